Background: an optimization exercise with open tools, aiming at small area. Do not read the settings as production practice.
At most, simulation tests tie the RTL to the original design; equivalence was not proved.
The runs stand in the order in which they began. Some may have run side by side, so a run need not build on the results above it, and the first need not be the original design.
The series may have gaps, and a smaller design here may also do less where the tests do not look.
The RTL of run 1 was laid out without a check of its function.
No activity file was given, so power comes from the tool's default toggle rates.

===== flow/config.mk =====
export PLATFORM = sky130hd
export DESIGN_NAME = eeg_filter_chain
export DESIGN_NICKNAME = eeg_filter_chain
export VERILOG_FILES = /design/flow/design.v
export SDC_FILE = /design/flow/constraint.sdc
export NUM_CORES = 4
export LEC_CHECK = 0
export CAP_MARGIN = 20
export CORE_MARGIN = 2
export CORE_UTILIZATION = 40
export PLACE_DENSITY = 0.55
export SLEW_MARGIN = 20

===== flow/constraint.sdc =====
create_clock -name core_clock -period 18.0 [get_ports {clk}]
set_input_delay 3.6000 -clock core_clock [delete_from_list [all_inputs] [get_ports {clk}]]
set_output_delay 3.6000 -clock core_clock [all_outputs]
set_load 0.01 [all_outputs]

===== flow/design.v =====
`timescale 1ns / 1ps
module biquad_notch_filter(
    input   logic               clk,               
    input   logic               rst,
    input   logic               enable,            
    input   logic signed [31:0] filter_in,
    output  logic               valid,
    output  logic signed [31:0] filter_out
    );
    localparam logic signed [15:0] coeff_a1 = -16'sd10778;  
    localparam logic signed [15:0] coeff_a2 = 16'sd15599;
    localparam logic signed [15:0] coeff_b1 = -16'sd11043;
    logic signed [31:0] x_reg [2:0];
    logic signed [31:0] y_reg [1:0];
    logic signed [49:0] accumulator;
    logic signed [47:0] shift_b0, mult_b1, shift_b2, mult_a1, mult_a2;
    logic [2:0] counter_for_valid;
    always_ff @(posedge clk) begin
        if (rst | ~enable) begin  
        x_reg[0]            <= 0;        
        x_reg[1]            <= 0;        
        x_reg[2]            <= 0;        
        y_reg[0]            <= 0;        
        y_reg[1]            <= 0;
        counter_for_valid   <= 0;
        valid               <= 0;        
        end else begin          
        counter_for_valid   <= counter_for_valid + 1;   
        x_reg[0] <= filter_in;     
        x_reg[1] <= x_reg[0]; 
        x_reg[2] <= x_reg[1]; 
        y_reg[0] <= filter_out;    
        y_reg[1] <= y_reg[0]; 
        if (counter_for_valid == 7) begin
            valid <= 1;
            counter_for_valid   <= 7;
        end
        end                         
    end
    always_ff @(posedge clk) begin
        if (rst | ~enable) begin
            shift_b0 <= 0;
            mult_b1 <= 0;
            shift_b2 <= 0;
            mult_a1 <= 0;
            mult_a2 <= 0;
            accumulator <= 0;
        end else begin     
            shift_b0 <= x_reg[0] <<< 14;
            mult_b1 <= x_reg[1] * coeff_b1;   
            shift_b2 <= x_reg[2] <<< 14;
            mult_a1 <= y_reg[0] * coeff_a1;   
            mult_a2 <= y_reg[1] * coeff_a2;   
            accumulator <= shift_b0 + mult_b1 + shift_b2 - mult_a1 - mult_a2;
        end
    end     
    assign filter_out = {accumulator[49], (accumulator[45:15] + accumulator[14] + accumulator[15])};
endmodule
`timescale 1ns / 1ps
module moving_difference #(
    parameter WINDOW_LENGTH = 128
)(
    input                         clk,
    input                         rst,
    input                         en,
    input                         validIn,
    input         signed [31:0]   filter_in,
    output  logic                 valid,
    output  logic signed [31:0]   filter_out
);
logic [31:0] window [0:WINDOW_LENGTH - 1];
logic [31:0] window_out;
logic [39:0] sum;
logic [39:0] average; 
logic [7:0] counter_for_valid;
integer i,j;
always_ff @(posedge clk) begin
    if (rst | ~en) begin
        for (i = 0; i < WINDOW_LENGTH; i = i + 1) begin
            window[i] <= 0;
        end
        window_out <= 0;
        valid <= 0;
        counter_for_valid <= 0;
    end
    else if (validIn) begin
        counter_for_valid <= counter_for_valid + 1;
        window[0] <= filter_in;
        window_out <= window[WINDOW_LENGTH - 1];
        for (j = 1; j < WINDOW_LENGTH; j = j + 1) begin
            window[j] <= window[j - 1];
        end
        if (counter_for_valid == 127) begin
            valid <= 1;
            counter_for_valid <= 127;
        end
    end
end
always_ff @(posedge clk) begin
    if (rst | ~en) begin
        filter_out  <= 0;
        average     <= 0;
        sum         <= 0;
    end
    else if (validIn) begin
        sum     <= $signed(sum) + $signed(filter_in) - $signed(window_out);
        average <= $signed(sum) / WINDOW_LENGTH;
        filter_out <= $signed(window[WINDOW_LENGTH - 1]) - $signed(average);
    end
end
endmodule
`timescale 1ns / 1ps
module fir_lowpass(
    input                   clk, rst, en, validIn,
    input  signed [31:0]    in_signal,
    output logic            valid,
    output signed [31:0]    out_signal
    );
    wire  signed [15:0] coeff [0:15];            
    assign coeff[0] = -16'sd48;
    assign coeff[1] = -16'sd47;
    assign coeff[2] = 16'sd354;
    assign coeff[3] = -16'sd923;
    assign coeff[4] = 16'sd1301;
    assign coeff[5] = -16'sd472;
    assign coeff[6] = -16'sd3268;
    assign coeff[7] = 16'sd19486;
    assign coeff[8] = 16'sd19486;
    assign coeff[9] = -16'sd3268;
    assign coeff[10] = -16'sd472;
    assign coeff[11] = 16'sd1301;
    assign coeff[12] = -16'sd923;
    assign coeff[13] = 16'sd354;
    assign coeff[14] = -16'sd47;
    assign coeff[15] = -16'sd48;
    logic signed [31:0] input_reg [0:15];        
    logic signed [47:0] product [0:15];          
    logic signed [51:0] accumulator_s0 [7:0];
    logic signed [51:0] accumulator_s1 [3:0];
    logic signed [51:0] accumulator_s2 [1:0];
    logic signed [51:0] accumulator_s3;
    logic [4:0] counter_for_valid;
    integer i, j, k, l, m;
    always_ff @(posedge clk) begin
        if (rst | ~en) begin
            for (i = 0; i <= 15; i = i + 1) begin
                input_reg[i] <= 0;
            end
            valid <= 0;
            counter_for_valid <= 0;
        end else if (validIn) begin
            counter_for_valid <= counter_for_valid + 1;
            input_reg[0] <= in_signal;
            for (i = 1; i <= 15; i = i + 1) begin
                input_reg[i] <= input_reg[i - 1];
            end  
            if (counter_for_valid == 21) begin
                valid <= 1;
                counter_for_valid <= 21;
            end 
        end
    end
    always_ff @(posedge clk) begin
        if (rst | ~en) begin
            for (j = 0; j <= 15; j = j + 1) begin
                product[j] <= 0;
            end
        end else if (validIn) begin
            for (j = 0; j <= 15; j = j + 1) begin
                product[j] <= input_reg[j] * coeff[j];
            end           
        end
    end
    always_ff @(posedge clk) begin
        if (rst | ~en) begin
            for (k = 0; k <= 7; k = k + 1) begin
                accumulator_s0[k] <= 0;
            end
        end else if (validIn) begin
            for (k = 0; k <= 7; k = k + 1) begin
                accumulator_s0[k] <= product[2*k] + product[2*k+1];          
            end
        end
    end
    always_ff @(posedge clk) begin
        if (rst | ~en) begin
            for (l = 0; l <= 3; l = l + 1) begin
                accumulator_s1[l] <= 0;
            end
        end else if (validIn) begin
            for (l = 0; l <= 3; l = l + 1) begin
                accumulator_s1[l] <= accumulator_s0[2*l] + accumulator_s0[2*l+1];          
            end
        end
    end
    always_ff @(posedge clk) begin
        if (rst | ~en) begin
            for (m = 0; m <= 1; m = m + 1) begin
                accumulator_s2[m] <= 0;
            end
        end else if (validIn) begin
            for (m = 0; m <= 1; m = m + 1) begin
                accumulator_s2[m] <= accumulator_s1[2*m] + accumulator_s1[2*m+1];          
            end
        end
    end    
    always_ff @(posedge clk) begin
        if (rst | ~en) begin
            accumulator_s3 <= 0;
        end else if (validIn) begin
            accumulator_s3 <= accumulator_s2[0] + accumulator_s2[1];          
        end
    end
    assign out_signal = {accumulator_s3[51], accumulator_s3[44:14]};
endmodule
`timescale 1ns / 1ps
module eeg_filter_chain(
    input                   clk,
    input                   rst,
    input                   en,
    input   signed [31:0]   in_signal,
    output  signed [31:0]   out_signal,
    output                  valid
    );
localparam WINDOW_LENGTH    = 128;
logic signed [31:0] notch_out;
logic signed [31:0] movdiff_out;
logic signed [31:0] lpf_out;
logic               notch_valid;
logic               movdiff_valid;
biquad_notch_filter first_stage_notch (
    .clk        (clk),
    .rst        (rst),
    .enable     (en),
    .filter_in  (in_signal),
    .filter_out (notch_out),
    .valid      (notch_valid)
);
moving_difference # (
    .WINDOW_LENGTH  (WINDOW_LENGTH)
) second_stage_difference(
    .clk        (clk),
    .rst        (rst),
    .en         (en),
    .validIn    (notch_valid),
    .filter_in  (notch_out),
    .filter_out (movdiff_out),
    .valid      (movdiff_valid)
);
fir_lowpass third_stage_lowpass(
    .clk        (clk),
    .rst        (rst),
    .en         (en),
    .validIn    (movdiff_valid),
    .in_signal  (movdiff_out),
    .out_signal (lpf_out),
    .valid      (valid)
);
assign out_signal = valid ? lpf_out : 32'd0;
endmodule

===== flow/run.sh =====
#!/bin/bash
# synth_recipe.tcl (not shown) runs the flow's synth.tcl, then flattens the netlist and writes it again
# the make line also repeats each setting of config.mk as NAME=value (left out here)
make -C /OpenROAD-flow-scripts/flow DESIGN_CONFIG=/design/flow/config.mk WORK_HOME=/design/flow/orfs CLKGATE_MAP_FILE= SYNTH_SCRIPT=/design/flow/synth_recipe.tcl finish

==> flow_results.xml, run 1 <==
<?xml version="1.0" encoding="UTF-8"?>
<metrics>
  <group name="timing">
    <metric name="fin_crit" unit="ns">7.96</metric>
    <metric name="tightestPinTransition" unit="ns">1.13</metric>
    <metric name="fin_worst_skew" unit="ns">0.140</metric>
    <metric name="final_hold_viol_count" unit="">0</metric>
    <metric name="final_min_period_over_clock_period" unit="%">44.2</metric>
    <metric name="fin_worst_hold_slack" unit="ns">0.416</metric>
    <metric name="worst_slew_margin_rel" unit="%">23.5</metric>
    <metric name="maxSlewViolCount" unit="">0</metric>
    <metric name="grt_setup_unrepaired" unit="">false</metric>
    <metric name="finalSetupTns" unit="ns">0</metric>
    <metric name="maxClockFrequency" unit="MHz">126</metric>
    <metric name="setup_viol_count_final" unit="">0</metric>
  </group>
  <group name="power_and_ir_drop">
    <metric name="clock_power_share" unit="%">44.7</metric>
    <metric name="peakVddDrop" unit="mV">0.129</metric>
    <metric name="share_comb_of_total_power" unit="%">13.0</metric>
    <metric name="total_power" unit="mW">34.3</metric>
    <metric name="switching_power" unit="mW">8.94</metric>
    <metric name="cell_internal_pwr" unit="mW">25.3</metric>
    <metric name="power-per-cell-area" unit="mW/mm²">82.9</metric>
    <metric name="power_frac_seq" unit="%">42.3</metric>
    <metric name="switching_share" unit="%">26.1</metric>
    <metric name="static-leakage-power" unit="nW">171</metric>
  </group>
  <group name="critical_path">
    <metric name="cp_cell_sequence" unit="">clkdlybuf4s50_1 -&gt; nand2b_4 -&gt; buf_12 -&gt; buf_4 -&gt; buf_4 -&gt; buf_12 -&gt; buf_4 -&gt; nor2_1</metric>
    <metric name="cp.arrival" unit="ns">8.85</metric>
    <metric name="reg2reg_setup_slack" unit="ns">10.60</metric>
    <metric name="timing.critical_path.fanout_max" unit="">204</metric>
    <metric name="critical-path-slowest-cell" unit="">sky130_fd_sc_hd__buf_4</metric>
    <metric name="cp.depth" unit="">8</metric>
    <metric name="crit_path_end_kind" unit="">flop</metric>
    <metric name="timing.reg2reg.worst_path_depth" unit="">21</metric>
    <metric name="critical_path.startpoint" unit="">rst</metric>
    <metric name="worst-endpoint-required" unit="ns">18.90</metric>
    <metric name="timing.critical_path.mode_cell" unit="">sky130_fd_sc_hd__buf_4</metric>
    <metric name="crit-reg2reg-capture" unit="">first_stage_notch.mult_b1[39]</metric>
    <metric name="r2r-start" unit="">first_stage_notch.shift_b0[28]</metric>
    <metric name="critical_path.startpoint_type" unit="">input port</metric>
    <metric name="critical_path.top_delay_family" unit="">buffers and inverters</metric>
    <metric name="max_stage_delay" unit="ns">0.93</metric>
    <metric name="critical_path.endpoint" unit="">second_stage_difference.window[59][7]</metric>
    <metric name="critPathBufInv" unit="">6</metric>
    <metric name="critPathKind" unit="">input port to flop</metric>
  </group>
  <group name="synth">
    <metric name="synthMostInstantiatedCell" unit="">sky130_fd_sc_hd__nor2_1</metric>
    <metric name="synth.cell_area" unit="mm²">0.376</metric>
    <metric name="postSynthCellCount" unit="">39500</metric>
    <metric name="synth_enable_flop_cells" unit="">0</metric>
    <metric name="synth_warnings" unit="">11</metric>
    <metric name="postSynth.topFlopCell" unit="">sky130_fd_sc_hd__dfxtp_1</metric>
    <metric name="synth_commonest_cells" unit="">6520 x sky130_fd_sc_hd__nor2_1, 6471 x sky130_fd_sc_hd__dfxtp_1, 5264 x sky130_fd_sc_hd__mux2i_1, 4269 x sky130_fd_sc_hd__inv_1, 3527 x sky130_fd_sc_hd__ha_1</metric>
    <metric name="yosysTopAreaCellShare" unit="%">34.4</metric>
    <metric name="synth_top_area_cell" unit="">sky130_fd_sc_hd__dfxtp_1</metric>
    <metric name="cell_types_with_the_largest_area_share_after_synthesis" unit="">sky130_fd_sc_hd__dfxtp_1 34%, sky130_fd_sc_hd__mux2i_1 14%, sky130_fd_sc_hd__ha_1 12%</metric>
    <metric name="synthDistinctLibCells" unit="">108</metric>
    <metric name="synth_fp_nets" unit="">45100</metric>
    <metric name="postSynth.asyncResetShare" unit="%">0</metric>
    <metric name="yosysSeqAreaShare" unit="%">34.4</metric>
    <metric name="synth_seq_cells" unit="">6471</metric>
    <metric name="syn-mean-instance-area" unit="µm²">9.53</metric>
  </group>
  <group name="route">
    <metric name="drc_errors_left" unit="">0</metric>
    <metric name="drt_first_iter_violations" unit="">13800</metric>
    <metric name="wl" unit="mm">886</metric>
    <metric name="drtPass1Iterations" unit="">6</metric>
    <metric name="post_drt_wl_per_cell" unit="µm">17.0</metric>
    <metric name="antenna_left" unit="">0</metric>
    <metric name="route.detailed.vias_per_inst" unit="">5.01</metric>
    <metric name="vias" unit="">260000</metric>
  </group>
  <group name="layout">
    <metric name="syn2layout_area_growth" unit="%">9.83</metric>
    <metric name="fillerInstances" unit="">90500</metric>
    <metric name="layout-drive-gt1-share" unit="%">3.96</metric>
    <metric name="largest_reg_flops" unit="">4096</metric>
    <metric name="finish.net_count" unit="">44500</metric>
  </group>
  <group name="clock_network">
    <metric name="numCtsBuffers" unit="">751</metric>
    <metric name="hold_buffers" unit="">0</metric>
    <metric name="tritoncts_clock_tree" unit="">yes</metric>
    <metric name="cts_resized" unit="">0</metric>
    <metric name="cts_setup_buffers" unit="">0</metric>
    <metric name="clock_insertion_delay_worst_skew" unit="ns">1.17</metric>
    <metric name="clock-root-buffer" unit="">sky130_fd_sc_hd__clkbuf_16</metric>
    <metric name="clk_pin_slew_worst_paths" unit="ns">0.06</metric>
    <metric name="cts_max_level" unit="">6</metric>
    <metric name="cts-root-to-sink-buffers" unit="">5</metric>
    <metric name="tritoncts_num_sinks" unit="">6471</metric>
  </group>
  <group name="placed_design">
    <metric name="hpwlAfterDp" unit="mm">658</metric>
    <metric name="port-buffer-count" unit="">67</metric>
    <metric name="routability_congestion_estimate_from_global_placement" unit="">0.886</metric>
  </group>
  <group name="die">
    <metric name="design.die.area" unit="mm²">0.948</metric>
    <metric name="die_h" unit="µm">974</metric>
    <metric name="fp.coreArea" unit="mm²">0.939</metric>
    <metric name="floorplan.initialDensity" unit="%">40.1</metric>
    <metric name="die_width" unit="µm">974</metric>
    <metric name="design.portCount" unit="">68</metric>
    <metric name="rows" unit="">356</metric>
  </group>
  <group name="global_routing">
    <metric name="maximum_number_of_pins_on_one_net_before_global_route_repair" unit="">232</metric>
    <metric name="wire_length_of_the_first_global_routing_pass" unit="mm">1420</metric>
    <metric name="grt_usage" unit="%">18.2</metric>
    <metric name="globalRouteOverflowTotal" unit="">0</metric>
    <metric name="antenna_violations_before_repair" unit="">12</metric>
    <metric name="first_global_vias" unit="">259000</metric>
  </group>
  <group name="worst_hold_path">
    <metric name="worst_min_path_class" unit="">flop to flop</metric>
  </group>
  <group name="run_status">
    <metric name="status" unit="">timing/DRC/antenna clean</metric>
  </group>
  <group name="flow_run">
    <metric name="timing.max_cap.violations" unit="">0</metric>
  </group>
</metrics>
==> tightest hold or removal path: stages, from the launching register on <==
cell,delay (ns)
sky130_fd_sc_hd__dfxtp_1,0.32
sky130_fd_sc_hd__mux2i_1,0.07
sky130_fd_sc_hd__nor2_1,0.07
==> through the flow <==
step	util (%)	instance area [µm²]	cells	worst slack (ns)
after global placement	41.4	388000	50600	9.03
after floorplan	-	376000	39500	11.61
after global routing	44.0	413000	52000	9.74
final	44.0	413000	52000	10.04
after CTS	44.0	413000	52000	10.16
after detailed placement	41.4	388000	50600	8.96
==> final cells by class <==
type	count	area [µm²]	area share (%)
Antenna cell	5	12.5	0.00303
Clock buffer	1058	21500	5.21
Clock inverter	251	3210	0.778
Sequential cell	6471	130000	31.4
Multi-Input combinational cell	27100	224000	54.3
Tap cell	12500	15700	3.79
Inverter	4269	16000	3.88
Timing Repair Buffer	294	2720	0.658
==> worst min-delay path by stage <==
stage                                           from                               endpoint  slack, ns  depth (start not counted)
2_1_floorplan          first_stage_notch.x_reg[0][0]         first_stage_notch.shift_b0[14]       0.41                          1
3_3_place_gp           first_stage_notch.x_reg[0][2]         first_stage_notch.shift_b0[16]       0.41                          1
3_5_place_dp          first_stage_notch.x_reg[2][31]         first_stage_notch.shift_b2[45]       0.41                          1
4_1_cts        second_stage_difference.window[98][1]  second_stage_difference.window[99][1]       0.41                          2
5_1_grt               first_stage_notch.x_reg[2][23]         first_stage_notch.shift_b2[37]       0.44                          1
6_report       second_stage_difference.window[98][1]  second_stage_difference.window[99][1]       0.42                          2
==> cells by family after synthesis <==
group,Yosys count,synth area share [%]
AND/OR/NAND/NOR,9656,10.8
flip-flops,6471,34.4
buffers and inverters,5921,5.91
adder cells (fa/ha/maj),5591,22.7
multiplexers,5284,14.1
AO/OA/AOI/OAI,5168,8.83
XOR/XNOR,1381,3.22
==> layer usage <==
metal  global-route usage (%)  up-vias  part of all wire, %
met2                     31.1     3293                   47
met5                        0        -               0.0014
met3                     2.00     1277                  2.9
li1                         -   131000                    -
met4                     5.88        2                  3.3
met1                     24.2   125000                   46
==> power groups by stage <==
stage | registers, mW | logic [mW] | clock network [mW]
floorplan | 14.8 | 3.29 | 0
global placement | 14.8 | 4.46 | 0
detailed placement | 14.8 | 4.52 | 0
CTS | 14.5 | 4.55 | 15.9
global route | 14.5 | 5.04 | 16.4
finish | 14.5 | 4.46 | 15.3
==> cell usage in the layout, fill, tap and decap left out, types with 380 or more instances in the layout <==
master / synthesis / routed
sky130_fd_sc_hd__fa_1: 2063 / 2063
sky130_fd_sc_hd__a21o_1: 922 / 922
sky130_fd_sc_hd__xnor2_1: 836 / 836
sky130_fd_sc_hd__dfxtp_1: 6471 / 6468
sky130_fd_sc_hd__mux2i_1: 5264 / 5264
sky130_fd_sc_hd__a21oi_1: 1494 / 1494
sky130_fd_sc_hd__clkbuf_16: 0 / 758
sky130_fd_sc_hd__inv_1: 4269 / 4268
sky130_fd_sc_hd__nand2_1: 1178 / 1177
sky130_fd_sc_hd__xor2_1: 544 / 544
sky130_fd_sc_hd__o21ai_0: 1005 / 1005
sky130_fd_sc_hd__nor2_1: 6520 / 6518
sky130_fd_sc_hd__ha_1: 3527 / 3527
sky130_fd_sc_hd__nand3_1: 380 / 380
==> inputs of run 2 (changes only) <==
==> flow/design.v (replaced) <==
`timescale 1ns / 1ps
module eeg_filter_chain(
    input                   clk,
    input                   rst,
    input                   en,
    input   signed [31:0]   in_signal,
    output  signed [31:0]   out_signal,
    output                  valid
    );
localparam logic signed [15:0] coeff_a1 = -16'sd10778;
localparam logic signed [15:0] coeff_a2 = 16'sd15599;
localparam logic signed [15:0] coeff_b1 = -16'sd11043;
wire clr = rst | ~en;
logic [7:0] cnt;             
logic       vld;
wire        add_en  = (cnt >= 8'd6);
wire        sub_en  = (cnt >= 8'd135);
wire        vld_nxt = (cnt >= 8'd157);
always_ff @(posedge clk) begin
    if (clr) begin
        cnt <= 0;
        vld <= 0;
    end else begin
        if (cnt != 8'd157) cnt <= cnt + 1'b1;
        vld <= vld_nxt;
    end
end
logic signed [31:0] u1, u2;
logic signed [31:0] f0, f1, f2, f3;      
wire signed [47:0] sb0 = in_signal <<< 14;
wire signed [47:0] mb1 = u1 * coeff_b1;
wire signed [47:0] sb2 = u2 <<< 14;
wire signed [47:0] ma1 = f2 * coeff_a1;
wire signed [47:0] ma2 = f3 * coeff_a2;
wire signed [49:0] acc = sb0 + mb1 + sb2 - ma1 - ma2;
wire signed [31:0] fo  = {acc[49], (acc[45:15] + acc[14] + acc[15])};
always_ff @(posedge clk) begin
    if (clr) begin
        u1 <= 0; u2 <= 0;
        f0 <= 0; f1 <= 0; f2 <= 0; f3 <= 0;
    end else begin
        u1 <= in_signal;
        u2 <= u1;
        f0 <= fo;
        f1 <= f0;
        f2 <= f1;
        f3 <= f2;
    end
end
logic [126*32-1:0] win;
always_ff @(posedge clk) win <= {win[125*32-1:0], f3};
wire [31:0] l127 = win[(127-4)*32 +: 32];
wire [31:0] l129 = win[(129-4)*32 +: 32];
logic [39:0] rsum;
wire  [31:0] addv = add_en ? f0   : 32'd0;
wire  [31:0] subv = sub_en ? l129 : 32'd0;
always_ff @(posedge clk) begin
    if (clr) rsum <= 0;
    else     rsum <= rsum + {{8{addv[31]}}, addv} - {{8{subv[31]}}, subv};
end
wire        rnd  = rsum[39] & (|rsum[6:0]);
wire [31:0] ynew = l127 + ~rsum[38:7] + {31'd0, ~rnd};
logic [24*32-1:0] fline;
always_ff @(posedge clk) fline <= {fline[23*32-1:0], ynew};
wire signed [15:0] coeff [0:15];
assign coeff[0] = -16'sd48;
assign coeff[1] = -16'sd47;
assign coeff[2] = 16'sd354;
assign coeff[3] = -16'sd923;
assign coeff[4] = 16'sd1301;
assign coeff[5] = -16'sd472;
assign coeff[6] = -16'sd3268;
assign coeff[7] = 16'sd19486;
assign coeff[8] = 16'sd19486;
assign coeff[9] = -16'sd3268;
assign coeff[10] = -16'sd472;
assign coeff[11] = 16'sd1301;
assign coeff[12] = -16'sd923;
assign coeff[13] = 16'sd354;
assign coeff[14] = -16'sd47;
assign coeff[15] = -16'sd48;
logic signed [51:0] fsum;
integer j;
always_comb begin
    fsum = 0;
    for (j = 0; j < 16; j = j + 1)
        fsum = fsum + $signed(fline[(8+j)*32 +: 32]) * coeff[j];
end
logic [31:0] outr;
always_ff @(posedge clk) begin
    if (clr | ~vld_nxt) outr <= 0;
    else                outr <= {fsum[51], fsum[44:14]};
end
assign out_signal = outr;
assign valid      = vld;
endmodule
==> run 2 against run 1 <==
Sequential cell count down 1398. Routed wire length down 42%. First-iteration DRC count fell by 62%. Sequential share of layout area up 6.9 points. Final area fell by 36%. Non-clock buffer count shrank 198. Global-route usage decreased by 0.73 points. Cell count is 46% lower. Count of clock-buffer cells in the layout fell by 352. Via count is 52% lower. Still clean on timing, DRC and antenna.
==> flow_results.xml, run 2 <==
<?xml version="1.0" encoding="UTF-8"?>
<metrics>
  <group name="run_status">
    <metric name="status" unit="">timing/DRC/antenna clean</metric>
  </group>
  <group name="route">
    <metric name="drtPass1Iterations" unit="">6</metric>
    <metric name="antenna_left" unit="">0</metric>
    <metric name="route.detailed.vias_per_inst" unit="">4.44</metric>
    <metric name="drc_errors_left" unit="">0</metric>
    <metric name="wl" unit="mm">515</metric>
    <metric name="post_drt_wl_per_cell" unit="µm">18.4</metric>
    <metric name="drt_first_iter_violations" unit="">5207</metric>
    <metric name="vias" unit="">124000</metric>
  </group>
  <group name="global_routing">
    <metric name="wire_length_of_the_first_global_routing_pass" unit="mm">804</metric>
    <metric name="globalRouteOverflowTotal" unit="">0</metric>
    <metric name="gr-max-usage-layer" unit="">met2</metric>
    <metric name="gr-usage-met3" unit="%">2.25</metric>
    <metric name="first_global_vias" unit="">138000</metric>
    <metric name="grt_met2_usage" unit="%">29.8</metric>
    <metric name="grt_usage" unit="%">17.5</metric>
    <metric name="grt_use_met1" unit="%">23.6</metric>
    <metric name="maximum_number_of_pins_on_one_net_before_global_route_repair" unit="">90</metric>
    <metric name="antenna_violations_before_repair" unit="">30</metric>
  </group>
  <group name="timing">
    <metric name="maxSlewViolCount" unit="">0</metric>
    <metric name="fin_crit" unit="ns">14.81</metric>
    <metric name="worst_slew_margin_rel" unit="%">26.1</metric>
    <metric name="fin_worst_skew" unit="ns">0.0832</metric>
    <metric name="grt_setup_unrepaired" unit="">false</metric>
    <metric name="finalSetupTns" unit="ns">0</metric>
    <metric name="tightestPinTransition" unit="ns">1.09</metric>
    <metric name="maxClockFrequency" unit="MHz">67.5</metric>
    <metric name="setup_viol_count_final" unit="">0</metric>
    <metric name="final_hold_viol_count" unit="">0</metric>
    <metric name="final_min_period_over_clock_period" unit="%">82.3</metric>
  </group>
  <group name="die">
    <metric name="design.portCount" unit="">68</metric>
    <metric name="floorplan.initialDensity" unit="%">40.2</metric>
    <metric name="rows" unit="">282</metric>
    <metric name="die_h" unit="µm">774</metric>
    <metric name="design.die.area" unit="mm²">0.599</metric>
    <metric name="fp.coreArea" unit="mm²">0.590</metric>
    <metric name="die_width" unit="µm">774</metric>
  </group>
  <group name="critical_path">
    <metric name="crit-reg2reg-capture" unit="">outr[30]</metric>
    <metric name="critical-path-slowest-cell" unit="">sky130_fd_sc_hd__o41ai_1</metric>
    <metric name="cp.arrival" unit="ns">15.74</metric>
    <metric name="reg2reg_setup_slack" unit="ns">3.19</metric>
    <metric name="max_stage_delay" unit="ns">0.79</metric>
    <metric name="timing.critical_path.fanout_max" unit="">6</metric>
    <metric name="r2r-start" unit="">fline[494]</metric>
    <metric name="critPathKind" unit="">flop to flop</metric>
    <metric name="timing.critical_path.mode_cell" unit="">sky130_fd_sc_hd__fa_1</metric>
    <metric name="critical_path.startpoint_type" unit="">flop</metric>
    <metric name="timing.reg2reg.worst_path_depth" unit="">46</metric>
    <metric name="worst-endpoint-required" unit="ns">18.93</metric>
    <metric name="crit_path_end_kind" unit="">flop</metric>
  </group>
  <group name="flow_run">
    <metric name="timing.max_cap.violations" unit="">0</metric>
  </group>
  <group name="layout">
    <metric name="fillerInstances" unit="">54200</metric>
    <metric name="multi_input_gate_area_in_the_final_layout" unit="mm²">0.117</metric>
    <metric name="layout.cells.most_common_list" unit="">5071 x sky130_fd_sc_hd__dfxtp_1, 4856 x sky130_fd_sc_hd__inv_1, 3046 x sky130_fd_sc_hd__fa_1, 2825 x sky130_fd_sc_hd__ha_1, 525 x sky130_fd_sc_hd__clkbuf_16</metric>
    <metric name="layoutNonFillerInstCount" unit="">28000</metric>
    <metric name="finish.net_count" unit="">25700</metric>
    <metric name="final_core_utilization" unit="%">45.0</metric>
    <metric name="max_flop_register" unit="">win</metric>
    <metric name="mostFrequentLayoutCell" unit="">sky130_fd_sc_hd__dfxtp_1</metric>
    <metric name="area.sequential" unit="mm²">0.102</metric>
    <metric name="largest_reg_flops" unit="">4032</metric>
    <metric name="layout-drive-gt1-share" unit="%">4.72</metric>
    <metric name="fin_area" unit="mm²">0.266</metric>
    <metric name="syn2layout_area_growth" unit="%">12.0</metric>
  </group>
  <group name="worst_hold_path">
    <metric name="worst_min_path_class" unit="">flop to flop</metric>
    <metric name="timing.hold.worst.start" unit="">win[786]</metric>
    <metric name="whs_path_depth" unit="">0</metric>
    <metric name="hold_end" unit="">win[818]</metric>
  </group>
  <group name="synth">
    <metric name="synth.cell_area" unit="mm²">0.237</metric>
    <metric name="yosysSeqAreaShare" unit="%">42.8</metric>
    <metric name="synth_seq_cells" unit="">5073</metric>
    <metric name="synth_top_area_cell" unit="">sky130_fd_sc_hd__dfxtp_1</metric>
    <metric name="yosysTopAreaCellShare" unit="%">42.8</metric>
    <metric name="syn-mean-instance-area" unit="µm²">12.4</metric>
    <metric name="synth_enable_flop_cells" unit="">0</metric>
    <metric name="synthMostInstantiatedCell" unit="">sky130_fd_sc_hd__dfxtp_1</metric>
    <metric name="postSynth.topFlopCell" unit="">sky130_fd_sc_hd__dfxtp_1</metric>
    <metric name="postSynthCellCount" unit="">19200</metric>
    <metric name="synthDistinctLibCells" unit="">95</metric>
    <metric name="synth_fp_nets" unit="">25100</metric>
    <metric name="cell_types_with_the_largest_area_share_after_synthesis" unit="">sky130_fd_sc_hd__dfxtp_1 43%, sky130_fd_sc_hd__fa_1 26%, sky130_fd_sc_hd__ha_1 15%</metric>
    <metric name="synth_commonest_cells" unit="">5073 x sky130_fd_sc_hd__dfxtp_1, 4856 x sky130_fd_sc_hd__inv_1, 3046 x sky130_fd_sc_hd__fa_1, 2825 x sky130_fd_sc_hd__ha_1, 440 x sky130_fd_sc_hd__a21oi_1</metric>
    <metric name="postSynth.asyncResetShare" unit="%">0</metric>
    <metric name="synth_warnings" unit="">1</metric>
  </group>
  <group name="clock_network">
    <metric name="numCtsBuffers" unit="">519</metric>
    <metric name="tritoncts_clock_tree" unit="">yes</metric>
    <metric name="clk_pin_slew_worst_paths" unit="ns">0.06</metric>
    <metric name="cts_resized" unit="">0</metric>
    <metric name="tritoncts_num_sinks" unit="">5073</metric>
    <metric name="hold_buffers" unit="">0</metric>
    <metric name="clock-root-buffer" unit="">sky130_fd_sc_hd__clkbuf_16</metric>
    <metric name="clock_insertion_delay_worst_skew" unit="ns">1.08</metric>
    <metric name="cts_max_level" unit="">6</metric>
    <metric name="cts-root-to-sink-buffers" unit="">4</metric>
    <metric name="cts_setup_buffers" unit="">0</metric>
  </group>
  <group name="placed_design">
    <metric name="port-buffer-count" unit="">67</metric>
    <metric name="numPlacedInstances" unit="">27000</metric>
    <metric name="routability_congestion_estimate_from_global_placement" unit="">0.887</metric>
    <metric name="hpwlAfterDp" unit="mm">425</metric>
    <metric name="placement.cell_area" unit="mm²">0.248</metric>
  </group>
</metrics>
[run 2: logic make-up after synthesis]
logic type	Yosys count	share of synthesized area [%]
adder cells (fa/ha/maj)	5871	40.6
flip-flops	5073	42.8
buffers and inverters	4912	7.79
AND/OR/NAND/NOR	1373	2.89
AO/OA/AOI/OAI	1343	3.64
XOR/XNOR	590	2.18
multiplexers	23	0.103
other	1	0.00158
[run 2: how the worst max path moves through the flow]
| stage | cells past startpoint | startpoint | end |
|---|---|---|---|
| final | 46 | fline[494] | outr[30] |
| after global routing | 48 | fline[522] | outr[30] |
| after CTS | 48 | fline[524] | outr[30] |
| after detailed placement | 48 | fline[524] | outr[30] |
| after global placement | 46 | fline[490] | outr[30] |
| after floorplan | 42 | fline[511] | outr[30] |
[run 2: metrics by stage]
| step | setup slack, ns | hold WS [ns] |
|---|---|---|
| after global placement | 2.96 | 0.310 |
| after global routing | 2.58 | 0.266 |
| after floorplan | 5.17 | 0.310 |
| after CTS | 3.20 | 0.263 |
| final | 3.19 | 0.266 |
| after detailed placement | 3.31 | 0.312 |
[run 2: critical path: cells and delay by family (launching register included)]
family	cells	cell delay, ns
and+or+nand+nor	5	0.71
AOI/OAI and AO/OA	12	4.08
buffers and inverters	9	0.62
xor gates and xnor gates	2	0.37
DFF	1	0.59
adders and majority gates	18	8.29
[run 2: layer usage]
layer,vias to the layer above,wire length [µm]
met3,762,18400
met2,1711,247000
li1,59400,-
met1,62300,235000
met4,4,14500
met5,-,27
[run 2: final cells by class]
| class | instances | area share (%) |
|---|---|---|
| tap | 7810 | 3.68 |
| timing repair buffer | 96 | 0.334 |
| sequential | 5073 | 38.2 |
| clock buffer | 706 | 5.56 |
| inverter | 4856 | 6.86 |
| multi-input combinational | 9201 | 44.1 |
| antenna | 7 | 0.00659 |
| clock inverter | 212 | 1.21 |
Power of run 2 is not shown: default switching activity piles up to over one toggle a cycle in this logic, so the estimate is an artifact.
--- run 3: outline of the changes from run 2 ---
flow/design.v: 96 -> 5190 lines; modules unchanged: 0
  eeg_filter_chain: edited, 95 -> 5179 lines, shown in part
  eeg_fa: new, 10 lines
==> module eeg_filter_chain, changes in run 3, first 48 of 5204 lines <==
@@ -8,5 +8,2 @@
     );
-localparam logic signed [15:0] coeff_a1 = -16'sd10778;
-localparam logic signed [15:0] coeff_a2 = 16'sd15599;
-localparam logic signed [15:0] coeff_b1 = -16'sd11043;
 wire clr = rst | ~en;
@@ -26,11 +23,5130 @@
 end
-logic signed [31:0] u1, u2;
-logic signed [31:0] f0, f1, f2, f3;      
-wire signed [47:0] sb0 = in_signal <<< 14;
-wire signed [47:0] mb1 = u1 * coeff_b1;
-wire signed [47:0] sb2 = u2 <<< 14;
-wire signed [47:0] ma1 = f2 * coeff_a1;
-wire signed [47:0] ma2 = f3 * coeff_a2;
-wire signed [49:0] acc = sb0 + mb1 + sb2 - ma1 - ma2;
-wire signed [31:0] fo  = {acc[49], (acc[45:15] + acc[14] + acc[15])};
+logic [31:0] u1, u2;
+logic [31:0] f0, f1, f2, f3;         
+logic [126*32-1:0] win;              
+logic [39:0] rsum;
+logic [23*32-1:0] fline;             
+logic [48-1:0] fcs;                 
+logic fcin;
+logic [31:0] outr;
+wire [31:0] l127 = win[(127-4)*32 +: 32];
+wire [31:0] l129 = win[(129-4)*32 +: 32];
+wire [31:0] addv = add_en ? f0   : 32'd0;
+wire [31:0] subv = sub_en ? l129 : 32'd0;
+wire [31:0] m0 = fline[0*32 +: 32];
+wire [31:0] m1 = fline[1*32 +: 32];
+wire [31:0] m2 = fline[2*32 +: 32];
+wire [31:0] m3 = fline[3*32 +: 32];
+wire [31:0] m4 = fline[4*32 +: 32];
+wire [31:0] m5 = fline[5*32 +: 32];
+wire [31:0] m6 = fline[6*32 +: 32];
+wire [31:0] m7 = fline[7*32 +: 32];
+wire [31:0] m8 = fline[8*32 +: 32];
+wire [31:0] m9 = fline[9*32 +: 32];
+wire [31:0] m10 = fline[10*32 +: 32];
+wire [31:0] m11 = fline[11*32 +: 32];
+wire [31:0] m12 = fline[12*32 +: 32];
+wire [31:0] m13 = fline[13*32 +: 32];
+wire [31:0] m14 = fline[14*32 +: 32];
+wire [31:0] m15 = fline[15*32 +: 32];
+wire [31:0] m16 = fline[16*32 +: 32];
+wire [31:0] m17 = fline[17*32 +: 32];
+wire [31:0] m18 = fline[18*32 +: 32];
==> module eeg_fa as of run 3 <==
module eeg_fa(
    input  a,
    input  b,
    input  c,
    output s,
    output co
    );
assign s  = a ^ b ^ c;
assign co = (a & b) | (a & c) | (b & c);
endmodule
--- a/flow/config.mk
+++ b/flow/config.mk
@@ -12 +12,3 @@
 export SLEW_MARGIN = 20
+export SYNTH_HIERARCHICAL = 1
+export SYNTH_MINIMUM_KEEP_SIZE = 0
==> run 3 against run 2 <==
Still clean. Via count shrank 55%. Die area shrank 38%. Sequential share of layout area grew 22 points. Count of clock-buffer cells in the layout shrank 25. Worst hold slack lost 0.043 ns. Setup slack gained 0.29 ns. Global-route usage shrank 2.9 points. Clock skew grew 0.023 ns. Core utilization grew 1.2 points. Critical endpoint is now f0[31]. Largest cell class is now flip-flops and latches.
==> flow_results.xml, run 3 <==
<?xml version="1.0" encoding="UTF-8"?>
<metrics>
  <group name="timing">
    <metric name="fin_worst_skew" unit="ns">0.106</metric>
    <metric name="post-route-worst-setup-slack" unit="ns">3.48</metric>
    <metric name="fin_worst_hold_slack" unit="ns">0.223</metric>
    <metric name="setup_viol_count_final" unit="">0</metric>
    <metric name="tightestPinTransition" unit="ns">0.954</metric>
    <metric name="maxSlewViolCount" unit="">0</metric>
    <metric name="final_hold_viol_count" unit="">0</metric>
    <metric name="grt_setup_unrepaired" unit="">false</metric>
    <metric name="fin_crit" unit="ns">14.52</metric>
    <metric name="maxClockFrequency" unit="MHz">68.9</metric>
    <metric name="worst_slew_margin_rel" unit="%">36.4</metric>
    <metric name="final_min_period_over_clock_period" unit="%">80.7</metric>
    <metric name="finalSetupTns" unit="ns">0</metric>
  </group>
  <group name="die">
    <metric name="design.die.area" unit="mm²">0.374</metric>
    <metric name="die_width" unit="µm">611</metric>
    <metric name="rows" unit="">223</metric>
    <metric name="floorplan.initialDensity" unit="%">40.1</metric>
    <metric name="die_h" unit="µm">611</metric>
    <metric name="design.portCount" unit="">68</metric>
    <metric name="fp.coreArea" unit="mm²">0.368</metric>
  </group>
  <group name="worst_hold_path">
    <metric name="whs_path_depth" unit="">0</metric>
    <metric name="timing.hold.worst.start" unit="">win[2989]</metric>
    <metric name="worst_min_path_class" unit="">flop to flop</metric>
    <metric name="hold_end" unit="">win[3021]</metric>
  </group>
  <group name="synth">
    <metric name="synth_enable_flop_cells" unit="">0</metric>
    <metric name="synthXorXnorAreaFrac" unit="%">0.0415</metric>
    <metric name="yosysSeqAreaShare" unit="%">69.0</metric>
    <metric name="synthDistinctLibCells" unit="">39</metric>
    <metric name="synth_compound_gate_area_share" unit="%">0.246</metric>
    <metric name="postSynth.topFlopCell" unit="">sky130_fd_sc_hd__dfxtp_1</metric>
    <metric name="synth_top_family_by_area" unit="">adder cells</metric>
    <metric name="postSynthCellCount" unit="">8132</metric>
    <metric name="synthAdderAreaFrac" unit="%">27.9</metric>
    <metric name="synthMostInstantiatedCell" unit="">sky130_fd_sc_hd__dfxtp_1</metric>
    <metric name="synth_top_area_cell" unit="">sky130_fd_sc_hd__dfxtp_1</metric>
    <metric name="synth.cell_area" unit="mm²">0.148</metric>
    <metric name="syn-mean-instance-area" unit="µm²">18.1</metric>
    <metric name="postSynth.asyncResetShare" unit="%">0</metric>
    <metric name="synth_commonest_cells" unit="">5090 x sky130_fd_sc_hd__dfxtp_1, 1962 x sky130_fd_sc_hd__fa_1, 484 x sky130_fd_sc_hd__inv_1, 228 x sky130_fd_sc_hd__and2_1, 154 x sky130_fd_sc_hd__ha_1</metric>
    <metric name="synth_fp_nets" unit="">10300</metric>
    <metric name="cell_types_with_the_largest_area_share_after_synthesis" unit="">sky130_fd_sc_hd__dfxtp_1 69%, sky130_fd_sc_hd__fa_1 27%, sky130_fd_sc_hd__ha_1 1.3%</metric>
    <metric name="synth_warnings" unit="">7</metric>
    <metric name="synthMuxAreaShare" unit="%">0</metric>
    <metric name="yosysTopAreaCellShare" unit="%">69.0</metric>
    <metric name="synth_seq_cells" unit="">5090</metric>
    <metric name="simple_gate_share_of_the_synthesized_area" unit="%">1.41</metric>
  </group>
  <group name="layout">
    <metric name="layout-drive-gt1-share" unit="%">8.68</metric>
    <metric name="mostFrequentLayoutCell" unit="">sky130_fd_sc_hd__dfxtp_1</metric>
    <metric name="layout.cells.most_common_list" unit="">5090 x sky130_fd_sc_hd__dfxtp_1, 1962 x sky130_fd_sc_hd__fa_1, 484 x sky130_fd_sc_hd__inv_1, 466 x sky130_fd_sc_hd__clkbuf_16, 228 x sky130_fd_sc_hd__and2_1</metric>
    <metric name="syn2layout_area_growth" unit="%">15.3</metric>
    <metric name="max_flop_register" unit="">win</metric>
    <metric name="finish.net_count" unit="">10800</metric>
    <metric name="largest_reg_flops" unit="">4032</metric>
  </group>
  <group name="route">
    <metric name="met2WireLength" unit="mm">125</metric>
    <metric name="post_drt_wl_per_cell" unit="µm">18.9</metric>
    <metric name="antenna_left" unit="">0</metric>
    <metric name="maxUsedRoutingLayer" unit="">met4</metric>
    <metric name="wl_met1" unit="mm">120</metric>
    <metric name="drc_errors_left" unit="">0</metric>
    <metric name="drtPass1Iterations" unit="">5</metric>
    <metric name="route.detailed.vias_per_inst" unit="">4.07</metric>
    <metric name="met3RoutedLength" unit="mm">10.1</metric>
    <metric name="drt_first_iter_violations" unit="">2261</metric>
    <metric name="wl" unit="mm">262</metric>
    <metric name="vias" unit="">56500</metric>
  </group>
  <group name="clock_network">
    <metric name="cts_max_level" unit="">5</metric>
    <metric name="clk_pin_slew_worst_paths" unit="ns">0.06</metric>
    <metric name="cts_resized" unit="">0</metric>
    <metric name="tritoncts_num_sinks" unit="">5090</metric>
    <metric name="cts_setup_buffers" unit="">0</metric>
    <metric name="tritoncts_clock_tree" unit="">yes</metric>
    <metric name="clock_insertion_delay_worst_skew" unit="ns">0.97</metric>
    <metric name="hold_buffers" unit="">0</metric>
    <metric name="cts-root-to-sink-buffers" unit="">4</metric>
    <metric name="clock-root-buffer" unit="">sky130_fd_sc_hd__clkbuf_16</metric>
    <metric name="numCtsBuffers" unit="">465</metric>
  </group>
  <group name="placed_design">
    <metric name="port-buffer-count" unit="">67</metric>
    <metric name="minimum_setup_slack_after_placement" unit="ns">3.19</metric>
    <metric name="routability_congestion_estimate_from_global_placement" unit="">0.868</metric>
    <metric name="hpwlAfterDp" unit="mm">192</metric>
  </group>
  <group name="critical_path">
    <metric name="critical-path-slowest-cell" unit="">sky130_fd_sc_hd__dfxtp_1</metric>
    <metric name="worst-endpoint-required" unit="ns">18.81</metric>
    <metric name="timing.critical_path.mode_cell" unit="">sky130_fd_sc_hd__ha_1</metric>
    <metric name="timing.critical_path.fanout_max" unit="">8</metric>
    <metric name="max_stage_delay" unit="ns">0.88</metric>
    <metric name="critical_path.startpoint_type" unit="">flop</metric>
    <metric name="timing.reg2reg.worst_path_depth" unit="">48</metric>
    <metric name="crit-reg2reg-capture" unit="">f0[31]</metric>
    <metric name="r2r-start" unit="">u1[2]</metric>
    <metric name="cp.arrival" unit="ns">15.34</metric>
    <metric name="crit_path_end_kind" unit="">flop</metric>
    <metric name="critPathKind" unit="">flop to flop</metric>
    <metric name="reg2reg_setup_slack" unit="ns">3.48</metric>
  </group>
  <group name="global_routing">
    <metric name="antenna_violations_before_repair" unit="">7</metric>
    <metric name="wire_length_of_the_first_global_routing_pass" unit="mm">408</metric>
    <metric name="first_global_vias" unit="">66500</metric>
    <metric name="maximum_number_of_pins_on_one_net_before_global_route_repair" unit="">151</metric>
    <metric name="grt_usage" unit="%">14.7</metric>
    <metric name="globalRouteOverflowTotal" unit="">0</metric>
  </group>
  <group name="run_status">
    <metric name="status" unit="">timing/DRC/antenna clean</metric>
  </group>
  <group name="flow_run">
    <metric name="timing.max_cap.violations" unit="">0</metric>
  </group>
</metrics>
-- run 3: worst max-delay path by stage --
stage	startpoint	endpoint	slack, ns	cells after the start
after floorplan	in_signal[0]	f0[31]	4.59	42
after global placement	in_signal[0]	f0[31]	2.98	43
after detailed placement	in_signal[0]	f0[31]	3.19	43
after CTS	u1[2]	f0[31]	3.31	48
final	u1[2]	f0[31]	3.48	48
after global routing	u1[2]	f0[31]	2.72	48
-- run 3: cell type report --
type	instances	area (µm²)
antenna	9	22.5
clock buffer	681	13500
clock inverter	169	2230
fill	31200	198000
inverter	484	1820
multi-input combinational	2516	43700
sequential	5090	102000
tap	4837	6050
timing repair buffer	105	968
-- run 3: through the flow --
| stage | utilization, % | cells | cell area, µm² |
|---|---|---|---|
| finish | 46.2 | 13900 | 170000 |
| global route | 46.2 | 13900 | 170000 |
| CTS | 46.2 | 13900 | 170000 |
| detailed placement | 42.0 | 13000 | 154000 |
| global placement | 42.0 | 13000 | 154000 |
| floorplan | - | 8132 | 148000 |
-- run 3: metal layers --
metal	vias up	track usage, %
met1	29400	19.9
met3	439	2.57
met4	0	4.02
met2	842	24.2
met5	-	0
li1	25800	-
-- run 3: kinds of logic after synthesis --
group | count (synthesis)
compound gates | 51
simple gates | 342
fa+ha+maj | 2116
flops | 5090
xor+xnor | 7
buf+inv | 526
-- run 3: Yosys stat by module, one instance, submodules excluded --
module            flops+latches  cell area (µm²)
eeg_filter_chain           5090           108000
eeg_fa                        0             20.0
-- run 3: critical path, delay by kind of cell (launching register included) --
kind	cells	cell delay [ns]
adders and majority gates	42	12.39
DFF	1	0.88
and+or+nand+nor	3	0.70
buffers and inverters	2	0.10
AOI/OAI and AO/OA	1	0.32
Power of run 3 is left out for the same reason.
==> inputs of run 4 (changes only) <==
==> flow/flow/run.sh (new file) <==
#!/bin/bash
# Own flow: the standard layout (standard.sh, unchanged synthesis and
# steps), with clock-tree synthesis run without dummy loads and with
# mid-size clock buffers in clusters of at most 18 flip-flops.
set -euo pipefail
export CTS_ARGS="-sink_clustering_enable -repair_clock_nets -dont_use_dummy_load -buf_list sky130_fd_sc_hd__clkbuf_8 -sink_clustering_size 18 -sink_clustering_max_diameter 60"
bash standard.sh > standard_make.log 2>&1
==> flow/standard.sh (new file) <==
#!/bin/bash
# synth_recipe.tcl (not shown) runs the flow's synth.tcl, then flattens the netlist and writes it again
# the make line also repeats each setting of config.mk as NAME=value (left out here)
make -C /OpenROAD-flow-scripts/flow DESIGN_CONFIG=/design/flow/config.mk WORK_HOME=/design/flow/orfs CLKGATE_MAP_FILE= SYNTH_SCRIPT=/design/flow/synth_recipe.tcl "${@:-finish}"
removed: flow/run.sh
==> run 4 against run 3 <==
Via count decreased by 2.6%. Synthesized cell count unchanged. Core utilization shrank 2.9 points. Global-route usage down 0.24 points. Non-clock buffer count stayed put. Worst hold slack improved by 0.023 ns.
==> flow_results.xml, run 4 <==
<?xml version="1.0" encoding="UTF-8"?>
<metrics>
  <group name="synth">
    <metric name="yosysSeqAreaShare" unit="%">69.0</metric>
    <metric name="syn-mean-instance-area" unit="µm²">18.1</metric>
    <metric name="synth_commonest_cells" unit="">5090 x sky130_fd_sc_hd__dfxtp_1, 1962 x sky130_fd_sc_hd__fa_1, 484 x sky130_fd_sc_hd__inv_1, 228 x sky130_fd_sc_hd__and2_1, 154 x sky130_fd_sc_hd__ha_1</metric>
    <metric name="postSynth.topFlopCell" unit="">sky130_fd_sc_hd__dfxtp_1</metric>
    <metric name="synth.cell_area" unit="mm²">0.148</metric>
    <metric name="synth_warnings" unit="">7</metric>
    <metric name="synthDistinctLibCells" unit="">39</metric>
    <metric name="synth_top_area_cell" unit="">sky130_fd_sc_hd__dfxtp_1</metric>
    <metric name="synth_enable_flop_cells" unit="">0</metric>
    <metric name="synth_fp_nets" unit="">10300</metric>
    <metric name="cell_types_with_the_largest_area_share_after_synthesis" unit="">sky130_fd_sc_hd__dfxtp_1 69%, sky130_fd_sc_hd__fa_1 27%, sky130_fd_sc_hd__ha_1 1.3%</metric>
    <metric name="yosysTopAreaCellShare" unit="%">69.0</metric>
    <metric name="synthMostInstantiatedCell" unit="">sky130_fd_sc_hd__dfxtp_1</metric>
    <metric name="postSynth.asyncResetShare" unit="%">0</metric>
    <metric name="synth_seq_cells" unit="">5090</metric>
    <metric name="postSynthCellCount" unit="">8132</metric>
  </group>
  <group name="placed_design">
    <metric name="hpwlAfterDp" unit="mm">192</metric>
    <metric name="routability_congestion_estimate_from_global_placement" unit="">0.868</metric>
    <metric name="minimum_setup_slack_after_placement" unit="ns">3.19</metric>
    <metric name="port-buffer-count" unit="">67</metric>
    <metric name="placement.cell_area" unit="mm²">0.154</metric>
  </group>
  <group name="timing">
    <metric name="fin_worst_skew" unit="ns">0.110</metric>
    <metric name="fin_crit" unit="ns">14.46</metric>
    <metric name="final_min_period_over_clock_period" unit="%">80.3</metric>
    <metric name="grt_setup_unrepaired" unit="">false</metric>
    <metric name="final_hold_viol_count" unit="">0</metric>
    <metric name="worst_slew_margin_rel" unit="%">26.4</metric>
    <metric name="finalSetupTns" unit="ns">0</metric>
    <metric name="post-route-worst-setup-slack" unit="ns">3.54</metric>
    <metric name="tightestPinTransition" unit="ns">1.09</metric>
    <metric name="maxSlewViolCount" unit="">0</metric>
    <metric name="setup_viol_count_final" unit="">0</metric>
    <metric name="maxClockFrequency" unit="MHz">69.1</metric>
    <metric name="fin_worst_hold_slack" unit="ns">0.246</metric>
  </group>
  <group name="flow_run">
    <metric name="timing.max_cap.violations" unit="">0</metric>
  </group>
  <group name="die">
    <metric name="rows" unit="">223</metric>
    <metric name="die_h" unit="µm">611</metric>
    <metric name="design.portCount" unit="">68</metric>
    <metric name="die_width" unit="µm">611</metric>
    <metric name="floorplan.initialDensity" unit="%">40.1</metric>
    <metric name="design.die.area" unit="mm²">0.374</metric>
    <metric name="fp.coreArea" unit="mm²">0.368</metric>
  </group>
  <group name="global_routing">
    <metric name="wire_length_of_the_first_global_routing_pass" unit="mm">401</metric>
    <metric name="first_global_vias" unit="">64900</metric>
    <metric name="grt_usage" unit="%">14.4</metric>
    <metric name="antenna_violations_before_repair" unit="">9</metric>
    <metric name="maximum_number_of_pins_on_one_net_before_global_route_repair" unit="">151</metric>
    <metric name="globalRouteOverflowTotal" unit="">0</metric>
  </group>
  <group name="layout">
    <metric name="syn2layout_area_growth" unit="%">8.01</metric>
    <metric name="mostFrequentLayoutCell" unit="">sky130_fd_sc_hd__dfxtp_1</metric>
    <metric name="multi_input_gate_area_in_the_final_layout" unit="mm²">0.0437</metric>
    <metric name="layout.cells.most_common_list" unit="">5090 x sky130_fd_sc_hd__dfxtp_1, 1962 x sky130_fd_sc_hd__fa_1, 484 x sky130_fd_sc_hd__inv_1, 358 x sky130_fd_sc_hd__clkbuf_8, 228 x sky130_fd_sc_hd__and2_1</metric>
    <metric name="fillerInstances" unit="">32100</metric>
    <metric name="finish.net_count" unit="">10700</metric>
    <metric name="max_flop_register" unit="">win</metric>
    <metric name="largest_reg_flops" unit="">4032</metric>
    <metric name="fin_area" unit="mm²">0.159</metric>
    <metric name="area.sequential" unit="mm²">0.102</metric>
    <metric name="layout-drive-gt1-share" unit="%">4.74</metric>
  </group>
  <group name="clock_network">
    <metric name="cts_setup_buffers" unit="">0</metric>
    <metric name="numCtsBuffers" unit="">358</metric>
    <metric name="cts_max_level" unit="">5</metric>
    <metric name="hold_buffers" unit="">0</metric>
    <metric name="clk_pin_slew_worst_paths" unit="ns">0.10</metric>
    <metric name="tritoncts_num_sinks" unit="">5090</metric>
    <metric name="tritoncts_clock_tree" unit="">yes</metric>
    <metric name="cts-root-to-sink-buffers" unit="">4</metric>
    <metric name="clock-root-buffer" unit="">sky130_fd_sc_hd__clkbuf_8</metric>
    <metric name="clock_insertion_delay_worst_skew" unit="ns">0.99</metric>
    <metric name="cts_resized" unit="">0</metric>
  </group>
  <group name="route">
    <metric name="route.detailed.vias_per_inst" unit="">4.11</metric>
    <metric name="drt_first_iter_violations" unit="">2209</metric>
    <metric name="drc_errors_left" unit="">0</metric>
    <metric name="vias" unit="">55000</metric>
    <metric name="antenna_left" unit="">0</metric>
    <metric name="wl" unit="mm">258</metric>
    <metric name="drtPass1Iterations" unit="">4</metric>
    <metric name="post_drt_wl_per_cell" unit="µm">19.2</metric>
  </group>
  <group name="worst_hold_path">
    <metric name="worst_min_path_class" unit="">flop to flop</metric>
  </group>
  <group name="critical_path">
    <metric name="critical_path.startpoint_type" unit="">flop</metric>
    <metric name="cp.arrival" unit="ns">15.38</metric>
    <metric name="critical-path-slowest-cell" unit="">sky130_fd_sc_hd__dfxtp_1</metric>
    <metric name="timing.critical_path.fanout_max" unit="">8</metric>
    <metric name="critPathKind" unit="">flop to flop</metric>
    <metric name="max_stage_delay" unit="ns">0.88</metric>
    <metric name="timing.critical_path.mode_cell" unit="">sky130_fd_sc_hd__ha_1</metric>
    <metric name="worst-endpoint-required" unit="ns">18.92</metric>
    <metric name="crit_path_end_kind" unit="">flop</metric>
  </group>
  <group name="run_status">
    <metric name="status" unit="">timing/DRC/antenna clean</metric>
  </group>
</metrics>
run 4: cell types whose count changed in the layout (fill, tap and decap cells not counted), sizes merged:
cell      before  now
clkbuf       681  358
bufinv        35    0
clkinv       100    0
diode          9   10
clkinvlp       9    0
inv          509  484
run 4: cell type report:
| class | instances | area share (%) |
|---|---|---|
| Clock buffer | 358 | 3.09 |
| Multi-Input combinational cell | 2516 | 27.4 |
| Antenna cell | 10 | 0.0157 |
| Sequential cell | 5090 | 63.9 |
| Inverter | 484 | 1.14 |
| Tap cell | 4837 | 3.80 |
| Timing Repair Buffer | 105 | 0.607 |
run 4: worst paths after layout:
check	endpoint	cells past startpoint	slack, ns	start
worst max-delay path	f0[31]	48	3.54	u1[2]
worst min-delay path	win[3637]	0	0.25	win[3605]
worst max register to register	f0[31]	48	3.54	u1[2]
worst min register to register	win[3637]	0	0.25	win[3605]
run 4: per-module statistics from Yosys (local to each module, per instance):
module            flip-flops and latches  cells inside  times used  area (µm²)
eeg_fa                                 0             1        1961        20.0
eeg_filter_chain                    5090          6171           1      108000
run 4: per-layer routing:
layer	up-vias	track usage [%]	routed length (µm)
li1	25100	-	-
met1	28800	19.7	118000
met2	748	23.8	123000
met3	416	2.37	9840
met4	6	3.92	7100
met5	-	0	34
run 4: stage by stage:
stage	instances	utilization [%]
6_report	13400	43.3
5_1_grt	13400	43.3
4_1_cts	13400	43.3
3_5_place_dp	13000	42.0
3_3_place_gp	13000	42.0
2_1_floorplan	8132	-
run 4: logic make-up after synthesis:
kind of cell,synth area share (%)
flip-flops,69.0
adder cells (fa/ha/maj),27.9
buffers and inverters,1.35
AND/OR/NAND/NOR,1.41
AO/OA/AOI/OAI,0.246
XOR/XNOR,0.0415
run 4: worst max-delay path: cells and delay by family, from the launching register on:
family / cells / cell delay, ns
flip-flops: 1 / 0.88
AO/OA/AOI/OAI: 1 / 0.33
buffers and inverters: 2 / 0.11
adder cells (fa/ha/maj): 42 / 12.39
AND/OR/NAND/NOR: 3 / 0.69
Power of run 4 is left out for the same reason.
--- run 5: outline of the changes from run 4 ---
flow/design.v: 5190 -> 5021 lines; modules unchanged: 1
  eeg_filter_chain: edited, 5179 -> 5010 lines, shown in part
==> module eeg_filter_chain, changes in run 5, first 42 of 8458 lines <==
@@ -26,3 +26,3 @@
 logic [126*32-1:0] win;              
-logic [39:0] rsum;
+logic [39:0] rsum_n;
 logic [23*32-1:0] fline;             
@@ -68,5085 +68,4916 @@
 eeg_fa fa6 (.a(u1[4]), .b(f2[3]), .c(f3[4]), .s(s6), .co(c6));
-wire n7 = ~f3[0];
+wire s7, c7;
+eeg_fa fa7 (.a(u1[5]), .b(f2[4]), .c(f2[0]), .s(s7), .co(c7));
 wire s8, c8;
-eeg_fa fa8 (.a(u1[2]), .b(f2[1]), .c(n7), .s(s8), .co(c8));
-wire s9, c9;
-eeg_fa fa9 (.a(u1[5]), .b(f2[4]), .c(f2[0]), .s(s9), .co(c9));
-wire s10, c10;
-eeg_fa fa10 (.a(u1[3]), .b(u1[0]), .c(f2[2]), .s(s10), .co(c10));
-wire s11 = ~(f3[5] ^ f3[1]);
-wire c12 = f3[5] | f3[1];
+eeg_fa fa8 (.a(u1[3]), .b(u1[0]), .c(f2[2]), .s(s8), .co(c8));
+wire s9 = ~(f3[5] ^ f3[1]);
+wire c10 = f3[5] | f3[1];
+wire s11, c11;
+eeg_fa fa11 (.a(u1[6]), .b(f2[5]), .c(f2[1]), .s(s11), .co(c11));
+wire s12, c12;
+eeg_fa fa12 (.a(u1[4]), .b(u1[1]), .c(f2[3]), .s(s12), .co(c12));
 wire s13, c13;
-eeg_fa fa13 (.a(u1[6]), .b(f2[5]), .c(f2[1]), .s(s13), .co(c13));
+eeg_fa fa13 (.a(u1[7]), .b(f2[6]), .c(f2[2]), .s(s13), .co(c13));
 wire s14, c14;
-eeg_fa fa14 (.a(u1[4]), .b(u1[1]), .c(f2[3]), .s(s14), .co(c14));
+eeg_fa fa14 (.a(u1[5]), .b(u1[2]), .c(f2[4]), .s(s14), .co(c14));
 wire s15, c15;
-eeg_fa fa15 (.a(u1[7]), .b(f2[6]), .c(f2[2]), .s(s15), .co(c15));
+eeg_fa fa15 (.a(u1[8]), .b(u1[0]), .c(f2[7]), .s(s15), .co(c15));
 wire s16, c16;
-eeg_fa fa16 (.a(u1[5]), .b(u1[2]), .c(f2[4]), .s(s16), .co(c16));
+eeg_fa fa16 (.a(f2[3]), .b(f3[8]), .c(f3[4]), .s(s16), .co(c16));
 wire s17, c17;
-eeg_fa fa17 (.a(u1[8]), .b(u1[0]), .c(f2[7]), .s(s17), .co(c17));
+eeg_fa fa17 (.a(u1[6]), .b(u1[3]), .c(f2[5]), .s(s17), .co(c17));
 wire s18, c18;
-eeg_fa fa18 (.a(f2[3]), .b(f3[8]), .c(f3[4]), .s(s18), .co(c18));
==> flow/flow/run.sh (replaced) <==
#!/bin/bash
# Own flow: the standard layout (standard.sh: unchanged synthesis and
# steps) with two settings passed through the environment:
#  - clock-tree synthesis without dummy loads, with clkbuf_8 buffers in
#    clusters of at most 18 flip-flops;
#  - port buffers of the smallest buffer cell.
set -euo pipefail
export CTS_ARGS="-sink_clustering_enable -repair_clock_nets -dont_use_dummy_load -buf_list sky130_fd_sc_hd__clkbuf_8 -sink_clustering_size 18 -sink_clustering_max_diameter 60"
export BUFFER_PORTS_ARGS="-buffer_cell sky130_fd_sc_hd__buf_1"
bash standard.sh > standard_make.log 2>&1
==> run 5 against run 4 <==
Sequential cell count did not move. First-iteration DRC count rose by 5.6%. Non-clock buffer count rose by 37. Synthesized cell count fell by 2.2%. Critical path depth rose by 5. Critical endpoint unchanged. Sequential share of layout area rose by 0.35 points. Critical path type unchanged. Clock skew rose by 0.020 ns. Global-route usage rose by 0.079 points. Area after synthesis fell by 0.52%. Register-to-register slack got worse by 1.2 ns.
==> flow_results.xml, run 5 <==
<?xml version="1.0" encoding="UTF-8"?>
<metrics>
  <group name="critical_path">
    <metric name="max_stage_delay" unit="ns">0.65</metric>
    <metric name="critical-path-slowest-cell" unit="">sky130_fd_sc_hd__dfxtp_1</metric>
    <metric name="critical_path.startpoint_type" unit="">flop</metric>
    <metric name="timing.critical_path.mode_cell" unit="">sky130_fd_sc_hd__ha_1</metric>
    <metric name="crit-reg2reg-capture" unit="">f0[31]</metric>
    <metric name="timing.reg2reg.worst_path_depth" unit="">53</metric>
    <metric name="critPathKind" unit="">flop to flop</metric>
    <metric name="crit_path_end_kind" unit="">flop</metric>
    <metric name="r2r-start" unit="">u1[0]</metric>
    <metric name="timing.critical_path.fanout_max" unit="">7</metric>
    <metric name="cp.arrival" unit="ns">16.63</metric>
    <metric name="reg2reg_setup_slack" unit="ns">2.33</metric>
    <metric name="worst-endpoint-required" unit="ns">18.96</metric>
  </group>
  <group name="placed_design">
    <metric name="placement.cell_area" unit="mm²">0.154</metric>
    <metric name="routability_congestion_estimate_from_global_placement" unit="">0.867</metric>
    <metric name="port-buffer-count" unit="">67</metric>
    <metric name="hpwlAfterDp" unit="mm">191</metric>
    <metric name="numPlacedInstances" unit="">12900</metric>
  </group>
  <group name="clock_network">
    <metric name="clock_insertion_delay_worst_skew" unit="ns">1.07</metric>
    <metric name="cts_max_level" unit="">5</metric>
    <metric name="clock-root-buffer" unit="">sky130_fd_sc_hd__clkbuf_8</metric>
    <metric name="hold_buffers" unit="">0</metric>
    <metric name="cts-root-to-sink-buffers" unit="">4</metric>
    <metric name="tritoncts_clock_tree" unit="">yes</metric>
    <metric name="tritoncts_num_sinks" unit="">5090</metric>
    <metric name="cts_setup_buffers" unit="">0</metric>
    <metric name="clk_pin_slew_worst_paths" unit="ns">0.10</metric>
    <metric name="numCtsBuffers" unit="">363</metric>
    <metric name="cts_resized" unit="">0</metric>
  </group>
  <group name="die">
    <metric name="rows" unit="">222</metric>
    <metric name="floorplan.initialDensity" unit="%">40.2</metric>
    <metric name="die_width" unit="µm">610</metric>
    <metric name="design.portCount" unit="">68</metric>
    <metric name="die_h" unit="µm">610</metric>
    <metric name="design.die.area" unit="mm²">0.372</metric>
    <metric name="fp.coreArea" unit="mm²">0.366</metric>
  </group>
  <group name="timing">
    <metric name="final_hold_viol_count" unit="">0</metric>
    <metric name="fin_crit" unit="ns">15.67</metric>
    <metric name="setup_viol_count_final" unit="">0</metric>
    <metric name="fin_worst_skew" unit="ns">0.131</metric>
    <metric name="final_min_period_over_clock_period" unit="%">87.1</metric>
    <metric name="tightestPinTransition" unit="ns">1.03</metric>
    <metric name="worst_slew_margin_rel" unit="%">30.5</metric>
    <metric name="fin_worst_hold_slack" unit="ns">0.264</metric>
    <metric name="maxSlewViolCount" unit="">0</metric>
    <metric name="grt_setup_unrepaired" unit="">false</metric>
    <metric name="finalSetupTns" unit="ns">0</metric>
    <metric name="maxClockFrequency" unit="MHz">63.8</metric>
  </group>
  <group name="global_routing">
    <metric name="grt_usage" unit="%">14.5</metric>
    <metric name="grt_use_met1" unit="%">21.0</metric>
    <metric name="maximum_number_of_pins_on_one_net_before_global_route_repair" unit="">76</metric>
    <metric name="globalRouteOverflowTotal" unit="">0</metric>
    <metric name="gr-usage-met3" unit="%">2.87</metric>
    <metric name="grt_met2_usage" unit="%">22.2</metric>
    <metric name="gr-max-usage-layer" unit="">met2</metric>
    <metric name="first_global_vias" unit="">63200</metric>
    <metric name="antenna_violations_before_repair" unit="">16</metric>
    <metric name="wire_length_of_the_first_global_routing_pass" unit="mm">401</metric>
  </group>
  <group name="synth">
    <metric name="synthDistinctLibCells" unit="">36</metric>
    <metric name="postSynth.topFlopCell" unit="">sky130_fd_sc_hd__dfxtp_1</metric>
    <metric name="synth_fp_nets" unit="">10100</metric>
    <metric name="cell_types_with_the_largest_area_share_after_synthesis" unit="">sky130_fd_sc_hd__dfxtp_1 69%, sky130_fd_sc_hd__fa_1 27%, sky130_fd_sc_hd__ha_1 1.3%</metric>
    <metric name="synth_commonest_cells" unit="">5090 x sky130_fd_sc_hd__dfxtp_1, 1962 x sky130_fd_sc_hd__fa_1, 312 x sky130_fd_sc_hd__inv_1, 223 x sky130_fd_sc_hd__and2_1, 154 x sky130_fd_sc_hd__ha_1</metric>
    <metric name="postSynth.asyncResetShare" unit="%">0</metric>
    <metric name="synth_warnings" unit="">7</metric>
    <metric name="postSynthCellCount" unit="">7954</metric>
    <metric name="synth_top_area_cell" unit="">sky130_fd_sc_hd__dfxtp_1</metric>
    <metric name="synth.cell_area" unit="mm²">0.147</metric>
    <metric name="synth_seq_cells" unit="">5090</metric>
    <metric name="synth_enable_flop_cells" unit="">0</metric>
    <metric name="synthMostInstantiatedCell" unit="">sky130_fd_sc_hd__dfxtp_1</metric>
    <metric name="syn-mean-instance-area" unit="µm²">18.5</metric>
    <metric name="yosysSeqAreaShare" unit="%">69.4</metric>
    <metric name="yosysTopAreaCellShare" unit="%">69.4</metric>
  </group>
  <group name="run_status">
    <metric name="status" unit="">timing/DRC/antenna clean</metric>
  </group>
  <group name="layout">
    <metric name="fin_area" unit="mm²">0.159</metric>
    <metric name="largest_reg_flops" unit="">4032</metric>
    <metric name="mostFrequentLayoutCell" unit="">sky130_fd_sc_hd__dfxtp_1</metric>
    <metric name="finish.net_count" unit="">10600</metric>
    <metric name="layoutNonFillerInstCount" unit="">13200</metric>
    <metric name="max_flop_register" unit="">win</metric>
    <metric name="layout.cells.most_common_list" unit="">5090 x sky130_fd_sc_hd__dfxtp_1, 1962 x sky130_fd_sc_hd__fa_1, 363 x sky130_fd_sc_hd__clkbuf_8, 312 x sky130_fd_sc_hd__inv_1, 223 x sky130_fd_sc_hd__and2_1</metric>
    <metric name="syn2layout_area_growth" unit="%">7.97</metric>
    <metric name="layout-drive-gt1-share" unit="%">5.30</metric>
  </group>
  <group name="route">
    <metric name="antenna_left" unit="">0</metric>
    <metric name="vias" unit="">54500</metric>
    <metric name="route.detailed.vias_per_inst" unit="">4.12</metric>
    <metric name="post_drt_wl_per_cell" unit="µm">19.6</metric>
    <metric name="drt_first_iter_violations" unit="">2333</metric>
    <metric name="wl" unit="mm">260</metric>
    <metric name="drc_errors_left" unit="">0</metric>
    <metric name="drtPass1Iterations" unit="">5</metric>
  </group>
  <group name="flow_run">
    <metric name="timing.max_cap.violations" unit="">0</metric>
  </group>
  <group name="worst_hold_path">
    <metric name="whs_path_depth" unit="">0</metric>
    <metric name="timing.hold.worst.start" unit="">win[72]</metric>
    <metric name="worst_min_path_class" unit="">flop to flop</metric>
    <metric name="hold_end" unit="">win[104]</metric>
  </group>
</metrics>
[run 5: cell count changes after synthesis, sizes merged, moves of 2 or more]
cell	previous run	this run
xor2	3	5
inv	484	312
a21boi	32	1
nand2	37	55
nand3	7	9
nand2b	3	20
nor2	8	6
nand4	1	3
buf	11	7
and2	228	223
xnor2	4	2
nor3b	31	29
[run 5: layer usage]
metal / wire, µm / vias up
met3: 12100 / 454
met2: 114000 / 864
met5: 13 / -
met1: 126000 / 28400
li1: - / 24800
met4: 7400 / 2
[run 5: cells by family after synthesis]
family	synth area share, %
AO/OA/AOI/OAI	0.0750
XOR/XNOR	0.0418
adder cells (fa/ha/maj)	28.1
buffers and inverters	0.912
flip-flops	69.4
AND/OR/NAND/NOR	1.51
[run 5: per-stage QoR]
step                worst slack [ns]  utilization (%)
detailed placement              2.13             42.0
floorplan                       3.33                -
global placement                1.81             42.0
global route                    1.62             43.4
finish                          2.33             43.4
CTS                             2.21             43.4
[run 5: area by class of cell]
class	instances	area, µm²
Antenna cell	5	12.5
Sequential cell	5090	102000
Multi-Input combinational cell	2513	43600
Clock buffer	363	5000
Tap cell	4816	6030
Fill cell	32000	207000
Timing Repair Buffer	142	815
Inverter	312	1170
[run 5: how the worst max path moves through the flow]
stage	from	end	slack, ns	cells past startpoint
floorplan	u1[2]	f0[31]	3.33	53
CTS	u1[0]	f0[31]	2.21	53
global route	u1[0]	f0[31]	1.62	53
detailed placement	u1[0]	f0[31]	2.13	53
finish	u1[0]	f0[31]	2.33	53
global placement	u1[0]	f0[31]	1.81	53
[run 5: Yosys stat by module, one instance, submodules excluded]
module	area [µm²]	flops+latches	cells inside
eeg_filter_chain	108000	5090	5993
eeg_fa	20.0	0	1
[run 5: critical path: cells and delay by family (launching register included)]
family                   cells  cell delay [ns]
AO/OA/AOI/OAI                1             0.33
buffers and inverters        4             0.24
AND/OR/NAND/NOR              3             0.73
adder cells (fa/ha/maj)     45            13.73
flip-flops                   1             0.65
Power of run 5 is left out for the same reason.
==> inputs of run 6 (changes only) <==
--- a/flow/config.mk
+++ b/flow/config.mk
@@ -9,4 +9,4 @@
 export CORE_MARGIN = 2
-export CORE_UTILIZATION = 40
-export PLACE_DENSITY = 0.55
+export CORE_UTILIZATION = 60
+export PLACE_DENSITY = 0.7
 export SLEW_MARGIN = 20
==> run 6 against run 5 <==
Still clean on timing, DRC and antenna. Fmax decreased by 1.9%. Final area decreased by 1.4%. Global-route usage increased by 6.2 points. Die area decreased by 33%. Critical path type unchanged. Critical endpoint unchanged.
==> flow_results.xml, run 6 <==
<?xml version="1.0" encoding="UTF-8"?>
<metrics>
  <group name="layout">
    <metric name="fillerInstances" unit="">16700</metric>
    <metric name="multi_input_gate_area_in_the_final_layout" unit="mm²">0.0436</metric>
    <metric name="area.sequential" unit="mm²">0.102</metric>
    <metric name="finish.net_count" unit="">10500</metric>
    <metric name="layout.cells.most_common_list" unit="">5090 x sky130_fd_sc_hd__dfxtp_1, 1962 x sky130_fd_sc_hd__fa_1, 353 x sky130_fd_sc_hd__clkbuf_8, 312 x sky130_fd_sc_hd__inv_1, 223 x sky130_fd_sc_hd__and2_1</metric>
    <metric name="layout-drive-gt1-share" unit="%">4.97</metric>
    <metric name="mostFrequentLayoutCell" unit="">sky130_fd_sc_hd__dfxtp_1</metric>
    <metric name="syn2layout_area_growth" unit="%">6.41</metric>
    <metric name="max_flop_register" unit="">win</metric>
    <metric name="largest_reg_flops" unit="">4032</metric>
  </group>
  <group name="synth">
    <metric name="synthMostInstantiatedCell" unit="">sky130_fd_sc_hd__dfxtp_1</metric>
    <metric name="postSynth.asyncResetShare" unit="%">0</metric>
    <metric name="syn-mean-instance-area" unit="µm²">18.5</metric>
    <metric name="synth_enable_flop_cells" unit="">0</metric>
    <metric name="cell_types_with_the_largest_area_share_after_synthesis" unit="">sky130_fd_sc_hd__dfxtp_1 69%, sky130_fd_sc_hd__fa_1 27%, sky130_fd_sc_hd__ha_1 1.3%</metric>
    <metric name="postSynth.topFlopCell" unit="">sky130_fd_sc_hd__dfxtp_1</metric>
    <metric name="postSynthCellCount" unit="">7954</metric>
    <metric name="synth_top_area_cell" unit="">sky130_fd_sc_hd__dfxtp_1</metric>
    <metric name="synth_seq_cells" unit="">5090</metric>
    <metric name="synthDistinctLibCells" unit="">36</metric>
    <metric name="synth_fp_nets" unit="">10100</metric>
    <metric name="yosysTopAreaCellShare" unit="%">69.4</metric>
    <metric name="synth.cell_area" unit="mm²">0.147</metric>
    <metric name="synth_commonest_cells" unit="">5090 x sky130_fd_sc_hd__dfxtp_1, 1962 x sky130_fd_sc_hd__fa_1, 312 x sky130_fd_sc_hd__inv_1, 223 x sky130_fd_sc_hd__and2_1, 154 x sky130_fd_sc_hd__ha_1</metric>
    <metric name="synth_warnings" unit="">7</metric>
    <metric name="yosysSeqAreaShare" unit="%">69.4</metric>
  </group>
  <group name="worst_hold_path">
    <metric name="whs_path_depth" unit="">0</metric>
    <metric name="worst_min_path_class" unit="">flop to flop</metric>
    <metric name="hold_end" unit="">win[3517]</metric>
    <metric name="timing.hold.worst.start" unit="">win[3485]</metric>
  </group>
  <group name="run_status">
    <metric name="status" unit="">timing/DRC/antenna clean</metric>
  </group>
  <group name="critical_path">
    <metric name="cp.arrival" unit="ns">16.83</metric>
    <metric name="critical-path-slowest-cell" unit="">sky130_fd_sc_hd__dfxtp_1</metric>
    <metric name="worst-endpoint-required" unit="ns">18.87</metric>
    <metric name="critPathBufInv" unit="">4</metric>
    <metric name="timing.critical_path.fanout_max" unit="">7</metric>
    <metric name="timing.critical_path.mode_cell" unit="">sky130_fd_sc_hd__ha_1</metric>
    <metric name="critPathKind" unit="">flop to flop</metric>
    <metric name="r2r-start" unit="">f2[7]</metric>
    <metric name="crit-reg2reg-capture" unit="">f0[31]</metric>
    <metric name="max_stage_delay" unit="ns">0.78</metric>
    <metric name="timing.reg2reg.worst_path_depth" unit="">53</metric>
    <metric name="reg2reg_setup_slack" unit="ns">2.03</metric>
    <metric name="crit_path_end_kind" unit="">flop</metric>
    <metric name="critical_path.startpoint_type" unit="">flop</metric>
    <metric name="critical_path.startpoint" unit="">f2[7]</metric>
    <metric name="critical_path.top_delay_family" unit="">adder cells</metric>
  </group>
  <group name="die">
    <metric name="design.portCount" unit="">68</metric>
    <metric name="die_width" unit="µm">499</metric>
    <metric name="die_h" unit="µm">499</metric>
    <metric name="design.die.area" unit="mm²">0.249</metric>
    <metric name="rows" unit="">181</metric>
    <metric name="floorplan.initialDensity" unit="%">60.4</metric>
    <metric name="fp.coreArea" unit="mm²">0.243</metric>
  </group>
  <group name="global_routing">
    <metric name="antenna_violations_before_repair" unit="">4</metric>
    <metric name="wire_length_of_the_first_global_routing_pass" unit="mm">382</metric>
    <metric name="globalRouteOverflowTotal" unit="">0</metric>
    <metric name="maximum_number_of_pins_on_one_net_before_global_route_repair" unit="">228</metric>
    <metric name="first_global_vias" unit="">62400</metric>
    <metric name="grt_usage" unit="%">20.7</metric>
  </group>
  <group name="flow_run">
    <metric name="timing.max_cap.violations" unit="">0</metric>
  </group>
  <group name="timing">
    <metric name="setup_viol_count_final" unit="">0</metric>
    <metric name="fin_worst_skew" unit="ns">0.134</metric>
    <metric name="maxSlewViolCount" unit="">0</metric>
    <metric name="grt_setup_unrepaired" unit="">false</metric>
    <metric name="fin_crit" unit="ns">15.97</metric>
    <metric name="final_min_period_over_clock_period" unit="%">88.7</metric>
    <metric name="final_hold_viol_count" unit="">0</metric>
    <metric name="finalSetupTns" unit="ns">0</metric>
    <metric name="worst_slew_margin_rel" unit="%">25.0</metric>
    <metric name="tightestPinTransition" unit="ns">1.12</metric>
    <metric name="fin_worst_hold_slack" unit="ns">0.221</metric>
    <metric name="maxClockFrequency" unit="MHz">62.6</metric>
  </group>
  <group name="clock_network">
    <metric name="clock-root-buffer" unit="">sky130_fd_sc_hd__clkbuf_8</metric>
    <metric name="hold_buffers" unit="">0</metric>
    <metric name="cts_max_level" unit="">5</metric>
    <metric name="cts_setup_buffers" unit="">0</metric>
    <metric name="tritoncts_num_sinks" unit="">5090</metric>
    <metric name="clock_insertion_delay_worst_skew" unit="ns">1.03</metric>
    <metric name="tritoncts_clock_tree" unit="">yes</metric>
    <metric name="cts-root-to-sink-buffers" unit="">4</metric>
    <metric name="cts_resized" unit="">0</metric>
    <metric name="clk_pin_slew_worst_paths" unit="ns">0.09</metric>
    <metric name="numCtsBuffers" unit="">353</metric>
  </group>
  <group name="route">
    <metric name="antenna_left" unit="">0</metric>
    <metric name="drc_errors_left" unit="">0</metric>
    <metric name="drt_first_iter_violations" unit="">2717</metric>
    <metric name="post_drt_wl_per_cell" unit="µm">21.1</metric>
    <metric name="wl" unit="mm">245</metric>
    <metric name="vias" unit="">54200</metric>
    <metric name="drtPass1Iterations" unit="">5</metric>
    <metric name="route.detailed.vias_per_inst" unit="">4.67</metric>
  </group>
  <group name="placed_design">
    <metric name="hpwlAfterDp" unit="mm">181</metric>
    <metric name="port-buffer-count" unit="">67</metric>
    <metric name="routability_congestion_estimate_from_global_placement" unit="">0.915</metric>
  </group>
</metrics>
[run 6: cell count changes in the layout (fill, tap and decap cells not counted), sizes merged]
cell	previous run	this run
buf	142	124
clkbuf	363	353
[run 6: area by class of cell]
class,count,share of cell area [%]
sequential,5090,65.2
multi-input combinational,2513,27.9
clock buffer,353,3.11
tap,3202,2.56
inverter,312,0.750
timing repair buffer,124,0.443
antenna,5,0.00801
[run 6: metrics by stage]
| stage | utilization, % | instances | cell area [µm²] | setup slack, ns |
|---|---|---|---|---|
| final | 64.2 | 11600 | 156000 | 2.03 |
| after floorplan | - | 7954 | 147000 | 3.33 |
| after global routing | 64.2 | 11600 | 156000 | 1.32 |
| after global placement | 62.2 | 11200 | 151000 | 1.81 |
| after detailed placement | 62.2 | 11200 | 151000 | 2.03 |
| after CTS | 64.2 | 11600 | 156000 | 1.92 |
[run 6: cells by family after synthesis]
family | Yosys count | synth area share (%)
buffers and inverters | 351 | 0.912
adders and majority gates | 2116 | 28.1
DFF | 5090 | 69.4
xor gates and xnor gates | 7 | 0.0418
AOI/OAI and AO/OA | 18 | 0.0750
and+or+nand+nor | 372 | 1.51
[run 6: worst max path at each step]
stage	to	depth (start not counted)
2_1_floorplan	f0[31]	53
3_3_place_gp	f0[31]	53
3_5_place_dp	f0[31]	53
4_1_cts	f0[31]	53
5_1_grt	f0[31]	53
6_report	f0[31]	53
[run 6: per-layer routing]
| layer | global-route usage, % | part of all wire [%] |
|---|---|---|
| met5 | 0 | 0 |
| met1 | 31.8 | 50 |
| met3 | 3.29 | 3.8 |
| met4 | 5.33 | 2.4 |
| met2 | 31.2 | 44 |
[run 6: Yosys stat by module, one instance, submodules excluded]
module	area, µm²	times used	cells inside	flops+latches
eeg_fa	20.0	1961	1	0
eeg_filter_chain	108000	1	5993	5090
[run 6: worst reg2reg max path, delay by kind of cell (launching register included)]
| family | cells | cell delay [ns] |
|---|---|---|
| AOI/OAI and AO/OA | 1 | 0.29 |
| adders and majority gates | 45 | 13.82 |
| buffers and inverters | 4 | 0.21 |
| DFF | 1 | 0.78 |
| and+or+nand+nor | 3 | 0.73 |
Power of run 6 is left out for the same reason.
==> run 7: too many edits to list; what changed since run 6 <==
flow/design.v: 5021 -> 5034 lines; modules unchanged: 1
  eeg_filter_chain: edited, 5010 -> 5023 lines, shown in part
==> module eeg_filter_chain, changes in run 7, first 44 of 7445 lines <==
@@ -35,2 +35,11 @@
 wire [31:0] subv = sub_en ? l129 : 32'd0;
+logic [3:0] gate;       
+always_ff @(posedge clk) begin
+    if (clr) gate <= 4'd0;
+    else     gate <= {gate[2:0], 1'b1};
+end
+wire [31:0] u1g = u1 & {32{gate[0]}};
+wire [31:0] u2g = u2 & {32{gate[1]}};
+wire [31:0] f2g = f2 & {32{gate[2]}};
+wire [31:0] f3g = f3 & {32{gate[3]}};
 wire [31:0] m0 = fline[0*32 +: 32];
@@ -59,369 +68,369 @@
 wire s1, c1;
-eeg_fa fa1 (.a(u1[1]), .b(f2[0]), .c(f3[1]), .s(s1), .co(c1));
+eeg_fa fa1 (.a(u1g[1]), .b(f2g[0]), .c(f3g[1]), .s(s1), .co(c1));
 wire s2, c2;
-eeg_fa fa2 (.a(u1[2]), .b(f2[1]), .c(f3[2]), .s(s2), .co(c2));
+eeg_fa fa2 (.a(u1g[2]), .b(f2g[1]), .c(f3g[2]), .s(s2), .co(c2));
 wire s3, c3;
-eeg_fa fa3 (.a(u1[3]), .b(f2[2]), .c(f3[3]), .s(s3), .co(c3));
-wire s4 = u1[1] ^ f2[0];
-wire c5 = u1[1] & f2[0];
+eeg_fa fa3 (.a(u1g[3]), .b(f2g[2]), .c(f3g[3]), .s(s3), .co(c3));
+wire s4 = u1g[1] ^ f2g[0];
+wire c5 = u1g[1] & f2g[0];
 wire s6, c6;
-eeg_fa fa6 (.a(u1[4]), .b(f2[3]), .c(f3[4]), .s(s6), .co(c6));
+eeg_fa fa6 (.a(u1g[4]), .b(f2g[3]), .c(f3g[4]), .s(s6), .co(c6));
 wire s7, c7;
-eeg_fa fa7 (.a(u1[5]), .b(f2[4]), .c(f2[0]), .s(s7), .co(c7));
+eeg_fa fa7 (.a(u1g[5]), .b(f2g[4]), .c(f2g[0]), .s(s7), .co(c7));
 wire s8, c8;
-eeg_fa fa8 (.a(u1[3]), .b(u1[0]), .c(f2[2]), .s(s8), .co(c8));
-wire s9 = ~(f3[5] ^ f3[1]);
-wire c10 = f3[5] | f3[1];
+eeg_fa fa8 (.a(u1g[3]), .b(u1g[0]), .c(f2g[2]), .s(s8), .co(c8));
+wire s9 = ~(f3g[5] ^ f3g[1]);
+wire c10 = f3g[5] | f3g[1];
 wire s11, c11;
-eeg_fa fa11 (.a(u1[6]), .b(f2[5]), .c(f2[1]), .s(s11), .co(c11));
+eeg_fa fa11 (.a(u1g[6]), .b(f2g[5]), .c(f2g[1]), .s(s11), .co(c11));
 wire s12, c12;
-eeg_fa fa12 (.a(u1[4]), .b(u1[1]), .c(f2[3]), .s(s12), .co(c12));
==> run 7 against run 6 <==
Fmax shrank 2.2%. Setup slack lost 0.35 ns. Die area shrank 0.19%. Core utilization is essentially flat. Final area shrank 0.13%.
==> flow_results.xml, run 7 <==
<?xml version="1.0" encoding="UTF-8"?>
<metrics>
  <group name="run_status">
    <metric name="status" unit="">timing/DRC/antenna clean</metric>
  </group>
  <group name="synth">
    <metric name="yosysTopAreaCellShare" unit="%">69.6</metric>
    <metric name="synthDistinctLibCells" unit="">36</metric>
    <metric name="postSynthCellCount" unit="">7896</metric>
    <metric name="synth_commonest_cells" unit="">5094 x sky130_fd_sc_hd__dfxtp_1, 1962 x sky130_fd_sc_hd__fa_1, 318 x sky130_fd_sc_hd__inv_1, 157 x sky130_fd_sc_hd__and2_1, 154 x sky130_fd_sc_hd__ha_1</metric>
    <metric name="postSynth.topFlopCell" unit="">sky130_fd_sc_hd__dfxtp_1</metric>
    <metric name="synth.cell_area" unit="mm²">0.147</metric>
    <metric name="syn-mean-instance-area" unit="µm²">18.6</metric>
    <metric name="postSynth.asyncResetShare" unit="%">0</metric>
    <metric name="yosysSeqAreaShare" unit="%">69.6</metric>
    <metric name="cell_types_with_the_largest_area_share_after_synthesis" unit="">sky130_fd_sc_hd__dfxtp_1 70%, sky130_fd_sc_hd__fa_1 27%, sky130_fd_sc_hd__ha_1 1.3%</metric>
    <metric name="synth_seq_cells" unit="">5094</metric>
    <metric name="synth_enable_flop_cells" unit="">0</metric>
    <metric name="synth_fp_nets" unit="">10000</metric>
    <metric name="synthMostInstantiatedCell" unit="">sky130_fd_sc_hd__dfxtp_1</metric>
    <metric name="synth_top_area_cell" unit="">sky130_fd_sc_hd__dfxtp_1</metric>
    <metric name="synth_warnings" unit="">7</metric>
  </group>
  <group name="critical_path">
    <metric name="timing.critical_path.fanout_max" unit="">9</metric>
    <metric name="reg2reg_setup_slack" unit="ns">1.68</metric>
    <metric name="critical-path-slowest-cell" unit="">sky130_fd_sc_hd__dfxtp_1</metric>
    <metric name="timing.critical_path.mode_cell" unit="">sky130_fd_sc_hd__ha_1</metric>
    <metric name="max_stage_delay" unit="ns">0.69</metric>
    <metric name="cp.arrival" unit="ns">17.23</metric>
    <metric name="critical_path.startpoint_type" unit="">flop</metric>
    <metric name="crit_path_end_kind" unit="">flop</metric>
    <metric name="critPathKind" unit="">flop to flop</metric>
    <metric name="worst-endpoint-required" unit="ns">18.91</metric>
  </group>
  <group name="die">
    <metric name="floorplan.initialDensity" unit="%">60.3</metric>
    <metric name="die_width" unit="µm">498</metric>
    <metric name="fp.coreArea" unit="mm²">0.243</metric>
    <metric name="design.die.area" unit="mm²">0.248</metric>
    <metric name="design.portCount" unit="">68</metric>
    <metric name="die_h" unit="µm">498</metric>
    <metric name="rows" unit="">181</metric>
  </group>
  <group name="clock_network">
    <metric name="cts_max_level" unit="">5</metric>
    <metric name="tritoncts_clock_tree" unit="">yes</metric>
    <metric name="cts_resized" unit="">0</metric>
    <metric name="tritoncts_num_sinks" unit="">5094</metric>
    <metric name="clock_insertion_delay_worst_skew" unit="ns">1.05</metric>
    <metric name="clk_pin_slew_worst_paths" unit="ns">0.10</metric>
    <metric name="numCtsBuffers" unit="">352</metric>
    <metric name="hold_buffers" unit="">0</metric>
    <metric name="cts_setup_buffers" unit="">0</metric>
    <metric name="cts-root-to-sink-buffers" unit="">4</metric>
    <metric name="clock-root-buffer" unit="">sky130_fd_sc_hd__clkbuf_8</metric>
  </group>
  <group name="route">
    <metric name="antenna_left" unit="">0</metric>
    <metric name="drt_first_iter_violations" unit="">2740</metric>
    <metric name="met2WireLength" unit="mm">115</metric>
    <metric name="post_drt_wl_per_cell" unit="µm">21.5</metric>
    <metric name="wl" unit="mm">248</metric>
    <metric name="met3RoutedLength" unit="mm">9.45</metric>
    <metric name="drtPass1Iterations" unit="">5</metric>
    <metric name="vias" unit="">54000</metric>
    <metric name="drc_errors_left" unit="">0</metric>
    <metric name="route.detailed.vias_per_inst" unit="">4.67</metric>
    <metric name="wl_met1" unit="mm">118</metric>
    <metric name="maxUsedRoutingLayer" unit="">met5</metric>
  </group>
  <group name="placed_design">
    <metric name="minimum_setup_slack_after_placement" unit="ns">1.44</metric>
    <metric name="hpwlAfterDp" unit="mm">186</metric>
    <metric name="port-buffer-count" unit="">67</metric>
    <metric name="placement.cell_area" unit="mm²">0.151</metric>
    <metric name="routability_congestion_estimate_from_global_placement" unit="">0.918</metric>
  </group>
  <group name="worst_hold_path">
    <metric name="worst_min_path_class" unit="">flop to flop</metric>
  </group>
  <group name="layout">
    <metric name="mostFrequentLayoutCell" unit="">sky130_fd_sc_hd__dfxtp_1</metric>
    <metric name="syn2layout_area_growth" unit="%">6.48</metric>
    <metric name="finish.net_count" unit="">10500</metric>
    <metric name="max_flop_register" unit="">win</metric>
    <metric name="largest_reg_flops" unit="">4032</metric>
    <metric name="layout-drive-gt1-share" unit="%">5.14</metric>
    <metric name="fin_area" unit="mm²">0.156</metric>
    <metric name="layout.cells.most_common_list" unit="">5094 x sky130_fd_sc_hd__dfxtp_1, 1962 x sky130_fd_sc_hd__fa_1, 352 x sky130_fd_sc_hd__clkbuf_8, 318 x sky130_fd_sc_hd__inv_1, 157 x sky130_fd_sc_hd__and2_1</metric>
  </group>
  <group name="timing">
    <metric name="grt_setup_unrepaired" unit="">false</metric>
    <metric name="final_hold_viol_count" unit="">0</metric>
    <metric name="setup_viol_count_final" unit="">0</metric>
    <metric name="finalSetupTns" unit="ns">0</metric>
    <metric name="worst_slew_margin_rel" unit="%">38.0</metric>
    <metric name="final_min_period_over_clock_period" unit="%">90.7</metric>
    <metric name="fin_worst_skew" unit="ns">0.137</metric>
    <metric name="tightestPinTransition" unit="ns">0.929</metric>
    <metric name="maxSlewViolCount" unit="">0</metric>
    <metric name="fin_crit" unit="ns">16.32</metric>
    <metric name="maxClockFrequency" unit="MHz">61.3</metric>
    <metric name="post-route-worst-setup-slack" unit="ns">1.68</metric>
  </group>
  <group name="global_routing">
    <metric name="antenna_violations_before_repair" unit="">13</metric>
    <metric name="first_global_vias" unit="">62700</metric>
    <metric name="globalRouteOverflowTotal" unit="">0</metric>
    <metric name="wire_length_of_the_first_global_routing_pass" unit="mm">387</metric>
    <metric name="grt_usage" unit="%">21.1</metric>
    <metric name="maximum_number_of_pins_on_one_net_before_global_route_repair" unit="">47</metric>
  </group>
  <group name="flow_run">
    <metric name="timing.max_cap.violations" unit="">0</metric>
  </group>
</metrics>
-- run 7: cell count changes after synthesis, moves of 3 or more --
cell,previous run,this run
sky130_fd_sc_hd__buf_6,0,3
sky130_fd_sc_hd__buf_4,5,0
sky130_fd_sc_hd__nor2_1,6,2
sky130_fd_sc_hd__inv_1,312,318
sky130_fd_sc_hd__dfxtp_1,5090,5094
sky130_fd_sc_hd__buf_2,2,10
sky130_fd_sc_hd__nand2_1,55,66
sky130_fd_sc_hd__clkbuf_1,32,17
sky130_fd_sc_hd__and2_1,223,157
-- run 7: worst paths after layout --
path,from,to,cells past startpoint
setup / recovery,gate[0],f0[31],56
hold reg to reg,win[2318],win[2350],0
hold / removal,win[2318],win[2350],0
setup reg to reg,gate[0],f0[31],56
-- run 7: area by class of cell --
class,count,area (µm²)
Fill cell,16600,87000
Antenna cell,8,20.0
Tap cell,3202,4010
Multi-Input combinational cell,2453,43200
Clock buffer,352,4840
Timing Repair Buffer,136,767
Sequential cell,5094,102000
Inverter,318,1190
-- run 7: per-module statistics from Yosys, one instance, submodules excluded --
module	times used	flops+latches	cells
eeg_fa	1961	0	1
eeg_filter_chain	1	5094	5935
-- run 7: layer usage --
layer | global-route usage, % | up-vias
li1 | - | 24600
met1 | 31.2 | 28200
met2 | 33.1 | 889
met3 | 3.28 | 394
met4 | 5.22 | 2
met5 | 0 | -
-- run 7: worst max-delay path: cells and delay by family (launching register included) --
| kind | cells | cell delay [ns] |
|---|---|---|
| AND/OR/NAND/NOR | 4 | 0.76 |
| adder cells (fa/ha/maj) | 45 | 13.69 |
| flip-flops | 1 | 0.69 |
| AO/OA/AOI/OAI | 1 | 0.29 |
| buffers and inverters | 6 | 0.81 |
-- run 7: cell families (layout without fill, tap and decap cells) --
| family | count (synthesis) | in the layout | synth area share [%] |
|---|---|---|---|
| AO/OA/AOI/OAI | 18 | 18 | 0.0768 |
| buffers and inverters | 349 | 806 | 0.919 |
| adder cells (fa/ha/maj) | 2116 | 2116 | 28.1 |
| other | 0 | 8 | 0 |
| XOR/XNOR | 7 | 7 | 0.0418 |
| AND/OR/NAND/NOR | 312 | 312 | 1.26 |
| flip-flops | 5094 | 5094 | 69.6 |
-- run 7: through the flow --
step	instances	hold slack (ns)	util [%]
2_1_floorplan	7896	0.310	-
3_3_place_gp	11200	0.310	62.2
3_5_place_dp	11200	0.312	62.2
4_1_cts	11600	0.239	64.2
5_1_grt	11600	0.240	64.2
6_report	11600	0.251	64.2
Power of run 7 is left out for the same reason.
==> inputs of run 8 (changes only) <==
==> flow/flow/run.sh (replaced) <==
#!/bin/bash
# Own flow: the standard layout (standard.sh: unchanged synthesis and
# steps) with two settings passed through the environment:
#  - clock-tree synthesis without dummy loads, with clkbuf_4 buffers in
#    clusters of at most 12 flip-flops;
#  - port buffers of the smallest buffer cell.
set -euo pipefail
export CTS_ARGS="-sink_clustering_enable -repair_clock_nets -dont_use_dummy_load -buf_list sky130_fd_sc_hd__clkbuf_4 -sink_clustering_size 12 -sink_clustering_max_diameter 40"
export BUFFER_PORTS_ARGS="-buffer_cell sky130_fd_sc_hd__buf_1"
bash standard.sh > standard_make.log 2>&1
==> run 8 against run 7 <==
Still clean. Die area unchanged. Count of clock-buffer cells in the layout up 191. Global-route usage up 0.10 points. Routed wire length about the same.
==> flow_results.xml, run 8 <==
<?xml version="1.0" encoding="UTF-8"?>
<metrics>
  <group name="clock_network">
    <metric name="clock_insertion_delay_worst_skew" unit="ns">1.36</metric>
    <metric name="cts_resized" unit="">0</metric>
    <metric name="clk_pin_slew_worst_paths" unit="ns">0.11</metric>
    <metric name="tritoncts_num_sinks" unit="">5094</metric>
    <metric name="numCtsBuffers" unit="">543</metric>
    <metric name="cts_max_level" unit="">6</metric>
    <metric name="tritoncts_clock_tree" unit="">yes</metric>
    <metric name="clock-root-buffer" unit="">sky130_fd_sc_hd__clkbuf_4</metric>
    <metric name="hold_buffers" unit="">0</metric>
    <metric name="cts-root-to-sink-buffers" unit="">4</metric>
    <metric name="cts_setup_buffers" unit="">0</metric>
  </group>
  <group name="layout">
    <metric name="max_flop_register" unit="">win</metric>
    <metric name="finish.net_count" unit="">10700</metric>
    <metric name="layout.cells.most_common_list" unit="">5094 x sky130_fd_sc_hd__dfxtp_1, 1962 x sky130_fd_sc_hd__fa_1, 543 x sky130_fd_sc_hd__clkbuf_4, 318 x sky130_fd_sc_hd__inv_1, 157 x sky130_fd_sc_hd__and2_1</metric>
    <metric name="mostFrequentLayoutCell" unit="">sky130_fd_sc_hd__dfxtp_1</metric>
    <metric name="layout-drive-gt1-share" unit="%">7.26</metric>
    <metric name="fillerInstances" unit="">16800</metric>
    <metric name="multi_input_gate_area_in_the_final_layout" unit="mm²">0.0432</metric>
    <metric name="syn2layout_area_growth" unit="%">5.96</metric>
    <metric name="final_core_utilization" unit="%">63.9</metric>
    <metric name="layoutNonFillerInstCount" unit="">11800</metric>
    <metric name="largest_reg_flops" unit="">4032</metric>
    <metric name="area.sequential" unit="mm²">0.102</metric>
  </group>
  <group name="synth">
    <metric name="synth_fp_nets" unit="">10000</metric>
    <metric name="postSynthCellCount" unit="">7896</metric>
    <metric name="yosysSeqAreaShare" unit="%">69.6</metric>
    <metric name="synth_top_area_cell" unit="">sky130_fd_sc_hd__dfxtp_1</metric>
    <metric name="synthMostInstantiatedCell" unit="">sky130_fd_sc_hd__dfxtp_1</metric>
    <metric name="cell_types_with_the_largest_area_share_after_synthesis" unit="">sky130_fd_sc_hd__dfxtp_1 70%, sky130_fd_sc_hd__fa_1 27%, sky130_fd_sc_hd__ha_1 1.3%</metric>
    <metric name="synth_warnings" unit="">7</metric>
    <metric name="synth_commonest_cells" unit="">5094 x sky130_fd_sc_hd__dfxtp_1, 1962 x sky130_fd_sc_hd__fa_1, 318 x sky130_fd_sc_hd__inv_1, 157 x sky130_fd_sc_hd__and2_1, 154 x sky130_fd_sc_hd__ha_1</metric>
    <metric name="syn-mean-instance-area" unit="µm²">18.6</metric>
    <metric name="postSynth.topFlopCell" unit="">sky130_fd_sc_hd__dfxtp_1</metric>
    <metric name="synthDistinctLibCells" unit="">36</metric>
    <metric name="synth.cell_area" unit="mm²">0.147</metric>
    <metric name="synth_seq_cells" unit="">5094</metric>
    <metric name="synth_enable_flop_cells" unit="">0</metric>
    <metric name="postSynth.asyncResetShare" unit="%">0</metric>
    <metric name="yosysTopAreaCellShare" unit="%">69.6</metric>
  </group>
  <group name="critical_path">
    <metric name="critical_path.startpoint_type" unit="">flop</metric>
    <metric name="cp.arrival" unit="ns">17.54</metric>
    <metric name="timing.critical_path.fanout_max" unit="">9</metric>
    <metric name="timing.critical_path.mode_cell" unit="">sky130_fd_sc_hd__ha_1</metric>
    <metric name="critical-path-slowest-cell" unit="">sky130_fd_sc_hd__dfxtp_1</metric>
    <metric name="crit_path_end_kind" unit="">flop</metric>
    <metric name="critical_path.top_delay_family" unit="">adder cells</metric>
    <metric name="max_stage_delay" unit="ns">0.68</metric>
    <metric name="critPathBufInv" unit="">6</metric>
    <metric name="worst-endpoint-required" unit="ns">19.19</metric>
    <metric name="critPathKind" unit="">flop to flop</metric>
  </group>
  <group name="placed_design">
    <metric name="port-buffer-count" unit="">67</metric>
    <metric name="routability_congestion_estimate_from_global_placement" unit="">0.918</metric>
    <metric name="hpwlAfterDp" unit="mm">186</metric>
    <metric name="numPlacedInstances" unit="">11200</metric>
    <metric name="minimum_setup_slack_after_placement" unit="ns">1.44</metric>
  </group>
  <group name="route">
    <metric name="wl" unit="mm">248</metric>
    <metric name="drt_first_iter_violations" unit="">2711</metric>
    <metric name="drc_errors_left" unit="">0</metric>
    <metric name="antenna_left" unit="">0</metric>
    <metric name="vias" unit="">55300</metric>
    <metric name="drtPass1Iterations" unit="">5</metric>
    <metric name="post_drt_wl_per_cell" unit="µm">21.1</metric>
    <metric name="route.detailed.vias_per_inst" unit="">4.70</metric>
  </group>
  <group name="timing">
    <metric name="final_min_period_over_clock_period" unit="%">90.9</metric>
    <metric name="finalSetupTns" unit="ns">0</metric>
    <metric name="setup_viol_count_final" unit="">0</metric>
    <metric name="maxSlewViolCount" unit="">0</metric>
    <metric name="maxClockFrequency" unit="MHz">61.1</metric>
    <metric name="fin_crit" unit="ns">16.36</metric>
    <metric name="post-route-worst-setup-slack" unit="ns">1.64</metric>
    <metric name="grt_setup_unrepaired" unit="">false</metric>
    <metric name="final_hold_viol_count" unit="">0</metric>
    <metric name="fin_worst_skew" unit="ns">0.189</metric>
    <metric name="tightestPinTransition" unit="ns">0.929</metric>
    <metric name="worst_slew_margin_rel" unit="%">38.0</metric>
  </group>
  <group name="die">
    <metric name="die_h" unit="µm">498</metric>
    <metric name="design.die.area" unit="mm²">0.248</metric>
    <metric name="floorplan.initialDensity" unit="%">60.3</metric>
    <metric name="design.portCount" unit="">68</metric>
    <metric name="die_width" unit="µm">498</metric>
    <metric name="rows" unit="">181</metric>
    <metric name="fp.coreArea" unit="mm²">0.243</metric>
  </group>
  <group name="global_routing">
    <metric name="first_global_vias" unit="">64300</metric>
    <metric name="wire_length_of_the_first_global_routing_pass" unit="mm">389</metric>
    <metric name="maximum_number_of_pins_on_one_net_before_global_route_repair" unit="">47</metric>
    <metric name="globalRouteOverflowTotal" unit="">0</metric>
    <metric name="grt_usage" unit="%">21.2</metric>
    <metric name="antenna_violations_before_repair" unit="">15</metric>
  </group>
  <group name="run_status">
    <metric name="status" unit="">timing/DRC/antenna clean</metric>
  </group>
  <group name="worst_hold_path">
    <metric name="worst_min_path_class" unit="">flop to flop</metric>
  </group>
  <group name="flow_run">
    <metric name="timing.max_cap.violations" unit="">0</metric>
  </group>
</metrics>
[run 8: cell types whose count changed in the layout (fill, tap and decap cells not counted)]
cell	delta
sky130_fd_sc_hd__clkbuf_8	-352
sky130_fd_sc_hd__clkbuf_4	+543
sky130_fd_sc_hd__diode_2	+4
[run 8: path summary, 6_finish.rpt]
path / from / endpoint / slack (ns) / cells past startpoint
setup / recovery: gate[0] / f0[31] / 1.64 / 56
hold / removal: win[2705] / win[2737] / 0.20 / 0
setup reg to reg: gate[0] / f0[31] / 1.64 / 56
hold reg to reg: win[2705] / win[2737] / 0.20 / 0
[run 8: cells by family after synthesis]
group | count (synthesis) | share of synthesized area [%]
flops | 5094 | 69.6
fa+ha+maj | 2116 | 28.1
buf+inv | 349 | 0.919
simple gates | 312 | 1.26
compound gates | 18 | 0.0768
xor+xnor | 7 | 0.0418
[run 8: cell type report]
type                    instances  share of cell area (%)
well taps                    3202                    2.58
clock buffers                 543                    2.63
repair buffers                136                   0.494
flip-flops and latches       5094                    65.7
inverters                     318                   0.769
multi-input cells            2453                    27.8
diodes                         12                  0.0193
[run 8: stage by stage]
stage | hold slack, ns | area, µm²
2_1_floorplan | 0.310 | 147000
3_3_place_gp | 0.310 | 151000
3_5_place_dp | 0.312 | 151000
4_1_cts | 0.166 | 155000
5_1_grt | 0.162 | 155000
6_report | 0.204 | 155000
[run 8: layer usage]
metal	vias up	GRT usage, %	routed length [µm]
met3	441	3.98	10600
met1	28600	31.0	117000
met4	2	5.81	6070
li1	25200	-	-
met5	-	0	13
met2	1038	32.9	114000
[run 8: worst register-to-register path, delay by kind of cell (launching register included)]
family	cells	cell delay [ns]
adder cells (fa/ha/maj)	45	13.72
buffers and inverters	6	0.83
flip-flops	1	0.68
AND/OR/NAND/NOR	4	0.79
AO/OA/AOI/OAI	1	0.29
[run 8: modules after synthesis, one instance, submodules excluded]
module | flops+latches | cell area [µm²] | times used | cells inside
eeg_filter_chain | 5094 | 107000 | 1 | 5935
eeg_fa | 0 | 20.0 | 1961 | 1
Power of run 8 is left out for the same reason.
==> inputs of run 9 (changes only) <==
==> flow/flow/run.sh (replaced) <==
#!/bin/bash
# Own flow: the standard layout (standard.sh: unchanged synthesis and
# steps) with two settings passed through the environment:
#  - clock-tree synthesis without dummy loads, with clkbuf_4 buffers in
#    clusters of at most 11 flip-flops;
#  - port buffers of the smallest buffer cell.
set -euo pipefail
export CTS_ARGS="-sink_clustering_enable -repair_clock_nets -dont_use_dummy_load -buf_list sky130_fd_sc_hd__clkbuf_4 -sink_clustering_size 11 -sink_clustering_max_diameter 40"
export BUFFER_PORTS_ARGS="-buffer_cell sky130_fd_sc_hd__buf_1"
bash standard.sh > standard_make.log 2>&1
==> run 9 against run 8 <==
Area after synthesis is the same. Core utilization rose by 0.11 points. Critical path depth is the same. Synthesized cell count unchanged. Critical endpoint unchanged. Worst hold slack improved by 0.015 ns. Fmax decreased by 0.24%.
==> flow_results.xml, run 9 <==
<?xml version="1.0" encoding="UTF-8"?>
<metrics>
  <group name="timing">
    <metric name="final_min_period_over_clock_period" unit="%">91.1</metric>
    <metric name="maxClockFrequency" unit="MHz">61.0</metric>
    <metric name="final_hold_viol_count" unit="">0</metric>
    <metric name="setup_viol_count_final" unit="">0</metric>
    <metric name="tightestPinTransition" unit="ns">0.902</metric>
    <metric name="finalSetupTns" unit="ns">0</metric>
    <metric name="grt_setup_unrepaired" unit="">false</metric>
    <metric name="maxSlewViolCount" unit="">0</metric>
    <metric name="fin_crit" unit="ns">16.39</metric>
    <metric name="post-route-worst-setup-slack" unit="ns">1.61</metric>
    <metric name="fin_worst_skew" unit="ns">0.185</metric>
    <metric name="worst_slew_margin_rel" unit="%">39.8</metric>
  </group>
  <group name="global_routing">
    <metric name="antenna_violations_before_repair" unit="">15</metric>
    <metric name="grt_met2_usage" unit="%">32.9</metric>
    <metric name="gr-usage-met3" unit="%">3.97</metric>
    <metric name="maximum_number_of_pins_on_one_net_before_global_route_repair" unit="">47</metric>
    <metric name="wire_length_of_the_first_global_routing_pass" unit="mm">390</metric>
    <metric name="grt_usage" unit="%">21.2</metric>
    <metric name="gr-max-usage-layer" unit="">met2</metric>
    <metric name="first_global_vias" unit="">64500</metric>
    <metric name="grt_use_met1" unit="%">31.0</metric>
    <metric name="globalRouteOverflowTotal" unit="">0</metric>
  </group>
  <group name="synth">
    <metric name="synthMuxAreaShare" unit="%">0</metric>
    <metric name="synth_commonest_cells" unit="">5094 x sky130_fd_sc_hd__dfxtp_1, 1962 x sky130_fd_sc_hd__fa_1, 318 x sky130_fd_sc_hd__inv_1, 157 x sky130_fd_sc_hd__and2_1, 154 x sky130_fd_sc_hd__ha_1</metric>
    <metric name="synth_warnings" unit="">7</metric>
    <metric name="postSynth.asyncResetShare" unit="%">0</metric>
    <metric name="synthXorXnorAreaFrac" unit="%">0.0418</metric>
    <metric name="synth.cell_area" unit="mm²">0.147</metric>
    <metric name="yosysTopAreaCellShare" unit="%">69.6</metric>
    <metric name="synthMostInstantiatedCell" unit="">sky130_fd_sc_hd__dfxtp_1</metric>
    <metric name="synth_enable_flop_cells" unit="">0</metric>
    <metric name="syn-mean-instance-area" unit="µm²">18.6</metric>
    <metric name="postSynthCellCount" unit="">7896</metric>
    <metric name="synth_fp_nets" unit="">10000</metric>
    <metric name="synth_compound_gate_area_share" unit="%">0.0768</metric>
    <metric name="cell_types_with_the_largest_area_share_after_synthesis" unit="">sky130_fd_sc_hd__dfxtp_1 70%, sky130_fd_sc_hd__fa_1 27%, sky130_fd_sc_hd__ha_1 1.3%</metric>
    <metric name="simple_gate_share_of_the_synthesized_area" unit="%">1.26</metric>
    <metric name="synth_seq_cells" unit="">5094</metric>
    <metric name="synth_top_family_by_area" unit="">adder cells</metric>
    <metric name="synth_top_area_cell" unit="">sky130_fd_sc_hd__dfxtp_1</metric>
    <metric name="synthDistinctLibCells" unit="">36</metric>
    <metric name="postSynth.topFlopCell" unit="">sky130_fd_sc_hd__dfxtp_1</metric>
    <metric name="synthAdderAreaFrac" unit="%">28.1</metric>
    <metric name="yosysSeqAreaShare" unit="%">69.6</metric>
  </group>
  <group name="layout">
    <metric name="layout-drive-gt1-share" unit="%">7.63</metric>
    <metric name="mostFrequentLayoutCell" unit="">sky130_fd_sc_hd__dfxtp_1</metric>
    <metric name="layout.cells.most_common_list" unit="">5094 x sky130_fd_sc_hd__dfxtp_1, 1962 x sky130_fd_sc_hd__fa_1, 578 x sky130_fd_sc_hd__clkbuf_4, 318 x sky130_fd_sc_hd__inv_1, 157 x sky130_fd_sc_hd__and2_1</metric>
    <metric name="largest_reg_flops" unit="">4032</metric>
    <metric name="syn2layout_area_growth" unit="%">6.14</metric>
    <metric name="finish.net_count" unit="">10700</metric>
    <metric name="max_flop_register" unit="">win</metric>
  </group>
  <group name="critical_path">
    <metric name="crit_path_end_kind" unit="">flop</metric>
    <metric name="cp.depth" unit="">56</metric>
    <metric name="critPathBufInv" unit="">6</metric>
    <metric name="timing.critical_path.mode_cell" unit="">sky130_fd_sc_hd__ha_1</metric>
    <metric name="cp.arrival" unit="ns">17.56</metric>
    <metric name="worst-endpoint-required" unit="ns">19.17</metric>
    <metric name="timing.reg2reg.worst_path_depth" unit="">56</metric>
    <metric name="critical_path.startpoint_type" unit="">flop</metric>
    <metric name="timing.critical_path.fanout_max" unit="">9</metric>
    <metric name="max_stage_delay" unit="ns">0.67</metric>
    <metric name="critical_path.top_delay_family" unit="">adder cells</metric>
    <metric name="critical-path-slowest-cell" unit="">sky130_fd_sc_hd__dfxtp_1</metric>
    <metric name="critPathKind" unit="">flop to flop</metric>
  </group>
  <group name="die">
    <metric name="floorplan.initialDensity" unit="%">60.3</metric>
    <metric name="design.die.area" unit="mm²">0.248</metric>
    <metric name="rows" unit="">181</metric>
    <metric name="die_h" unit="µm">498</metric>
    <metric name="die_width" unit="µm">498</metric>
    <metric name="design.portCount" unit="">68</metric>
    <metric name="fp.coreArea" unit="mm²">0.243</metric>
  </group>
  <group name="route">
    <metric name="route.detailed.vias_per_inst" unit="">4.70</metric>
    <metric name="post_drt_wl_per_cell" unit="µm">21.1</metric>
    <metric name="drtPass1Iterations" unit="">5</metric>
    <metric name="drt_first_iter_violations" unit="">2572</metric>
    <metric name="wl" unit="mm">248</metric>
    <metric name="antenna_left" unit="">0</metric>
    <metric name="drc_errors_left" unit="">0</metric>
    <metric name="vias" unit="">55400</metric>
  </group>
  <group name="clock_network">
    <metric name="clock_insertion_delay_worst_skew" unit="ns">1.35</metric>
    <metric name="cts_max_level" unit="">6</metric>
    <metric name="clk_pin_slew_worst_paths" unit="ns">0.10</metric>
    <metric name="cts_setup_buffers" unit="">0</metric>
    <metric name="tritoncts_clock_tree" unit="">yes</metric>
    <metric name="clock-root-buffer" unit="">sky130_fd_sc_hd__clkbuf_4</metric>
    <metric name="tritoncts_num_sinks" unit="">5094</metric>
    <metric name="cts-root-to-sink-buffers" unit="">4</metric>
    <metric name="numCtsBuffers" unit="">578</metric>
    <metric name="cts_resized" unit="">0</metric>
    <metric name="hold_buffers" unit="">0</metric>
  </group>
  <group name="flow_run">
    <metric name="timing.max_cap.violations" unit="">0</metric>
  </group>
  <group name="worst_hold_path">
    <metric name="whs_path_depth" unit="">0</metric>
    <metric name="worst_min_path_class" unit="">flop to flop</metric>
  </group>
  <group name="placed_design">
    <metric name="minimum_setup_slack_after_placement" unit="ns">1.44</metric>
    <metric name="routability_congestion_estimate_from_global_placement" unit="">0.918</metric>
    <metric name="port-buffer-count" unit="">67</metric>
    <metric name="hpwlAfterDp" unit="mm">186</metric>
  </group>
  <group name="run_status">
    <metric name="status" unit="">timing/DRC/antenna clean</metric>
  </group>
</metrics>
[run 9: cells by family (layout without fill, tap and decap cells)]
group | Yosys count | after routing
other cells | 0 | 13
fa+ha+maj | 2116 | 2116
simple gates | 312 | 312
buf+inv | 349 | 1032
xor+xnor | 7 | 7
compound gates | 18 | 18
flops | 5094 | 5094
[run 9: modules after synthesis (local to each module, per instance)]
module | area, µm² | cells
eeg_fa | 20.0 | 1
eeg_filter_chain | 107000 | 5935
[run 9: worst paths after layout]
check / from / to / slack (ns)
worst max-delay path: gate[0] / f0[31] / 1.61
worst min-delay path: win[2997] / win[3029] / 0.22
worst max register to register: gate[0] / f0[31] / 1.61
worst min register to register: win[2997] / win[3029] / 0.22
[run 9: final cells by class]
type	instances	area (µm²)
Inverter	318	1190
Antenna cell	13	32.5
Tap cell	3202	4010
Sequential cell	5094	102000
Fill cell	16900	87500
Timing Repair Buffer	136	767
Multi-Input combinational cell	2453	43200
Clock buffer	578	4340
[run 9: per-stage QoR]
step	std cells	utilization, %	cell area (µm²)	hold slack [ns]
finish	11800	64.0	156000	0.219
CTS	11800	64.0	156000	0.195
global placement	11200	62.2	151000	0.310
detailed placement	11200	62.2	151000	0.312
global route	11800	64.0	156000	0.210
floorplan	7896	-	147000	0.310
[run 9: metal layers]
layer	vias to the layer above	routed length, µm
li1	25300	-
met1	28600	117000
met2	1069	115000
met3	445	10700
met4	4	6270
met5	-	27
Power of run 9 is left out for the same reason.

-- static timing again, ports no longer ideal --
The results above use ideal ports. As a check the final layouts listed here were re-extracted and re-timed, cells and wires unchanged. Step 1 (the two cells are an assumption about what drives the block):
set clk [get_ports {clk}]
set_driving_cell -lib_cell sky130_fd_sc_hd__clkbuf_16 $clk
set_driving_cell -lib_cell sky130_fd_sc_hd__buf_2 [delete_from_list [all_inputs] $clk]
Step 2 adds t to the input delays and takes it off the output delays; t is the mean of the earliest and latest rising clock arrival at the registers after step 1. Input paths then give back, and output paths get back, about the clock's delay inside the block. Three values: ideal, step 1, step 2; two values: the first two.
| run | shift t [ns] | setup WS [ns] | worst setup path after step 2 | worst slew at a driven data input, ns |
|---|---|---|---|---|
| run 1 | 1.221 | 10.043 / 10.153 / 8.931 | input to register | 0.04 |
| run 2 | 1.162 | 3.188 / 3.188 / 3.188 | register to register | 0.08 |
| run 3 | 1.016 | 3.477 / 3.477 / 3.282 | input to register | 0.07 |
| run 4 | 1.062 | 3.537 / 3.537 / 3.337 | input to register | 0.07 |
| run 5 | 1.100 | 2.331 / 2.331 / 2.331 | register to register | 0.15 |
| run 6 | 1.089 | 2.034 / 2.034 / 2.034 | register to register | 0.05 |
| run 7 | 1.089 | 1.681 / 1.681 / 1.681 | register to register | 0.07 |
| run 8 | 1.361 | 1.645 / 1.645 / 1.645 | register to register | 0.07 |
| run 9 | 1.367 | 1.606 / 1.606 / 1.606 | register to register | 0.07 |
After both steps setup and hold are still met in every run listed. For run 1, which loses most, drivers alone change the setup slack by +0.110 ns; drivers and shift together by -1.112 ns.
